This is an optimization exercise on Yosys and OpenROAD, whose aim is small area, a short achievable clock period and few clock cycles, not a production implementation. Only simulation tests tie the RTL to the original design; equivalence was not proved. The runs stand in the order in which they began. Some may have run side by side, so a run need not build on the results above it, and the first need not be the original design. The series may have gaps, and a smaller design here may also do less where the tests do not look.

`flow/design.v`:
```
module PolyFinder (
      input  [16:0] io_startState,
      input  [16:0] io_targetState,
      input  [9:0] io_maxTick,
      input   io_start_valid,
      output  io_start_ready,
      output  io_found,
      output [4:0] io_polyFound,
      output  io_done_valid,
      input   io_done_ready,
      input   reset,
      input   Slow_clk);
  wire  _zz_96_;
  wire  _zz_97_;
  wire  _zz_98_;
  wire  _zz_99_;
  wire  _zz_100_;
  wire  _zz_101_;
  wire  _zz_102_;
  wire  _zz_103_;
  wire  _zz_104_;
  wire  _zz_105_;
  wire  _zz_106_;
  wire  _zz_107_;
  wire  _zz_108_;
  wire  _zz_109_;
  wire  _zz_110_;
  wire  _zz_111_;
  wire  _zz_112_;
  wire  _zz_113_;
  wire  _zz_114_;
  wire  _zz_115_;
  wire  _zz_116_;
  wire  _zz_117_;
  wire  _zz_118_;
  wire  _zz_119_;
  wire  _zz_120_;
  wire  _zz_121_;
  wire  _zz_122_;
  wire  _zz_123_;
  wire  _zz_124_;
  wire  _zz_125_;
  wire  _zz_126_;
  wire  _zz_127_;
  wire  _zz_128_;
  wire  _zz_129_;
  wire  _zz_130_;
  wire  _zz_131_;
  wire  _zz_132_;
  wire  _zz_133_;
  wire  _zz_134_;
  wire  _zz_135_;
  wire  _zz_136_;
  wire  _zz_137_;
  wire  _zz_138_;
  wire  _zz_139_;
  wire  _zz_140_;
  wire  _zz_141_;
  wire  _zz_142_;
  wire  _zz_143_;
  wire  _zz_144_;
  wire  _zz_145_;
  wire  _zz_146_;
  wire  _zz_147_;
  wire  _zz_148_;
  wire  _zz_149_;
  wire  _zz_150_;
  wire  _zz_151_;
  wire  _zz_152_;
  wire  _zz_153_;
  wire  _zz_154_;
  wire  _zz_155_;
  wire  _zz_156_;
  wire  _zz_157_;
  wire  _zz_158_;
  wire  _zz_159_;
  reg  searching;
  reg [31:0] found;
  wire  _zz_1_;
  wire  _zz_2_;
  wire  _zz_3_;
  wire  _zz_4_;
  wire  _zz_5_;
  wire  _zz_6_;
  wire  _zz_7_;
  wire  _zz_8_;
  wire  _zz_9_;
  wire  _zz_10_;
  wire  _zz_11_;
  wire  _zz_12_;
  wire  _zz_13_;
  wire  _zz_14_;
  wire  _zz_15_;
  wire  _zz_16_;
  wire  _zz_17_;
  wire  _zz_18_;
  wire  _zz_19_;
  wire  _zz_20_;
  wire  _zz_21_;
  wire  _zz_22_;
  wire  _zz_23_;
  wire  _zz_24_;
  wire  _zz_25_;
  wire  _zz_26_;
  wire  _zz_27_;
  wire  _zz_28_;
  wire  _zz_29_;
  wire  _zz_30_;
  wire  _zz_31_;
  reg  searching_regNext;
  reg [9:0] counter;
  wire [16:0] states_0;
  wire [16:0] states_1;
  wire [16:0] states_2;
  wire [16:0] states_3;
  wire [16:0] states_4;
  wire [16:0] states_5;
  wire [16:0] states_6;
  wire [16:0] states_7;
  wire [16:0] states_8;
  wire [16:0] states_9;
  wire [16:0] states_10;
  wire [16:0] states_11;
  wire [16:0] states_12;
  wire [16:0] states_13;
  wire [16:0] states_14;
  wire [16:0] states_15;
  wire [16:0] states_16;
  wire [16:0] states_17;
  wire [16:0] states_18;
  wire [16:0] states_19;
  wire [16:0] states_20;
  wire [16:0] states_21;
  wire [16:0] states_22;
  wire [16:0] states_23;
  wire [16:0] states_24;
  wire [16:0] states_25;
  wire [16:0] states_26;
  wire [16:0] states_27;
  wire [16:0] states_28;
  wire [16:0] states_29;
  wire [16:0] states_30;
  wire [16:0] states_31;
  reg [16:0] _zz_32_;
  wire [16:0] _zz_33_;
  reg [16:0] _zz_34_;
  wire [16:0] _zz_35_;
  reg [16:0] _zz_36_;
  wire [16:0] _zz_37_;
  reg [16:0] _zz_38_;
  wire [16:0] _zz_39_;
  reg [16:0] _zz_40_;
  wire [16:0] _zz_41_;
  reg [16:0] _zz_42_;
  wire [16:0] _zz_43_;
  reg [16:0] _zz_44_;
  wire [16:0] _zz_45_;
  reg [16:0] _zz_46_;
  wire [16:0] _zz_47_;
  reg [16:0] _zz_48_;
  wire [16:0] _zz_49_;
  reg [16:0] _zz_50_;
  wire [16:0] _zz_51_;
  reg [16:0] _zz_52_;
  wire [16:0] _zz_53_;
  reg [16:0] _zz_54_;
  wire [16:0] _zz_55_;
  reg [16:0] _zz_56_;
  wire [16:0] _zz_57_;
  reg [16:0] _zz_58_;
  wire [16:0] _zz_59_;
  reg [16:0] _zz_60_;
  wire [16:0] _zz_61_;
  reg [16:0] _zz_62_;
  wire [16:0] _zz_63_;
  reg [16:0] _zz_64_;
  wire [16:0] _zz_65_;
  reg [16:0] _zz_66_;
  wire [16:0] _zz_67_;
  reg [16:0] _zz_68_;
  wire [16:0] _zz_69_;
  reg [16:0] _zz_70_;
  wire [16:0] _zz_71_;
  reg [16:0] _zz_72_;
  wire [16:0] _zz_73_;
  reg [16:0] _zz_74_;
  wire [16:0] _zz_75_;
  reg [16:0] _zz_76_;
  wire [16:0] _zz_77_;
  reg [16:0] _zz_78_;
  wire [16:0] _zz_79_;
  reg [16:0] _zz_80_;
  wire [16:0] _zz_81_;
  reg [16:0] _zz_82_;
  wire [16:0] _zz_83_;
  reg [16:0] _zz_84_;
  wire [16:0] _zz_85_;
  reg [16:0] _zz_86_;
  wire [16:0] _zz_87_;
  reg [16:0] _zz_88_;
  wire [16:0] _zz_89_;
  reg [16:0] _zz_90_;
  wire [16:0] _zz_91_;
  reg [16:0] _zz_92_;
  wire [16:0] _zz_93_;
  reg [16:0] _zz_94_;
  wire [16:0] _zz_95_;
  assign _zz_96_ = ((_zz_33_[0] ^ _zz_33_[1]) ^ _zz_33_[2]);
  assign _zz_97_ = _zz_33_[3];
  assign _zz_98_ = ((_zz_35_[0] ^ _zz_35_[1]) ^ _zz_35_[2]);
  assign _zz_99_ = _zz_35_[3];
  assign _zz_100_ = ((_zz_37_[0] ^ _zz_37_[1]) ^ _zz_37_[2]);
  assign _zz_101_ = _zz_37_[3];
  assign _zz_102_ = ((_zz_39_[0] ^ _zz_39_[1]) ^ _zz_39_[2]);
  assign _zz_103_ = _zz_39_[3];
  assign _zz_104_ = ((_zz_41_[0] ^ _zz_41_[1]) ^ _zz_41_[2]);
  assign _zz_105_ = _zz_41_[3];
  assign _zz_106_ = ((_zz_43_[0] ^ _zz_43_[1]) ^ _zz_43_[2]);
  assign _zz_107_ = _zz_43_[3];
  assign _zz_108_ = ((_zz_45_[0] ^ _zz_45_[1]) ^ _zz_45_[2]);
  assign _zz_109_ = _zz_45_[3];
  assign _zz_110_ = ((_zz_47_[0] ^ _zz_47_[1]) ^ _zz_47_[2]);
  assign _zz_111_ = _zz_47_[3];
  assign _zz_112_ = ((_zz_49_[0] ^ _zz_49_[1]) ^ _zz_49_[2]);
  assign _zz_113_ = _zz_49_[3];
  assign _zz_114_ = ((_zz_51_[0] ^ _zz_51_[1]) ^ _zz_51_[2]);
  assign _zz_115_ = _zz_51_[3];
  assign _zz_116_ = ((_zz_53_[0] ^ _zz_53_[1]) ^ _zz_53_[2]);
  assign _zz_117_ = _zz_53_[3];
  assign _zz_118_ = ((_zz_55_[0] ^ _zz_55_[1]) ^ _zz_55_[2]);
  assign _zz_119_ = _zz_55_[3];
  assign _zz_120_ = ((_zz_57_[0] ^ _zz_57_[1]) ^ _zz_57_[2]);
  assign _zz_121_ = _zz_57_[3];
  assign _zz_122_ = ((_zz_59_[0] ^ _zz_59_[1]) ^ _zz_59_[2]);
  assign _zz_123_ = _zz_59_[3];
  assign _zz_124_ = ((_zz_61_[0] ^ _zz_61_[1]) ^ _zz_61_[2]);
  assign _zz_125_ = _zz_61_[3];
  assign _zz_126_ = ((_zz_63_[0] ^ _zz_63_[1]) ^ _zz_63_[2]);
  assign _zz_127_ = _zz_63_[3];
  assign _zz_128_ = ((_zz_65_[0] ^ _zz_65_[1]) ^ _zz_65_[2]);
  assign _zz_129_ = _zz_65_[3];
  assign _zz_130_ = ((_zz_67_[0] ^ _zz_67_[1]) ^ _zz_67_[2]);
  assign _zz_131_ = _zz_67_[3];
  assign _zz_132_ = ((_zz_69_[0] ^ _zz_69_[1]) ^ _zz_69_[2]);
  assign _zz_133_ = _zz_69_[3];
  assign _zz_134_ = ((_zz_71_[0] ^ _zz_71_[1]) ^ _zz_71_[2]);
  assign _zz_135_ = _zz_71_[3];
  assign _zz_136_ = ((_zz_73_[0] ^ _zz_73_[1]) ^ _zz_73_[2]);
  assign _zz_137_ = _zz_73_[3];
  assign _zz_138_ = ((_zz_75_[0] ^ _zz_75_[1]) ^ _zz_75_[2]);
  assign _zz_139_ = _zz_75_[3];
  assign _zz_140_ = ((_zz_77_[0] ^ _zz_77_[1]) ^ _zz_77_[2]);
  assign _zz_141_ = _zz_77_[3];
  assign _zz_142_ = ((_zz_79_[0] ^ _zz_79_[1]) ^ _zz_79_[2]);
  assign _zz_143_ = _zz_79_[3];
  assign _zz_144_ = ((_zz_81_[0] ^ _zz_81_[1]) ^ _zz_81_[2]);
  assign _zz_145_ = _zz_81_[3];
  assign _zz_146_ = ((_zz_83_[0] ^ _zz_83_[1]) ^ _zz_83_[2]);
  assign _zz_147_ = _zz_83_[3];
  assign _zz_148_ = ((_zz_85_[0] ^ _zz_85_[1]) ^ _zz_85_[2]);
  assign _zz_149_ = _zz_85_[3];
  assign _zz_150_ = ((_zz_87_[0] ^ _zz_87_[1]) ^ _zz_87_[2]);
  assign _zz_151_ = _zz_87_[3];
  assign _zz_152_ = ((_zz_89_[0] ^ _zz_89_[1]) ^ _zz_89_[2]);
  assign _zz_153_ = _zz_89_[3];
  assign _zz_154_ = ((_zz_91_[0] ^ _zz_91_[1]) ^ _zz_91_[2]);
  assign _zz_155_ = _zz_91_[3];
  assign _zz_156_ = ((_zz_93_[0] ^ _zz_93_[1]) ^ _zz_93_[2]);
  assign _zz_157_ = _zz_93_[3];
  assign _zz_158_ = ((_zz_95_[0] ^ _zz_95_[1]) ^ _zz_95_[2]);
  assign _zz_159_ = _zz_95_[3];
  assign _zz_1_ = found[3];
  assign _zz_2_ = found[5];
  assign _zz_3_ = found[6];
  assign _zz_4_ = found[7];
  assign _zz_5_ = found[9];
  assign _zz_6_ = found[10];
  assign _zz_7_ = found[11];
  assign _zz_8_ = found[12];
  assign _zz_9_ = found[13];
  assign _zz_10_ = found[14];
  assign _zz_11_ = found[15];
  assign _zz_12_ = found[17];
  assign _zz_13_ = found[18];
  assign _zz_14_ = found[19];
  assign _zz_15_ = found[20];
  assign _zz_16_ = found[21];
  assign _zz_17_ = found[22];
  assign _zz_18_ = found[23];
  assign _zz_19_ = found[24];
  assign _zz_20_ = found[25];
  assign _zz_21_ = found[26];
  assign _zz_22_ = found[27];
  assign _zz_23_ = found[28];
  assign _zz_24_ = found[29];
  assign _zz_25_ = found[30];
  assign _zz_26_ = found[31];
  assign _zz_27_ = (((((((((((((((found[1] || _zz_1_) || _zz_2_) || _zz_4_) || _zz_5_) || _zz_7_) || _zz_9_) || _zz_11_) || _zz_12_) || _zz_14_) || _zz_16_) || _zz_18_) || _zz_20_) || _zz_22_) || _zz_24_) || _zz_26_);
  assign _zz_28_ = (((((((((((((((found[2] || _zz_1_) || _zz_3_) || _zz_4_) || _zz_6_) || _zz_7_) || _zz_10_) || _zz_11_) || _zz_13_) || _zz_14_) || _zz_17_) || _zz_18_) || _zz_21_) || _zz_22_) || _zz_25_) || _zz_26_);
  assign _zz_29_ = (((((((((((((((found[4] || _zz_2_) || _zz_3_) || _zz_4_) || _zz_8_) || _zz_9_) || _zz_10_) || _zz_11_) || _zz_15_) || _zz_16_) || _zz_17_) || _zz_18_) || _zz_23_) || _zz_24_) || _zz_25_) || _zz_26_);
  assign _zz_30_ = (((((((((((((((found[8] || _zz_5_) || _zz_6_) || _zz_7_) || _zz_8_) || _zz_9_) || _zz_10_) || _zz_11_) || _zz_19_) || _zz_20_) || _zz_21_) || _zz_22_) || _zz_23_) || _zz_24_) || _zz_25_) || _zz_26_);
  assign _zz_31_ = (((((((((((((((found[16] || _zz_12_) || _zz_13_) || _zz_14_) || _zz_15_) || _zz_16_) || _zz_17_) || _zz_18_) || _zz_19_) || _zz_20_) || _zz_21_) || _zz_22_) || _zz_23_) || _zz_24_) || _zz_25_) || _zz_26_);
  assign io_polyFound = {_zz_31_,{_zz_30_,{_zz_29_,{_zz_28_,_zz_27_}}}};
  assign io_done_valid = ((! searching) && searching_regNext);
  assign io_found = (found != (32'b00000000000000000000000000000000));
  assign io_start_ready = 1'b1;
  assign states_0 = _zz_32_;
  assign _zz_33_ = (_zz_32_ & (17'b11101001001011000));
  assign states_1 = _zz_34_;
  assign _zz_35_ = (_zz_34_ & (17'b10111111000000100));
  assign states_2 = _zz_36_;
  assign _zz_37_ = (_zz_36_ & (17'b11111111101101011));
  assign states_3 = _zz_38_;
  assign _zz_39_ = (_zz_38_ & (17'b10011111101100111));
  assign states_4 = _zz_40_;
  assign _zz_41_ = (_zz_40_ & (17'b11011100111101110));
  assign states_5 = _zz_42_;
  assign _zz_43_ = (_zz_42_ & (17'b11001100011010001));
  assign states_6 = _zz_44_;
  assign _zz_45_ = (_zz_44_ & (17'b10111100011000111));
  assign states_7 = _zz_46_;
  assign _zz_47_ = (_zz_46_ & (17'b11000101001010101));
  assign states_8 = _zz_48_;
  assign _zz_49_ = (_zz_48_ & (17'b10101011101110111));
  assign states_9 = _zz_50_;
  assign _zz_51_ = (_zz_50_ & (17'b11101100100010001));
  assign states_10 = _zz_52_;
  assign _zz_53_ = (_zz_52_ & (17'b10101011101101001));
  assign states_11 = _zz_54_;
  assign _zz_55_ = (_zz_54_ & (17'b11001100100011111));
  assign states_12 = _zz_56_;
  assign _zz_57_ = (_zz_56_ & (17'b10010101111010000));
  assign states_13 = _zz_58_;
  assign _zz_59_ = (_zz_58_ & (17'b11100111101110011));
  assign states_14 = _zz_60_;
  assign _zz_61_ = (_zz_60_ & (17'b10011011001011101));
  assign states_15 = _zz_62_;
  assign _zz_63_ = (_zz_62_ & (17'b11001011111110101));
  assign states_16 = _zz_64_;
  assign _zz_65_ = (_zz_64_ & (17'b11001010010100000));
  assign states_17 = _zz_66_;
  assign _zz_67_ = (_zz_66_ & (17'b11011001001111001));
  assign states_18 = _zz_68_;
  assign _zz_69_ = (_zz_68_ & (17'b10011101000110100));
  assign states_19 = _zz_70_;
  assign _zz_71_ = (_zz_70_ & (17'b11010111001000001));
  assign states_20 = _zz_72_;
  assign _zz_73_ = (_zz_72_ & (17'b11000000011010100));
  assign states_21 = _zz_74_;
  assign _zz_75_ = (_zz_74_ & (17'b10111100010010001));
  assign states_22 = _zz_76_;
  assign _zz_77_ = (_zz_76_ & (17'b10010111001100100));
  assign states_23 = _zz_78_;
  assign _zz_79_ = (_zz_78_ & (17'b10111110001110010));
  assign states_24 = _zz_80_;
  assign _zz_81_ = (_zz_80_ & (17'b11001110001101101));
  assign states_25 = _zz_82_;
  assign _zz_83_ = (_zz_82_ & (17'b10011111100110010));
  assign states_26 = _zz_84_;
  assign _zz_85_ = (_zz_84_ & (17'b11010111000010100));
  assign states_27 = _zz_86_;
  assign _zz_87_ = (_zz_86_ & (17'b10100111001110110));
  assign states_28 = _zz_88_;
  assign _zz_89_ = (_zz_88_ & (17'b10011110010010111));
  assign states_29 = _zz_90_;
  assign _zz_91_ = (_zz_90_ & (17'b10011000011001011));
  assign states_30 = _zz_92_;
  assign _zz_93_ = (_zz_92_ & (17'b10011011101010000));
  assign states_31 = _zz_94_;
  assign _zz_95_ = (_zz_94_ & (17'b11100101110001101));
  always @ (posedge Slow_clk) begin
    if(searching)begin
      counter <= (counter - (10'b0000000001));
      if((counter == (10'b0000000000)))begin
        searching <= 1'b0;
        found <= (32'b00000000000000000000000000000000);
      end
    end else begin
      counter <= io_maxTick;
    end
    if((io_start_valid && io_start_ready))begin
      searching <= 1'b1;
      found <= (32'b00000000000000000000000000000000);
    end
    if((io_start_valid && io_start_ready))begin
      _zz_32_ <= io_startState;
    end
    if(searching)begin
      _zz_32_ <= {_zz_32_[15 : 0],((((((((((((((_zz_96_ ^ _zz_97_) ^ _zz_33_[4]) ^ _zz_33_[5]) ^ _zz_33_[6]) ^ _zz_33_[7]) ^ _zz_33_[8]) ^ _zz_33_[9]) ^ _zz_33_[10]) ^ _zz_33_[11]) ^ _zz_33_[12]) ^ _zz_33_[13]) ^ _zz_33_[14]) ^ _zz_33_[15]) ^ _zz_33_[16])};
      if(((counter[9 : 2] == (8'b00000000)) && (_zz_32_ == io_targetState)))begin
        found[0] <= 1'b1;
        searching <= 1'b0;
      end
    end
    if((io_start_valid && io_start_ready))begin
      _zz_34_ <= io_startState;
    end
    if(searching)begin
      _zz_34_ <= {_zz_34_[15 : 0],((((((((((((((_zz_98_ ^ _zz_99_) ^ _zz_35_[4]) ^ _zz_35_[5]) ^ _zz_35_[6]) ^ _zz_35_[7]) ^ _zz_35_[8]) ^ _zz_35_[9]) ^ _zz_35_[10]) ^ _zz_35_[11]) ^ _zz_35_[12]) ^ _zz_35_[13]) ^ _zz_35_[14]) ^ _zz_35_[15]) ^ _zz_35_[16])};
      if(((counter[9 : 2] == (8'b00000000)) && (_zz_34_ == io_targetState)))begin
        found[1] <= 1'b1;
        searching <= 1'b0;
      end
    end
    if((io_start_valid && io_start_ready))begin
      _zz_36_ <= io_startState;
    end
    if(searching)begin
      _zz_36_ <= {_zz_36_[15 : 0],((((((((((((((_zz_100_ ^ _zz_101_) ^ _zz_37_[4]) ^ _zz_37_[5]) ^ _zz_37_[6]) ^ _zz_37_[7]) ^ _zz_37_[8]) ^ _zz_37_[9]) ^ _zz_37_[10]) ^ _zz_37_[11]) ^ _zz_37_[12]) ^ _zz_37_[13]) ^ _zz_37_[14]) ^ _zz_37_[15]) ^ _zz_37_[16])};
      if(((counter[9 : 2] == (8'b00000000)) && (_zz_36_ == io_targetState)))begin
        found[2] <= 1'b1;
        searching <= 1'b0;
      end
    end
    if((io_start_valid && io_start_ready))begin
      _zz_38_ <= io_startState;
    end
    if(searching)begin
      _zz_38_ <= {_zz_38_[15 : 0],((((((((((((((_zz_102_ ^ _zz_103_) ^ _zz_39_[4]) ^ _zz_39_[5]) ^ _zz_39_[6]) ^ _zz_39_[7]) ^ _zz_39_[8]) ^ _zz_39_[9]) ^ _zz_39_[10]) ^ _zz_39_[11]) ^ _zz_39_[12]) ^ _zz_39_[13]) ^ _zz_39_[14]) ^ _zz_39_[15]) ^ _zz_39_[16])};
      if(((counter[9 : 2] == (8'b00000000)) && (_zz_38_ == io_targetState)))begin
        found[3] <= 1'b1;
        searching <= 1'b0;
      end
    end
    if((io_start_valid && io_start_ready))begin
      _zz_40_ <= io_startState;
    end
    if(searching)begin
      _zz_40_ <= {_zz_40_[15 : 0],((((((((((((((_zz_104_ ^ _zz_105_) ^ _zz_41_[4]) ^ _zz_41_[5]) ^ _zz_41_[6]) ^ _zz_41_[7]) ^ _zz_41_[8]) ^ _zz_41_[9]) ^ _zz_41_[10]) ^ _zz_41_[11]) ^ _zz_41_[12]) ^ _zz_41_[13]) ^ _zz_41_[14]) ^ _zz_41_[15]) ^ _zz_41_[16])};
      if(((counter[9 : 2] == (8'b00000000)) && (_zz_40_ == io_targetState)))begin
        found[4] <= 1'b1;
        searching <= 1'b0;
      end
    end
    if((io_start_valid && io_start_ready))begin
      _zz_42_ <= io_startState;
    end
    if(searching)begin
      _zz_42_ <= {_zz_42_[15 : 0],((((((((((((((_zz_106_ ^ _zz_107_) ^ _zz_43_[4]) ^ _zz_43_[5]) ^ _zz_43_[6]) ^ _zz_43_[7]) ^ _zz_43_[8]) ^ _zz_43_[9]) ^ _zz_43_[10]) ^ _zz_43_[11]) ^ _zz_43_[12]) ^ _zz_43_[13]) ^ _zz_43_[14]) ^ _zz_43_[15]) ^ _zz_43_[16])};
      if(((counter[9 : 2] == (8'b00000000)) && (_zz_42_ == io_targetState)))begin
        found[5] <= 1'b1;
        searching <= 1'b0;
      end
    end
    if((io_start_valid && io_start_ready))begin
      _zz_44_ <= io_startState;
    end
    if(searching)begin
      _zz_44_ <= {_zz_44_[15 : 0],((((((((((((((_zz_108_ ^ _zz_109_) ^ _zz_45_[4]) ^ _zz_45_[5]) ^ _zz_45_[6]) ^ _zz_45_[7]) ^ _zz_45_[8]) ^ _zz_45_[9]) ^ _zz_45_[10]) ^ _zz_45_[11]) ^ _zz_45_[12]) ^ _zz_45_[13]) ^ _zz_45_[14]) ^ _zz_45_[15]) ^ _zz_45_[16])};
      if(((counter[9 : 2] == (8'b00000000)) && (_zz_44_ == io_targetState)))begin
        found[6] <= 1'b1;
        searching <= 1'b0;
      end
    end
    if((io_start_valid && io_start_ready))begin
      _zz_46_ <= io_startState;
    end
    if(searching)begin
      _zz_46_ <= {_zz_46_[15 : 0],((((((((((((((_zz_110_ ^ _zz_111_) ^ _zz_47_[4]) ^ _zz_47_[5]) ^ _zz_47_[6]) ^ _zz_47_[7]) ^ _zz_47_[8]) ^ _zz_47_[9]) ^ _zz_47_[10]) ^ _zz_47_[11]) ^ _zz_47_[12]) ^ _zz_47_[13]) ^ _zz_47_[14]) ^ _zz_47_[15]) ^ _zz_47_[16])};
      if(((counter[9 : 2] == (8'b00000000)) && (_zz_46_ == io_targetState)))begin
        found[7] <= 1'b1;
        searching <= 1'b0;
      end
    end
    if((io_start_valid && io_start_ready))begin
      _zz_48_ <= io_startState;
    end
    if(searching)begin
      _zz_48_ <= {_zz_48_[15 : 0],((((((((((((((_zz_112_ ^ _zz_113_) ^ _zz_49_[4]) ^ _zz_49_[5]) ^ _zz_49_[6]) ^ _zz_49_[7]) ^ _zz_49_[8]) ^ _zz_49_[9]) ^ _zz_49_[10]) ^ _zz_49_[11]) ^ _zz_49_[12]) ^ _zz_49_[13]) ^ _zz_49_[14]) ^ _zz_49_[15]) ^ _zz_49_[16])};
      if(((counter[9 : 2] == (8'b00000000)) && (_zz_48_ == io_targetState)))begin
        found[8] <= 1'b1;
        searching <= 1'b0;
      end
    end
    if((io_start_valid && io_start_ready))begin
      _zz_50_ <= io_startState;
    end
    if(searching)begin
      _zz_50_ <= {_zz_50_[15 : 0],((((((((((((((_zz_114_ ^ _zz_115_) ^ _zz_51_[4]) ^ _zz_51_[5]) ^ _zz_51_[6]) ^ _zz_51_[7]) ^ _zz_51_[8]) ^ _zz_51_[9]) ^ _zz_51_[10]) ^ _zz_51_[11]) ^ _zz_51_[12]) ^ _zz_51_[13]) ^ _zz_51_[14]) ^ _zz_51_[15]) ^ _zz_51_[16])};
      if(((counter[9 : 2] == (8'b00000000)) && (_zz_50_ == io_targetState)))begin
        found[9] <= 1'b1;
        searching <= 1'b0;
      end
    end
    if((io_start_valid && io_start_ready))begin
      _zz_52_ <= io_startState;
    end
    if(searching)begin
      _zz_52_ <= {_zz_52_[15 : 0],((((((((((((((_zz_116_ ^ _zz_117_) ^ _zz_53_[4]) ^ _zz_53_[5]) ^ _zz_53_[6]) ^ _zz_53_[7]) ^ _zz_53_[8]) ^ _zz_53_[9]) ^ _zz_53_[10]) ^ _zz_53_[11]) ^ _zz_53_[12]) ^ _zz_53_[13]) ^ _zz_53_[14]) ^ _zz_53_[15]) ^ _zz_53_[16])};
      if(((counter[9 : 2] == (8'b00000000)) && (_zz_52_ == io_targetState)))begin
        found[10] <= 1'b1;
        searching <= 1'b0;
      end
    end
    if((io_start_valid && io_start_ready))begin
      _zz_54_ <= io_startState;
    end
    if(searching)begin
      _zz_54_ <= {_zz_54_[15 : 0],((((((((((((((_zz_118_ ^ _zz_119_) ^ _zz_55_[4]) ^ _zz_55_[5]) ^ _zz_55_[6]) ^ _zz_55_[7]) ^ _zz_55_[8]) ^ _zz_55_[9]) ^ _zz_55_[10]) ^ _zz_55_[11]) ^ _zz_55_[12]) ^ _zz_55_[13]) ^ _zz_55_[14]) ^ _zz_55_[15]) ^ _zz_55_[16])};
      if(((counter[9 : 2] == (8'b00000000)) && (_zz_54_ == io_targetState)))begin
        found[11] <= 1'b1;
        searching <= 1'b0;
      end
    end
    if((io_start_valid && io_start_ready))begin
      _zz_56_ <= io_startState;
    end
    if(searching)begin
      _zz_56_ <= {_zz_56_[15 : 0],((((((((((((((_zz_120_ ^ _zz_121_) ^ _zz_57_[4]) ^ _zz_57_[5]) ^ _zz_57_[6]) ^ _zz_57_[7]) ^ _zz_57_[8]) ^ _zz_57_[9]) ^ _zz_57_[10]) ^ _zz_57_[11]) ^ _zz_57_[12]) ^ _zz_57_[13]) ^ _zz_57_[14]) ^ _zz_57_[15]) ^ _zz_57_[16])};
      if(((counter[9 : 2] == (8'b00000000)) && (_zz_56_ == io_targetState)))begin
        found[12] <= 1'b1;
        searching <= 1'b0;
      end
    end
    if((io_start_valid && io_start_ready))begin
      _zz_58_ <= io_startState;
    end
    if(searching)begin
      _zz_58_ <= {_zz_58_[15 : 0],((((((((((((((_zz_122_ ^ _zz_123_) ^ _zz_59_[4]) ^ _zz_59_[5]) ^ _zz_59_[6]) ^ _zz_59_[7]) ^ _zz_59_[8]) ^ _zz_59_[9]) ^ _zz_59_[10]) ^ _zz_59_[11]) ^ _zz_59_[12]) ^ _zz_59_[13]) ^ _zz_59_[14]) ^ _zz_59_[15]) ^ _zz_59_[16])};
      if(((counter[9 : 2] == (8'b00000000)) && (_zz_58_ == io_targetState)))begin
        found[13] <= 1'b1;
        searching <= 1'b0;
      end
    end
    if((io_start_valid && io_start_ready))begin
      _zz_60_ <= io_startState;
    end
    if(searching)begin
      _zz_60_ <= {_zz_60_[15 : 0],((((((((((((((_zz_124_ ^ _zz_125_) ^ _zz_61_[4]) ^ _zz_61_[5]) ^ _zz_61_[6]) ^ _zz_61_[7]) ^ _zz_61_[8]) ^ _zz_61_[9]) ^ _zz_61_[10]) ^ _zz_61_[11]) ^ _zz_61_[12]) ^ _zz_61_[13]) ^ _zz_61_[14]) ^ _zz_61_[15]) ^ _zz_61_[16])};
      if(((counter[9 : 2] == (8'b00000000)) && (_zz_60_ == io_targetState)))begin
        found[14] <= 1'b1;
        searching <= 1'b0;
      end
    end
    if((io_start_valid && io_start_ready))begin
      _zz_62_ <= io_startState;
    end
    if(searching)begin
      _zz_62_ <= {_zz_62_[15 : 0],((((((((((((((_zz_126_ ^ _zz_127_) ^ _zz_63_[4]) ^ _zz_63_[5]) ^ _zz_63_[6]) ^ _zz_63_[7]) ^ _zz_63_[8]) ^ _zz_63_[9]) ^ _zz_63_[10]) ^ _zz_63_[11]) ^ _zz_63_[12]) ^ _zz_63_[13]) ^ _zz_63_[14]) ^ _zz_63_[15]) ^ _zz_63_[16])};
      if(((counter[9 : 2] == (8'b00000000)) && (_zz_62_ == io_targetState)))begin
        found[15] <= 1'b1;
        searching <= 1'b0;
      end
    end
    if((io_start_valid && io_start_ready))begin
      _zz_64_ <= io_startState;
    end
    if(searching)begin
      _zz_64_ <= {_zz_64_[15 : 0],((((((((((((((_zz_128_ ^ _zz_129_) ^ _zz_65_[4]) ^ _zz_65_[5]) ^ _zz_65_[6]) ^ _zz_65_[7]) ^ _zz_65_[8]) ^ _zz_65_[9]) ^ _zz_65_[10]) ^ _zz_65_[11]) ^ _zz_65_[12]) ^ _zz_65_[13]) ^ _zz_65_[14]) ^ _zz_65_[15]) ^ _zz_65_[16])};
      if(((counter[9 : 2] == (8'b00000000)) && (_zz_64_ == io_targetState)))begin
        found[16] <= 1'b1;
        searching <= 1'b0;
      end
    end
    if((io_start_valid && io_start_ready))begin
      _zz_66_ <= io_startState;
    end
    if(searching)begin
      _zz_66_ <= {_zz_66_[15 : 0],((((((((((((((_zz_130_ ^ _zz_131_) ^ _zz_67_[4]) ^ _zz_67_[5]) ^ _zz_67_[6]) ^ _zz_67_[7]) ^ _zz_67_[8]) ^ _zz_67_[9]) ^ _zz_67_[10]) ^ _zz_67_[11]) ^ _zz_67_[12]) ^ _zz_67_[13]) ^ _zz_67_[14]) ^ _zz_67_[15]) ^ _zz_67_[16])};
      if(((counter[9 : 2] == (8'b00000000)) && (_zz_66_ == io_targetState)))begin
        found[17] <= 1'b1;
        searching <= 1'b0;
      end
    end
    if((io_start_valid && io_start_ready))begin
      _zz_68_ <= io_startState;
    end
    if(searching)begin
      _zz_68_ <= {_zz_68_[15 : 0],((((((((((((((_zz_132_ ^ _zz_133_) ^ _zz_69_[4]) ^ _zz_69_[5]) ^ _zz_69_[6]) ^ _zz_69_[7]) ^ _zz_69_[8]) ^ _zz_69_[9]) ^ _zz_69_[10]) ^ _zz_69_[11]) ^ _zz_69_[12]) ^ _zz_69_[13]) ^ _zz_69_[14]) ^ _zz_69_[15]) ^ _zz_69_[16])};
      if(((counter[9 : 2] == (8'b00000000)) && (_zz_68_ == io_targetState)))begin
        found[18] <= 1'b1;
        searching <= 1'b0;
      end
    end
    if((io_start_valid && io_start_ready))begin
      _zz_70_ <= io_startState;
    end
    if(searching)begin
      _zz_70_ <= {_zz_70_[15 : 0],((((((((((((((_zz_134_ ^ _zz_135_) ^ _zz_71_[4]) ^ _zz_71_[5]) ^ _zz_71_[6]) ^ _zz_71_[7]) ^ _zz_71_[8]) ^ _zz_71_[9]) ^ _zz_71_[10]) ^ _zz_71_[11]) ^ _zz_71_[12]) ^ _zz_71_[13]) ^ _zz_71_[14]) ^ _zz_71_[15]) ^ _zz_71_[16])};
      if(((counter[9 : 2] == (8'b00000000)) && (_zz_70_ == io_targetState)))begin
        found[19] <= 1'b1;
        searching <= 1'b0;
      end
    end
    if((io_start_valid && io_start_ready))begin
      _zz_72_ <= io_startState;
    end
    if(searching)begin
      _zz_72_ <= {_zz_72_[15 : 0],((((((((((((((_zz_136_ ^ _zz_137_) ^ _zz_73_[4]) ^ _zz_73_[5]) ^ _zz_73_[6]) ^ _zz_73_[7]) ^ _zz_73_[8]) ^ _zz_73_[9]) ^ _zz_73_[10]) ^ _zz_73_[11]) ^ _zz_73_[12]) ^ _zz_73_[13]) ^ _zz_73_[14]) ^ _zz_73_[15]) ^ _zz_73_[16])};
      if(((counter[9 : 2] == (8'b00000000)) && (_zz_72_ == io_targetState)))begin
        found[20] <= 1'b1;
        searching <= 1'b0;
      end
    end
    if((io_start_valid && io_start_ready))begin
      _zz_74_ <= io_startState;
    end
    if(searching)begin
      _zz_74_ <= {_zz_74_[15 : 0],((((((((((((((_zz_138_ ^ _zz_139_) ^ _zz_75_[4]) ^ _zz_75_[5]) ^ _zz_75_[6]) ^ _zz_75_[7]) ^ _zz_75_[8]) ^ _zz_75_[9]) ^ _zz_75_[10]) ^ _zz_75_[11]) ^ _zz_75_[12]) ^ _zz_75_[13]) ^ _zz_75_[14]) ^ _zz_75_[15]) ^ _zz_75_[16])};
      if(((counter[9 : 2] == (8'b00000000)) && (_zz_74_ == io_targetState)))begin
        found[21] <= 1'b1;
        searching <= 1'b0;
      end
    end
    if((io_start_valid && io_start_ready))begin
      _zz_76_ <= io_startState;
    end
    if(searching)begin
      _zz_76_ <= {_zz_76_[15 : 0],((((((((((((((_zz_140_ ^ _zz_141_) ^ _zz_77_[4]) ^ _zz_77_[5]) ^ _zz_77_[6]) ^ _zz_77_[7]) ^ _zz_77_[8]) ^ _zz_77_[9]) ^ _zz_77_[10]) ^ _zz_77_[11]) ^ _zz_77_[12]) ^ _zz_77_[13]) ^ _zz_77_[14]) ^ _zz_77_[15]) ^ _zz_77_[16])};
      if(((counter[9 : 2] == (8'b00000000)) && (_zz_76_ == io_targetState)))begin
        found[22] <= 1'b1;
        searching <= 1'b0;
      end
    end
    if((io_start_valid && io_start_ready))begin
      _zz_78_ <= io_startState;
    end
    if(searching)begin
      _zz_78_ <= {_zz_78_[15 : 0],((((((((((((((_zz_142_ ^ _zz_143_) ^ _zz_79_[4]) ^ _zz_79_[5]) ^ _zz_79_[6]) ^ _zz_79_[7]) ^ _zz_79_[8]) ^ _zz_79_[9]) ^ _zz_79_[10]) ^ _zz_79_[11]) ^ _zz_79_[12]) ^ _zz_79_[13]) ^ _zz_79_[14]) ^ _zz_79_[15]) ^ _zz_79_[16])};
      if(((counter[9 : 2] == (8'b00000000)) && (_zz_78_ == io_targetState)))begin
        found[23] <= 1'b1;
        searching <= 1'b0;
      end
    end
    if((io_start_valid && io_start_ready))begin
      _zz_80_ <= io_startState;
    end
    if(searching)begin
      _zz_80_ <= {_zz_80_[15 : 0],((((((((((((((_zz_144_ ^ _zz_145_) ^ _zz_81_[4]) ^ _zz_81_[5]) ^ _zz_81_[6]) ^ _zz_81_[7]) ^ _zz_81_[8]) ^ _zz_81_[9]) ^ _zz_81_[10]) ^ _zz_81_[11]) ^ _zz_81_[12]) ^ _zz_81_[13]) ^ _zz_81_[14]) ^ _zz_81_[15]) ^ _zz_81_[16])};
      if(((counter[9 : 2] == (8'b00000000)) && (_zz_80_ == io_targetState)))begin
        found[24] <= 1'b1;
        searching <= 1'b0;
      end
    end
    if((io_start_valid && io_start_ready))begin
      _zz_82_ <= io_startState;
    end
    if(searching)begin
      _zz_82_ <= {_zz_82_[15 : 0],((((((((((((((_zz_146_ ^ _zz_147_) ^ _zz_83_[4]) ^ _zz_83_[5]) ^ _zz_83_[6]) ^ _zz_83_[7]) ^ _zz_83_[8]) ^ _zz_83_[9]) ^ _zz_83_[10]) ^ _zz_83_[11]) ^ _zz_83_[12]) ^ _zz_83_[13]) ^ _zz_83_[14]) ^ _zz_83_[15]) ^ _zz_83_[16])};
      if(((counter[9 : 2] == (8'b00000000)) && (_zz_82_ == io_targetState)))begin
        found[25] <= 1'b1;
        searching <= 1'b0;
      end
    end
    if((io_start_valid && io_start_ready))begin
      _zz_84_ <= io_startState;
    end
    if(searching)begin
      _zz_84_ <= {_zz_84_[15 : 0],((((((((((((((_zz_148_ ^ _zz_149_) ^ _zz_85_[4]) ^ _zz_85_[5]) ^ _zz_85_[6]) ^ _zz_85_[7]) ^ _zz_85_[8]) ^ _zz_85_[9]) ^ _zz_85_[10]) ^ _zz_85_[11]) ^ _zz_85_[12]) ^ _zz_85_[13]) ^ _zz_85_[14]) ^ _zz_85_[15]) ^ _zz_85_[16])};
      if(((counter[9 : 2] == (8'b00000000)) && (_zz_84_ == io_targetState)))begin
        found[26] <= 1'b1;
        searching <= 1'b0;
      end
    end
    if((io_start_valid && io_start_ready))begin
      _zz_86_ <= io_startState;
    end
    if(searching)begin
      _zz_86_ <= {_zz_86_[15 : 0],((((((((((((((_zz_150_ ^ _zz_151_) ^ _zz_87_[4]) ^ _zz_87_[5]) ^ _zz_87_[6]) ^ _zz_87_[7]) ^ _zz_87_[8]) ^ _zz_87_[9]) ^ _zz_87_[10]) ^ _zz_87_[11]) ^ _zz_87_[12]) ^ _zz_87_[13]) ^ _zz_87_[14]) ^ _zz_87_[15]) ^ _zz_87_[16])};
      if(((counter[9 : 2] == (8'b00000000)) && (_zz_86_ == io_targetState)))begin
        found[27] <= 1'b1;
        searching <= 1'b0;
      end
    end
    if((io_start_valid && io_start_ready))begin
      _zz_88_ <= io_startState;
    end
    if(searching)begin
      _zz_88_ <= {_zz_88_[15 : 0],((((((((((((((_zz_152_ ^ _zz_153_) ^ _zz_89_[4]) ^ _zz_89_[5]) ^ _zz_89_[6]) ^ _zz_89_[7]) ^ _zz_89_[8]) ^ _zz_89_[9]) ^ _zz_89_[10]) ^ _zz_89_[11]) ^ _zz_89_[12]) ^ _zz_89_[13]) ^ _zz_89_[14]) ^ _zz_89_[15]) ^ _zz_89_[16])};
      if(((counter[9 : 2] == (8'b00000000)) && (_zz_88_ == io_targetState)))begin
        found[28] <= 1'b1;
        searching <= 1'b0;
      end
    end
    if((io_start_valid && io_start_ready))begin
      _zz_90_ <= io_startState;
    end
    if(searching)begin
      _zz_90_ <= {_zz_90_[15 : 0],((((((((((((((_zz_154_ ^ _zz_155_) ^ _zz_91_[4]) ^ _zz_91_[5]) ^ _zz_91_[6]) ^ _zz_91_[7]) ^ _zz_91_[8]) ^ _zz_91_[9]) ^ _zz_91_[10]) ^ _zz_91_[11]) ^ _zz_91_[12]) ^ _zz_91_[13]) ^ _zz_91_[14]) ^ _zz_91_[15]) ^ _zz_91_[16])};
      if(((counter[9 : 2] == (8'b00000000)) && (_zz_90_ == io_targetState)))begin
        found[29] <= 1'b1;
        searching <= 1'b0;
      end
    end
    if((io_start_valid && io_start_ready))begin
      _zz_92_ <= io_startState;
    end
    if(searching)begin
      _zz_92_ <= {_zz_92_[15 : 0],((((((((((((((_zz_156_ ^ _zz_157_) ^ _zz_93_[4]) ^ _zz_93_[5]) ^ _zz_93_[6]) ^ _zz_93_[7]) ^ _zz_93_[8]) ^ _zz_93_[9]) ^ _zz_93_[10]) ^ _zz_93_[11]) ^ _zz_93_[12]) ^ _zz_93_[13]) ^ _zz_93_[14]) ^ _zz_93_[15]) ^ _zz_93_[16])};
      if(((counter[9 : 2] == (8'b00000000)) && (_zz_92_ == io_targetState)))begin
        found[30] <= 1'b1;
        searching <= 1'b0;
      end
    end
    if((io_start_valid && io_start_ready))begin
      _zz_94_ <= io_startState;
    end
    if(searching)begin
      _zz_94_ <= {_zz_94_[15 : 0],((((((((((((((_zz_158_ ^ _zz_159_) ^ _zz_95_[4]) ^ _zz_95_[5]) ^ _zz_95_[6]) ^ _zz_95_[7]) ^ _zz_95_[8]) ^ _zz_95_[9]) ^ _zz_95_[10]) ^ _zz_95_[11]) ^ _zz_95_[12]) ^ _zz_95_[13]) ^ _zz_95_[14]) ^ _zz_95_[15]) ^ _zz_95_[16])};
      if(((counter[9 : 2] == (8'b00000000)) && (_zz_94_ == io_targetState)))begin
        found[31] <= 1'b1;
        searching <= 1'b0;
      end
    end
    if(reset)begin
      searching <= 1'b0;
      found <= (32'b00000000000000000000000000000000);
    end
  end
  always @ (posedge Slow_clk) begin
    searching_regNext <= searching;
    if(reset)begin
      searching_regNext <= 1'b0;
    end
  end
endmodule
module OffsetFinder (
      input   io_start,
      output  io_done,
      input   io_reset,
      input  [4:0] io_nPoly,
      input  [16:0] io_targetState,
      output  io_found,
      output [16:0] io_offset,
      input   reset,
      input   Slow_clk);
  reg [16:0] _zz_37_;
  reg [16:0] _zz_38_;
  reg [16:0] _zz_39_;
  reg [16:0] _zz_40_;
  wire  _zz_41_;
  wire  _zz_42_;
  wire  _zz_43_;
  wire  _zz_44_;
  wire  _zz_45_;
  wire  _zz_46_;
  wire  _zz_47_;
  wire  _zz_48_;
  wire [6:0] _zz_49_;
  wire [6:0] _zz_50_;
  wire [6:0] _zz_51_;
  wire  _zz_52_;
  wire  _zz_53_;
  wire  _zz_54_;
  wire  _zz_55_;
  wire  _zz_56_;
  wire  _zz_57_;
  wire  _zz_58_;
  wire  _zz_59_;
  wire  _zz_60_;
  wire  _zz_61_;
  wire  _zz_62_;
  wire  _zz_63_;
  wire [16:0] lfsrLut_0;
  wire [16:0] lfsrLut_1;
  wire [16:0] lfsrLut_2;
  wire [16:0] lfsrLut_3;
  wire [16:0] lfsrLut_4;
  wire [16:0] lfsrLut_5;
  wire [16:0] lfsrLut_6;
  wire [16:0] lfsrLut_7;
  wire [16:0] lfsrLut_8;
  wire [16:0] lfsrLut_9;
  wire [16:0] lfsrLut_10;
  wire [16:0] lfsrLut_11;
  wire [16:0] lfsrLut_12;
  wire [16:0] lfsrLut_13;
  wire [16:0] lfsrLut_14;
  wire [16:0] lfsrLut_15;
  wire [16:0] lfsrLut_16;
  wire [16:0] lfsrLut_17;
  wire [16:0] lfsrLut_18;
  wire [16:0] lfsrLut_19;
  wire [16:0] lfsrLut_20;
  wire [16:0] lfsrLut_21;
  wire [16:0] lfsrLut_22;
  wire [16:0] lfsrLut_23;
  wire [16:0] lfsrLut_24;
  wire [16:0] lfsrLut_25;
  wire [16:0] lfsrLut_26;
  wire [16:0] lfsrLut_27;
  wire [16:0] lfsrLut_28;
  wire [16:0] lfsrLut_29;
  wire [16:0] lfsrLut_30;
  wire [16:0] lfsrLut_31;
  wire [16:0] lfsrLut_32;
  wire [16:0] lfsrLut_33;
  wire [16:0] lfsrLut_34;
  wire [16:0] lfsrLut_35;
  wire [16:0] lfsrLut_36;
  wire [16:0] lfsrLut_37;
  wire [16:0] lfsrLut_38;
  wire [16:0] lfsrLut_39;
  wire [16:0] lfsrLut_40;
  wire [16:0] lfsrLut_41;
  wire [16:0] lfsrLut_42;
  wire [16:0] lfsrLut_43;
  wire [16:0] lfsrLut_44;
  wire [16:0] lfsrLut_45;
  wire [16:0] lfsrLut_46;
  wire [16:0] lfsrLut_47;
  wire [16:0] lfsrLut_48;
  wire [16:0] lfsrLut_49;
  wire [16:0] lfsrLut_50;
  wire [16:0] lfsrLut_51;
  wire [16:0] lfsrLut_52;
  wire [16:0] lfsrLut_53;
  wire [16:0] lfsrLut_54;
  wire [16:0] lfsrLut_55;
  wire [16:0] lfsrLut_56;
  wire [16:0] lfsrLut_57;
  wire [16:0] lfsrLut_58;
  wire [16:0] lfsrLut_59;
  wire [16:0] lfsrLut_60;
  wire [16:0] lfsrLut_61;
  wire [16:0] lfsrLut_62;
  wire [16:0] lfsrLut_63;
  wire [16:0] lfsrLut_64;
  wire [16:0] lfsrLut_65;
  wire [16:0] lfsrLut_66;
  wire [16:0] lfsrLut_67;
  wire [16:0] lfsrLut_68;
  wire [16:0] lfsrLut_69;
  wire [16:0] lfsrLut_70;
  wire [16:0] lfsrLut_71;
  wire [16:0] lfsrLut_72;
  wire [16:0] lfsrLut_73;
  wire [16:0] lfsrLut_74;
  wire [16:0] lfsrLut_75;
  wire [16:0] lfsrLut_76;
  wire [16:0] lfsrLut_77;
  wire [16:0] lfsrLut_78;
  wire [16:0] lfsrLut_79;
  wire [16:0] lfsrLut_80;
  wire [16:0] lfsrLut_81;
  wire [16:0] lfsrLut_82;
  wire [16:0] lfsrLut_83;
  wire [16:0] lfsrLut_84;
  wire [16:0] lfsrLut_85;
  wire [16:0] lfsrLut_86;
  wire [16:0] lfsrLut_87;
  wire [16:0] lfsrLut_88;
  wire [16:0] lfsrLut_89;
  wire [16:0] lfsrLut_90;
  wire [16:0] lfsrLut_91;
  wire [16:0] lfsrLut_92;
  wire [16:0] lfsrLut_93;
  wire [16:0] lfsrLut_94;
  wire [16:0] lfsrLut_95;
  wire [16:0] lfsrLut_96;
  wire [16:0] lfsrLut_97;
  wire [16:0] lfsrLut_98;
  wire [16:0] lfsrLut_99;
  wire [16:0] lfsrLut_100;
  wire [16:0] lfsrLut_101;
  wire [16:0] lfsrLut_102;
  wire [16:0] lfsrLut_103;
  wire [16:0] lfsrLut_104;
  wire [16:0] lfsrLut_105;
  wire [16:0] lfsrLut_106;
  wire [16:0] lfsrLut_107;
  wire [16:0] lfsrLut_108;
  wire [16:0] lfsrLut_109;
  wire [16:0] lfsrLut_110;
  wire [16:0] lfsrLut_111;
  wire [16:0] lfsrLut_112;
  wire [16:0] lfsrLut_113;
  wire [16:0] lfsrLut_114;
  wire [16:0] lfsrLut_115;
  wire [16:0] lfsrLut_116;
  wire [16:0] lfsrLut_117;
  wire [16:0] lfsrLut_118;
  wire [16:0] lfsrLut_119;
  wire [16:0] lfsrLut_120;
  wire [16:0] lfsrLut_121;
  wire [16:0] lfsrLut_122;
  wire [16:0] lfsrLut_123;
  wire [16:0] lfsrLut_124;
  wire [16:0] lfsrLut_125;
  wire [16:0] lfsrLut_126;
  wire [16:0] lfsrLut_127;
  reg [3:0] done;
  reg  found;
  reg [16:0] offset;
  reg [6:0] _zz_2_;
  wire [16:0] _zz_3_;
  reg [16:0] _zz_4_;
  reg [16:0] _zz_5_;
  reg [14:0] _zz_6_;
  reg [6:0] _zz_8_;
  wire [16:0] _zz_9_;
  reg [16:0] _zz_10_;
  reg [16:0] _zz_11_;
  reg [14:0] _zz_12_;
  reg [6:0] _zz_14_;
  wire [16:0] _zz_15_;
  reg [16:0] _zz_16_;
  reg [16:0] _zz_17_;
  reg [14:0] _zz_18_;
  reg [6:0] _zz_20_;
  wire [16:0] _zz_21_;
  reg [16:0] _zz_22_;
  reg [16:0] _zz_23_;
  reg [14:0] _zz_24_;
  reg [2:0] _zz_25_;
  reg [2:0] _zz_26_;
  wire [16:0] _zz_27_;
  reg [2:0] _zz_28_;
  reg [2:0] _zz_29_;
  wire [16:0] _zz_30_;
  reg [2:0] _zz_31_;
  reg [2:0] _zz_32_;
  wire [16:0] _zz_33_;
  reg [2:0] _zz_34_;
  reg [2:0] _zz_35_;
  wire [16:0] _zz_36_;
  reg [16:0] _zz_1_ [0:127];
  reg [16:0] _zz_7_ [0:127];
  reg [16:0] _zz_13_ [0:127];
  reg [16:0] _zz_19_ [0:127];
  assign _zz_41_ = (_zz_5_ == io_targetState);
  assign _zz_42_ = ((_zz_6_ == (15'b111111111111111)) || found);
  assign _zz_43_ = (_zz_11_ == io_targetState);
  assign _zz_44_ = ((_zz_12_ == (15'b111111111111111)) || found);
  assign _zz_45_ = (_zz_17_ == io_targetState);
  assign _zz_46_ = ((_zz_18_ == (15'b111111111111111)) || found);
  assign _zz_47_ = (_zz_23_ == io_targetState);
  assign _zz_48_ = ((_zz_24_ == (15'b111111111111111)) || found);
  assign _zz_49_ = ({2'd0,io_nPoly} <<< 2);
  assign _zz_50_ = ({2'd0,io_nPoly} <<< 2);
  assign _zz_51_ = ({2'd0,io_nPoly} <<< 2);
  assign _zz_52_ = 1'b1;
  assign _zz_53_ = 1'b1;
  assign _zz_54_ = 1'b1;
  assign _zz_55_ = 1'b1;
  assign _zz_56_ = ((_zz_27_[0] ^ _zz_27_[1]) ^ _zz_27_[2]);
  assign _zz_57_ = _zz_27_[3];
  assign _zz_58_ = ((_zz_30_[0] ^ _zz_30_[1]) ^ _zz_30_[2]);
  assign _zz_59_ = _zz_30_[3];
  assign _zz_60_ = ((_zz_33_[0] ^ _zz_33_[1]) ^ _zz_33_[2]);
  assign _zz_61_ = _zz_33_[3];
  assign _zz_62_ = ((_zz_36_[0] ^ _zz_36_[1]) ^ _zz_36_[2]);
  assign _zz_63_ = _zz_36_[3];
  initial begin
    $readmemb("offset_rom.mem",_zz_1_);
  end
  always @ (posedge Slow_clk) begin
    if(_zz_52_) begin
      _zz_37_ <= _zz_1_[_zz_2_];
    end
  end
  initial begin
    $readmemb("offset_rom.mem",_zz_7_);
  end
  always @ (posedge Slow_clk) begin
    if(_zz_53_) begin
      _zz_38_ <= _zz_7_[_zz_8_];
    end
  end
  initial begin
    $readmemb("offset_rom.mem",_zz_13_);
  end
  always @ (posedge Slow_clk) begin
    if(_zz_54_) begin
      _zz_39_ <= _zz_13_[_zz_14_];
    end
  end
  initial begin
    $readmemb("offset_rom.mem",_zz_19_);
  end
  always @ (posedge Slow_clk) begin
    if(_zz_55_) begin
      _zz_40_ <= _zz_19_[_zz_20_];
    end
  end
  assign lfsrLut_0 = (17'b11101001001011000);
  assign lfsrLut_1 = (17'b11001011000111111);
  assign lfsrLut_2 = (17'b01110001100110111);
  assign lfsrLut_3 = (17'b11001010111101010);
  assign lfsrLut_4 = (17'b10111111000000100);
  assign lfsrLut_5 = (17'b01011100011011101);
  assign lfsrLut_6 = (17'b00110000001000011);
  assign lfsrLut_7 = (17'b01100101001101100);
  assign lfsrLut_8 = (17'b11111111101101011);
  assign lfsrLut_9 = (17'b11100011110110100);
  assign lfsrLut_10 = (17'b00000100111010110);
  assign lfsrLut_11 = (17'b11111101011111110);
  assign lfsrLut_12 = (17'b10011111101100111);
  assign lfsrLut_13 = (17'b00111110100011000);
  assign lfsrLut_14 = (17'b01111000100001011);
  assign lfsrLut_15 = (17'b01101010110111111);
  assign lfsrLut_16 = (17'b11011100111101110);
  assign lfsrLut_17 = (17'b10010001111000001);
  assign lfsrLut_18 = (17'b10001010101110100);
  assign lfsrLut_19 = (17'b10100101011010100);
  assign lfsrLut_20 = (17'b11001100011010001);
  assign lfsrLut_21 = (17'b10110111001101000);
  assign lfsrLut_22 = (17'b00011101101100001);
  assign lfsrLut_23 = (17'b10100110001010000);
  assign lfsrLut_24 = (17'b10111100011000111);
  assign lfsrLut_25 = (17'b11100010011100000);
  assign lfsrLut_26 = (17'b01001100010010010);
  assign lfsrLut_27 = (17'b01000110011011001);
  assign lfsrLut_28 = (17'b11000101001010101);
  assign lfsrLut_29 = (17'b00011100110001100);
  assign lfsrLut_30 = (17'b00100001101010101);
  assign lfsrLut_31 = (17'b00110001011011110);
  assign lfsrLut_32 = (17'b10101011101110111);
  assign lfsrLut_33 = (17'b11101111011000001);
  assign lfsrLut_34 = (17'b01110100001110111);
  assign lfsrLut_35 = (17'b01011001111001000);
  assign lfsrLut_36 = (17'b11101100100010001);
  assign lfsrLut_37 = (17'b11000111100101000);
  assign lfsrLut_38 = (17'b00110001111101101);
  assign lfsrLut_39 = (17'b01011110011110010);
  assign lfsrLut_40 = (17'b10101011101101001);
  assign lfsrLut_41 = (17'b10110110111101111);
  assign lfsrLut_42 = (17'b01011101000010110);
  assign lfsrLut_43 = (17'b00011100101010111);
  assign lfsrLut_44 = (17'b11001100100011111);
  assign lfsrLut_45 = (17'b10111100011001011);
  assign lfsrLut_46 = (17'b01010000000110111);
  assign lfsrLut_47 = (17'b11001100001000011);
  assign lfsrLut_48 = (17'b10010101111010000);
  assign lfsrLut_49 = (17'b00010000110000101);
  assign lfsrLut_50 = (17'b00001101100110000);
  assign lfsrLut_51 = (17'b11001000010000111);
  assign lfsrLut_52 = (17'b11100111101110011);
  assign lfsrLut_53 = (17'b00001001100010010);
  assign lfsrLut_54 = (17'b00000011101110100);
  assign lfsrLut_55 = (17'b01000001101100001);
  assign lfsrLut_56 = (17'b10011011001011101);
  assign lfsrLut_57 = (17'b10100101100010101);
  assign lfsrLut_58 = (17'b11000000101011110);
  assign lfsrLut_59 = (17'b10101110001001110);
  assign lfsrLut_60 = (17'b11001011111110101);
  assign lfsrLut_61 = (17'b10011111110011000);
  assign lfsrLut_62 = (17'b11011000100001001);
  assign lfsrLut_63 = (17'b11111100100000100);
  assign lfsrLut_64 = (17'b11001010010100000);
  assign lfsrLut_65 = (17'b01100100001110101);
  assign lfsrLut_66 = (17'b11010011100110010);
  assign lfsrLut_67 = (17'b00000100000100100);
  assign lfsrLut_68 = (17'b11011001001111001);
  assign lfsrLut_69 = (17'b10001111001011001);
  assign lfsrLut_70 = (17'b11101101100010010);
  assign lfsrLut_71 = (17'b01010000111000110);
  assign lfsrLut_72 = (17'b10011101000110100);
  assign lfsrLut_73 = (17'b01101011111010110);
  assign lfsrLut_74 = (17'b11011010010001110);
  assign lfsrLut_75 = (17'b00111110011100111);
  assign lfsrLut_76 = (17'b11010111001000001);
  assign lfsrLut_77 = (17'b00010000000010101);
  assign lfsrLut_78 = (17'b11101011110011011);
  assign lfsrLut_79 = (17'b11000111111100111);
  assign lfsrLut_80 = (17'b11000000011010100);
  assign lfsrLut_81 = (17'b10100000001111011);
  assign lfsrLut_82 = (17'b11000111101111000);
  assign lfsrLut_83 = (17'b11111111101100101);
  assign lfsrLut_84 = (17'b10111100010010001);
  assign lfsrLut_85 = (17'b10100010000001010);
  assign lfsrLut_86 = (17'b11111100110001100);
  assign lfsrLut_87 = (17'b00010000100000010);
  assign lfsrLut_88 = (17'b10010111001100100);
  assign lfsrLut_89 = (17'b10110111100010010);
  assign lfsrLut_90 = (17'b00101111011101100);
  assign lfsrLut_91 = (17'b10000010011011011);
  assign lfsrLut_92 = (17'b10111110001110010);
  assign lfsrLut_93 = (17'b01101010011011100);
  assign lfsrLut_94 = (17'b01101001100001101);
  assign lfsrLut_95 = (17'b11100001010101011);
  assign lfsrLut_96 = (17'b11001110001101101);
  assign lfsrLut_97 = (17'b11110110010110001);
  assign lfsrLut_98 = (17'b00001100100011001);
  assign lfsrLut_99 = (17'b00100000101110010);
  assign lfsrLut_100 = (17'b10011111100110010);
  assign lfsrLut_101 = (17'b11101010001001111);
  assign lfsrLut_102 = (17'b00100111111000100);
  assign lfsrLut_103 = (17'b11111011000100001);
  assign lfsrLut_104 = (17'b11010111000010100);
  assign lfsrLut_105 = (17'b11000000111100001);
  assign lfsrLut_106 = (17'b11001010001001111);
  assign lfsrLut_107 = (17'b01111001001001011);
  assign lfsrLut_108 = (17'b10100111001110110);
  assign lfsrLut_109 = (17'b00011101100111110);
  assign lfsrLut_110 = (17'b01111011100000111);
  assign lfsrLut_111 = (17'b11100010000011111);
  assign lfsrLut_112 = (17'b10011110010010111);
  assign lfsrLut_113 = (17'b00000010101111101);
  assign lfsrLut_114 = (17'b10110001001001111);
  assign lfsrLut_115 = (17'b00111110001001100);
  assign lfsrLut_116 = (17'b10011000011001011);
  assign lfsrLut_117 = (17'b10110000101101110);
  assign lfsrLut_118 = (17'b11011001100011110);
  assign lfsrLut_119 = (17'b11111010000001001);
  assign lfsrLut_120 = (17'b10011011101010000);
  assign lfsrLut_121 = (17'b10011000111111010);
  assign lfsrLut_122 = (17'b01000001100011110);
  assign lfsrLut_123 = (17'b11111001101011011);
  assign lfsrLut_124 = (17'b11100101110001101);
  assign lfsrLut_125 = (17'b00011100110110010);
  assign lfsrLut_126 = (17'b10011001110110111);
  assign lfsrLut_127 = (17'b10010101001011000);
  always @ (*) begin
    done = (4'b0000);
    case(_zz_25_)
      3'b001 : begin
      end
      3'b010 : begin
      end
      3'b011 : begin
      end
      3'b100 : begin
      end
      3'b101 : begin
        done[0] = 1'b1;
      end
      default : begin
      end
    endcase
    case(_zz_28_)
      3'b001 : begin
      end
      3'b010 : begin
      end
      3'b011 : begin
      end
      3'b100 : begin
      end
      3'b101 : begin
        done[1] = 1'b1;
      end
      default : begin
      end
    endcase
    case(_zz_31_)
      3'b001 : begin
      end
      3'b010 : begin
      end
      3'b011 : begin
      end
      3'b100 : begin
      end
      3'b101 : begin
        done[2] = 1'b1;
      end
      default : begin
      end
    endcase
    case(_zz_34_)
      3'b001 : begin
      end
      3'b010 : begin
      end
      3'b011 : begin
      end
      3'b100 : begin
      end
      3'b101 : begin
        done[3] = 1'b1;
      end
      default : begin
      end
    endcase
  end
  assign io_done = (done != (4'b0000));
  assign io_found = found;
  assign io_offset = offset;
  assign _zz_3_ = _zz_37_;
  always @ (*) begin
    _zz_2_ = (7'b0000000);
    case(_zz_25_)
      3'b001 : begin
        _zz_2_ = ({2'd0,io_nPoly} <<< 2);
      end
      3'b010 : begin
      end
      3'b011 : begin
      end
      3'b100 : begin
      end
      3'b101 : begin
        _zz_2_ = ({2'd0,io_nPoly} <<< 2);
      end
      default : begin
      end
    endcase
  end
  assign _zz_9_ = _zz_38_;
  always @ (*) begin
    _zz_8_ = (7'b0000000);
    case(_zz_28_)
      3'b001 : begin
        _zz_8_ = ({2'd0,io_nPoly} <<< 2);
      end
      3'b010 : begin
        _zz_8_ = (_zz_49_ | (7'b0000001));
      end
      3'b011 : begin
      end
      3'b100 : begin
      end
      3'b101 : begin
        _zz_8_ = ({2'd0,io_nPoly} <<< 2);
      end
      default : begin
      end
    endcase
  end
  assign _zz_15_ = _zz_39_;
  always @ (*) begin
    _zz_14_ = (7'b0000000);
    case(_zz_31_)
      3'b001 : begin
        _zz_14_ = ({2'd0,io_nPoly} <<< 2);
      end
      3'b010 : begin
        _zz_14_ = (_zz_50_ | (7'b0000010));
      end
      3'b011 : begin
      end
      3'b100 : begin
      end
      3'b101 : begin
        _zz_14_ = ({2'd0,io_nPoly} <<< 2);
      end
      default : begin
      end
    endcase
  end
  assign _zz_21_ = _zz_40_;
  always @ (*) begin
    _zz_20_ = (7'b0000000);
    case(_zz_34_)
      3'b001 : begin
        _zz_20_ = ({2'd0,io_nPoly} <<< 2);
      end
      3'b010 : begin
        _zz_20_ = (_zz_51_ | (7'b0000011));
      end
      3'b011 : begin
      end
      3'b100 : begin
      end
      3'b101 : begin
        _zz_20_ = ({2'd0,io_nPoly} <<< 2);
      end
      default : begin
      end
    endcase
  end
  always @ (*) begin
    _zz_26_ = _zz_25_;
    case(_zz_25_)
      3'b001 : begin
        if(io_start)begin
          _zz_26_ = 3'b010;
        end
      end
      3'b010 : begin
        _zz_26_ = 3'b100;
      end
      3'b011 : begin
        _zz_26_ = 3'b100;
      end
      3'b100 : begin
        if(_zz_41_)begin
          _zz_26_ = 3'b101;
        end else begin
          if(_zz_42_)begin
            _zz_26_ = 3'b101;
          end
        end
      end
      3'b101 : begin
        if(io_start)begin
          _zz_26_ = 3'b010;
        end
        if(io_reset)begin
          _zz_26_ = 3'b001;
        end
      end
      default : begin
        _zz_26_ = 3'b001;
      end
    endcase
  end
  assign _zz_27_ = (_zz_5_ & _zz_4_);
  always @ (*) begin
    _zz_29_ = _zz_28_;
    case(_zz_28_)
      3'b001 : begin
        if(io_start)begin
          _zz_29_ = 3'b010;
        end
      end
      3'b010 : begin
        _zz_29_ = 3'b011;
      end
      3'b011 : begin
        _zz_29_ = 3'b100;
      end
      3'b100 : begin
        if(_zz_43_)begin
          _zz_29_ = 3'b101;
        end else begin
          if(_zz_44_)begin
            _zz_29_ = 3'b101;
          end
        end
      end
      3'b101 : begin
        if(io_start)begin
          _zz_29_ = 3'b010;
        end
        if(io_reset)begin
          _zz_29_ = 3'b001;
        end
      end
      default : begin
        _zz_29_ = 3'b001;
      end
    endcase
  end
  assign _zz_30_ = (_zz_11_ & _zz_10_);
  always @ (*) begin
    _zz_32_ = _zz_31_;
    case(_zz_31_)
      3'b001 : begin
        if(io_start)begin
          _zz_32_ = 3'b010;
        end
      end
      3'b010 : begin
        _zz_32_ = 3'b011;
      end
      3'b011 : begin
        _zz_32_ = 3'b100;
      end
      3'b100 : begin
        if(_zz_45_)begin
          _zz_32_ = 3'b101;
        end else begin
          if(_zz_46_)begin
            _zz_32_ = 3'b101;
          end
        end
      end
      3'b101 : begin
        if(io_start)begin
          _zz_32_ = 3'b010;
        end
        if(io_reset)begin
          _zz_32_ = 3'b001;
        end
      end
      default : begin
        _zz_32_ = 3'b001;
      end
    endcase
  end
  assign _zz_33_ = (_zz_17_ & _zz_16_);
  always @ (*) begin
    _zz_35_ = _zz_34_;
    case(_zz_34_)
      3'b001 : begin
        if(io_start)begin
          _zz_35_ = 3'b010;
        end
      end
      3'b010 : begin
        _zz_35_ = 3'b011;
      end
      3'b011 : begin
        _zz_35_ = 3'b100;
      end
      3'b100 : begin
        if(_zz_47_)begin
          _zz_35_ = 3'b101;
        end else begin
          if(_zz_48_)begin
            _zz_35_ = 3'b101;
          end
        end
      end
      3'b101 : begin
        if(io_start)begin
          _zz_35_ = 3'b010;
        end
        if(io_reset)begin
          _zz_35_ = 3'b001;
        end
      end
      default : begin
        _zz_35_ = 3'b001;
      end
    endcase
  end
  assign _zz_36_ = (_zz_23_ & _zz_22_);
  always @ (posedge Slow_clk) begin
    _zz_25_ <= _zz_26_;
    if(reset)begin
      _zz_25_ <= 3'b000;
    end
    case(_zz_25_)
      3'b001 : begin
        found <= 1'b0;
      end
      3'b010 : begin
      end
      3'b011 : begin
      end
      3'b100 : begin
        if(_zz_41_)begin
          found <= 1'b1;
          offset <= {(2'b00),_zz_6_};
        end
      end
      3'b101 : begin
        if(io_start)begin
          found <= 1'b0;
        end
      end
      default : begin
      end
    endcase
    _zz_28_ <= _zz_29_;
    if(reset)begin
      _zz_28_ <= 3'b000;
    end
    case(_zz_28_)
      3'b001 : begin
        found <= 1'b0;
      end
      3'b010 : begin
      end
      3'b011 : begin
      end
      3'b100 : begin
        if(_zz_43_)begin
          found <= 1'b1;
          offset <= {(2'b01),_zz_12_};
        end
      end
      3'b101 : begin
        if(io_start)begin
          found <= 1'b0;
        end
      end
      default : begin
      end
    endcase
    _zz_31_ <= _zz_32_;
    if(reset)begin
      _zz_31_ <= 3'b000;
    end
    case(_zz_31_)
      3'b001 : begin
        found <= 1'b0;
      end
      3'b010 : begin
      end
      3'b011 : begin
      end
      3'b100 : begin
        if(_zz_45_)begin
          found <= 1'b1;
          offset <= {(2'b10),_zz_18_};
        end
      end
      3'b101 : begin
        if(io_start)begin
          found <= 1'b0;
        end
      end
      default : begin
      end
    endcase
    _zz_34_ <= _zz_35_;
    if(reset)begin
      _zz_34_ <= 3'b000;
    end
    case(_zz_34_)
      3'b001 : begin
        found <= 1'b0;
      end
      3'b010 : begin
      end
      3'b011 : begin
      end
      3'b100 : begin
        if(_zz_47_)begin
          found <= 1'b1;
          offset <= {(2'b11),_zz_24_};
        end
      end
      3'b101 : begin
        if(io_start)begin
          found <= 1'b0;
        end
      end
      default : begin
      end
    endcase
    if(reset)begin
      found <= 1'b0;
    end
  end
  always @ (posedge Slow_clk) begin
    case(_zz_25_)
      3'b001 : begin
        _zz_6_ <= (15'b000000000000000);
      end
      3'b010 : begin
        _zz_4_ <= _zz_3_;
        _zz_5_ <= (17'b00000000000000001);
      end
      3'b011 : begin
        _zz_5_ <= _zz_3_;
      end
      3'b100 : begin
        if(! _zz_41_) begin
          if(! _zz_42_) begin
            _zz_6_ <= (_zz_6_ + (15'b000000000000001));
            _zz_5_ <= {_zz_5_[15 : 0],((((((((((((((_zz_56_ ^ _zz_57_) ^ _zz_27_[4]) ^ _zz_27_[5]) ^ _zz_27_[6]) ^ _zz_27_[7]) ^ _zz_27_[8]) ^ _zz_27_[9]) ^ _zz_27_[10]) ^ _zz_27_[11]) ^ _zz_27_[12]) ^ _zz_27_[13]) ^ _zz_27_[14]) ^ _zz_27_[15]) ^ _zz_27_[16])};
          end
        end
      end
      3'b101 : begin
      end
      default : begin
      end
    endcase
    case(_zz_28_)
      3'b001 : begin
        _zz_12_ <= (15'b000000000000000);
      end
      3'b010 : begin
        _zz_10_ <= _zz_9_;
      end
      3'b011 : begin
        _zz_11_ <= _zz_9_;
      end
      3'b100 : begin
        if(! _zz_43_) begin
          if(! _zz_44_) begin
            _zz_12_ <= (_zz_12_ + (15'b000000000000001));
            _zz_11_ <= {_zz_11_[15 : 0],((((((((((((((_zz_58_ ^ _zz_59_) ^ _zz_30_[4]) ^ _zz_30_[5]) ^ _zz_30_[6]) ^ _zz_30_[7]) ^ _zz_30_[8]) ^ _zz_30_[9]) ^ _zz_30_[10]) ^ _zz_30_[11]) ^ _zz_30_[12]) ^ _zz_30_[13]) ^ _zz_30_[14]) ^ _zz_30_[15]) ^ _zz_30_[16])};
          end
        end
      end
      3'b101 : begin
      end
      default : begin
      end
    endcase
    case(_zz_31_)
      3'b001 : begin
        _zz_18_ <= (15'b000000000000000);
      end
      3'b010 : begin
        _zz_16_ <= _zz_15_;
      end
      3'b011 : begin
        _zz_17_ <= _zz_15_;
      end
      3'b100 : begin
        if(! _zz_45_) begin
          if(! _zz_46_) begin
            _zz_18_ <= (_zz_18_ + (15'b000000000000001));
            _zz_17_ <= {_zz_17_[15 : 0],((((((((((((((_zz_60_ ^ _zz_61_) ^ _zz_33_[4]) ^ _zz_33_[5]) ^ _zz_33_[6]) ^ _zz_33_[7]) ^ _zz_33_[8]) ^ _zz_33_[9]) ^ _zz_33_[10]) ^ _zz_33_[11]) ^ _zz_33_[12]) ^ _zz_33_[13]) ^ _zz_33_[14]) ^ _zz_33_[15]) ^ _zz_33_[16])};
          end
        end
      end
      3'b101 : begin
      end
      default : begin
      end
    endcase
    case(_zz_34_)
      3'b001 : begin
        _zz_24_ <= (15'b000000000000000);
      end
      3'b010 : begin
        _zz_22_ <= _zz_21_;
      end
      3'b011 : begin
        _zz_23_ <= _zz_21_;
      end
      3'b100 : begin
        if(! _zz_47_) begin
          if(! _zz_48_) begin
            _zz_24_ <= (_zz_24_ + (15'b000000000000001));
            _zz_23_ <= {_zz_23_[15 : 0],((((((((((((((_zz_62_ ^ _zz_63_) ^ _zz_36_[4]) ^ _zz_36_[5]) ^ _zz_36_[6]) ^ _zz_36_[7]) ^ _zz_36_[8]) ^ _zz_36_[9]) ^ _zz_36_[10]) ^ _zz_36_[11]) ^ _zz_36_[12]) ^ _zz_36_[13]) ^ _zz_36_[14]) ^ _zz_36_[15]) ^ _zz_36_[16])};
          end
        end
      end
      3'b101 : begin
      end
      default : begin
      end
    endcase
  end
endmodule
module PulseIdentifier (
      input   io_pulseIn_valid,
      output reg  io_pulseIn_ready,
      input  [1:0] io_pulseIn_payload_id,
      input  [15:0] io_pulseIn_payload_pulse_width,
      input  [23:0] io_pulseIn_payload_pulse_timestamp,
      input  [16:0] io_pulseIn_payload_beamWord,
      output reg  io_pulseOut_valid,
      input   io_pulseOut_ready,
      output [5:0] io_pulseOut_payload_npoly,
      output [15:0] io_pulseOut_payload_pulse_width,
      output [23:0] io_pulseOut_payload_pulse_timestamp,
      output [16:0] io_pulseOut_payload_beamWord,
      output [1:0] io_pulseOut_payload_id,
      input   reset,
      input   Slow_clk);
  wire [9:0] _zz_1_;
  reg  _zz_2_;
  wire  _zz_3_;
  wire  polyFinder_1__io_start_ready;
  wire  polyFinder_1__io_found;
  wire [4:0] polyFinder_1__io_polyFound;
  wire  polyFinder_1__io_done_valid;
  wire  _zz_4_;
  wire  _zz_5_;
  wire  _zz_6_;
  wire [21:0] _zz_7_;
  wire [21:0] _zz_8_;
  wire [21:0] _zz_9_;
  reg [16:0] lastState;
  reg [23:0] lastTimestamp;
  wire [23:0] pulseDelta;
  reg [5:0] nPoly;
  wire  fsm_wantExit;
  reg [2:0] fsm_stateReg;
  reg [2:0] fsm_stateNext;
  assign _zz_4_ = (io_pulseOut_valid && io_pulseOut_ready);
  assign _zz_5_ = (_zz_9_ < (22'b0000000000010000000000));
  assign _zz_6_ = (polyFinder_1__io_done_valid && _zz_3_);
  assign _zz_7_ = (_zz_8_ + (22'b0000000000000000000010));
  assign _zz_8_ = (pulseDelta >>> 2);
  assign _zz_9_ = (pulseDelta >>> 2);
  PolyFinder polyFinder_1_ (
    .io_startState(lastState),
    .io_targetState(io_pulseIn_payload_beamWord),
    .io_maxTick(_zz_1_),
    .io_start_valid(_zz_2_),
    .io_start_ready(polyFinder_1__io_start_ready),
    .io_found(polyFinder_1__io_found),
    .io_polyFound(polyFinder_1__io_polyFound),
    .io_done_valid(polyFinder_1__io_done_valid),
    .io_done_ready(_zz_3_),
    .reset(reset),
    .Slow_clk(Slow_clk)
  );
  assign _zz_3_ = 1'b1;
  assign pulseDelta = (io_pulseIn_payload_pulse_timestamp - lastTimestamp);
  assign _zz_1_ = _zz_7_[9:0];
  assign io_pulseOut_payload_npoly = nPoly;
  assign io_pulseOut_payload_pulse_width = io_pulseIn_payload_pulse_width;
  assign io_pulseOut_payload_pulse_timestamp = io_pulseIn_payload_pulse_timestamp;
  assign io_pulseOut_payload_beamWord = io_pulseIn_payload_beamWord;
  assign io_pulseOut_payload_id = io_pulseIn_payload_id;
  assign fsm_wantExit = 1'b0;
  always @ (*) begin
    io_pulseOut_valid = 1'b0;
    case(fsm_stateReg)
      3'b001 : begin
      end
      3'b010 : begin
      end
      3'b011 : begin
      end
      3'b100 : begin
        io_pulseOut_valid = 1'b1;
      end
      default : begin
      end
    endcase
  end
  always @ (*) begin
    io_pulseIn_ready = 1'b0;
    case(fsm_stateReg)
      3'b001 : begin
      end
      3'b010 : begin
      end
      3'b011 : begin
      end
      3'b100 : begin
        if(_zz_4_)begin
          io_pulseIn_ready = 1'b1;
        end
      end
      default : begin
      end
    endcase
  end
  always @ (*) begin
    _zz_2_ = 1'b0;
    case(fsm_stateReg)
      3'b001 : begin
      end
      3'b010 : begin
        if(_zz_5_)begin
          _zz_2_ = 1'b1;
        end
      end
      3'b011 : begin
      end
      3'b100 : begin
      end
      default : begin
      end
    endcase
    if(((! (fsm_stateReg == 3'b011)) && (fsm_stateNext == 3'b011)))begin
      _zz_2_ = 1'b1;
    end
  end
  always @ (*) begin
    fsm_stateNext = fsm_stateReg;
    case(fsm_stateReg)
      3'b001 : begin
        if(io_pulseIn_valid)begin
          fsm_stateNext = 3'b010;
        end
      end
      3'b010 : begin
        if(_zz_5_)begin
          fsm_stateNext = 3'b011;
        end else begin
          fsm_stateNext = 3'b100;
        end
      end
      3'b011 : begin
        if(_zz_6_)begin
          fsm_stateNext = 3'b100;
        end
      end
      3'b100 : begin
        if(_zz_4_)begin
          fsm_stateNext = 3'b001;
        end
      end
      default : begin
        fsm_stateNext = 3'b001;
      end
    endcase
  end
  always @ (posedge Slow_clk) begin
    fsm_stateReg <= fsm_stateNext;
    if(reset)begin
      fsm_stateReg <= 3'b000;
    end
  end
  always @ (posedge Slow_clk) begin
    case(fsm_stateReg)
      3'b001 : begin
      end
      3'b010 : begin
        if(! _zz_5_) begin
          nPoly <= (6'b111111);
        end
      end
      3'b011 : begin
        if(_zz_6_)begin
          if(polyFinder_1__io_found)begin
            nPoly <= {1'd0, polyFinder_1__io_polyFound};
          end else begin
            nPoly <= (6'b111111);
          end
        end
      end
      3'b100 : begin
        lastTimestamp <= io_pulseIn_payload_pulse_timestamp;
        lastState <= io_pulseIn_payload_beamWord;
      end
      default : begin
      end
    endcase
    if(reset)begin
      lastTimestamp <= 24'h000000;
      lastState <= 17'h00000;
    end
  end
endmodule
module PulseOffsetFinder (
      input   io_pulseIn_valid,
      output reg  io_pulseIn_ready,
      input  [5:0] io_pulseIn_payload_npoly,
      input  [15:0] io_pulseIn_payload_pulse_width,
      input  [23:0] io_pulseIn_payload_pulse_timestamp,
      input  [16:0] io_pulseIn_payload_beamWord,
      input  [1:0] io_pulseIn_payload_id,
      output reg  io_pulseOut_valid,
      input   io_pulseOut_ready,
      output reg [16:0] io_pulseOut_payload_offset,
      output [5:0] io_pulseOut_payload_npoly,
      output [15:0] io_pulseOut_payload_pulse_width,
      output [23:0] io_pulseOut_payload_pulse_timestamp,
      output [16:0] io_pulseOut_payload_beamWord,
      output [1:0] io_pulseOut_payload_id,
      input   reset,
      input   Slow_clk);
  reg  _zz_1_;
  reg  _zz_2_;
  wire [4:0] _zz_3_;
  wire  offsetFinder_1__io_done;
  wire  offsetFinder_1__io_found;
  wire [16:0] offsetFinder_1__io_offset;
  wire  _zz_4_;
  wire  _zz_5_;
  wire [21:0] _zz_6_;
  reg [23:0] lastTimestamp;
  wire [23:0] pulseDelta;
  reg [5:0] lastNPoly;
  wire  fsm_wantExit;
  reg [2:0] fsm_stateReg;
  reg [2:0] fsm_stateNext;
  assign _zz_4_ = (io_pulseOut_valid && io_pulseOut_ready);
  assign _zz_5_ = ((io_pulseIn_payload_npoly != (6'b111111)) && (((22'b0000000000100000000000) < _zz_6_) || (io_pulseIn_payload_npoly != lastNPoly)));
  assign _zz_6_ = (pulseDelta >>> 2);
  OffsetFinder offsetFinder_1_ (
    .io_start(_zz_1_),
    .io_done(offsetFinder_1__io_done),
    .io_reset(_zz_2_),
    .io_nPoly(_zz_3_),
    .io_targetState(io_pulseIn_payload_beamWord),
    .io_found(offsetFinder_1__io_found),
    .io_offset(offsetFinder_1__io_offset),
    .reset(reset),
    .Slow_clk(Slow_clk)
  );
  assign _zz_3_ = io_pulseIn_payload_npoly[4:0];
  assign pulseDelta = (io_pulseIn_payload_pulse_timestamp - lastTimestamp);
  assign io_pulseOut_payload_pulse_width = io_pulseIn_payload_pulse_width;
  assign io_pulseOut_payload_pulse_timestamp = io_pulseIn_payload_pulse_timestamp;
  assign io_pulseOut_payload_beamWord = io_pulseIn_payload_beamWord;
  assign io_pulseOut_payload_id = io_pulseIn_payload_id;
  assign io_pulseOut_payload_npoly = io_pulseIn_payload_npoly;
  always @ (*) begin
    io_pulseOut_payload_offset = (17'b00000000000000000);
    if(offsetFinder_1__io_found)begin
      io_pulseOut_payload_offset = offsetFinder_1__io_offset;
    end
  end
  always @ (*) begin
    io_pulseOut_valid = 1'b0;
    case(fsm_stateReg)
      3'b001 : begin
      end
      3'b010 : begin
      end
      3'b011 : begin
      end
      3'b100 : begin
        io_pulseOut_valid = 1'b1;
      end
      default : begin
      end
    endcase
  end
  always @ (*) begin
    io_pulseIn_ready = 1'b0;
    case(fsm_stateReg)
      3'b001 : begin
      end
      3'b010 : begin
      end
      3'b011 : begin
      end
      3'b100 : begin
        if(_zz_4_)begin
          io_pulseIn_ready = 1'b1;
        end
      end
      default : begin
      end
    endcase
  end
  always @ (*) begin
    _zz_1_ = 1'b0;
    case(fsm_stateReg)
      3'b001 : begin
      end
      3'b010 : begin
        if(_zz_5_)begin
          _zz_1_ = 1'b1;
        end
      end
      3'b011 : begin
      end
      3'b100 : begin
      end
      default : begin
      end
    endcase
    if(((! (fsm_stateReg == 3'b011)) && (fsm_stateNext == 3'b011)))begin
      _zz_1_ = 1'b1;
    end
  end
  always @ (*) begin
    _zz_2_ = 1'b0;
    case(fsm_stateReg)
      3'b001 : begin
      end
      3'b010 : begin
        if(! _zz_5_) begin
          _zz_2_ = 1'b1;
        end
      end
      3'b011 : begin
      end
      3'b100 : begin
        if(_zz_4_)begin
          _zz_2_ = 1'b1;
        end
      end
      default : begin
      end
    endcase
  end
  assign fsm_wantExit = 1'b0;
  always @ (*) begin
    fsm_stateNext = fsm_stateReg;
    case(fsm_stateReg)
      3'b001 : begin
        if(io_pulseIn_valid)begin
          fsm_stateNext = 3'b010;
        end
      end
      3'b010 : begin
        if(_zz_5_)begin
          fsm_stateNext = 3'b011;
        end else begin
          fsm_stateNext = 3'b100;
        end
      end
      3'b011 : begin
        if(offsetFinder_1__io_done)begin
          fsm_stateNext = 3'b100;
        end
      end
      3'b100 : begin
        if(_zz_4_)begin
          fsm_stateNext = 3'b001;
        end
      end
      default : begin
        fsm_stateNext = 3'b001;
      end
    endcase
  end
  always @ (posedge Slow_clk) begin
    fsm_stateReg <= fsm_stateNext;
    if(reset)begin
      fsm_stateReg <= 3'b000;
    end
  end
  always @ (posedge Slow_clk) begin
    case(fsm_stateReg)
      3'b001 : begin
      end
      3'b010 : begin
      end
      3'b011 : begin
      end
      3'b100 : begin
        if(offsetFinder_1__io_found)begin
          lastTimestamp <= io_pulseIn_payload_pulse_timestamp;
        end
        lastNPoly <= io_pulseIn_payload_npoly;
      end
      default : begin
      end
    endcase
    if(reset)begin
      lastTimestamp <= 24'h000000;
      lastNPoly <= 6'h00;
    end
  end
endmodule
module LighthousePulseDecoder (
      input          clk,
      input          reset,
      input          in_valid,
      output         in_ready,
      input  [1:0]   in_id,
      input  [15:0]  in_width,
      input  [23:0]  in_timestamp,
      input  [16:0]  in_beamWord,
      output         out_valid,
      input          out_ready,
      output [16:0]  out_offset,
      output [5:0]   out_npoly,
      output [15:0]  out_width,
      output [23:0]  out_timestamp,
      output [16:0]  out_beamWord,
      output [1:0]   out_id);
  wire         ident_valid;
  wire         ident_ready;
  wire [5:0]   ident_npoly;
  wire [15:0]  ident_width;
  wire [23:0]  ident_timestamp;
  wire [16:0]  ident_beamWord;
  wire [1:0]   ident_id;
  PulseIdentifier pulseIdentifier (
    .io_pulseIn_valid(in_valid),
    .io_pulseIn_ready(in_ready),
    .io_pulseIn_payload_id(in_id),
    .io_pulseIn_payload_pulse_width(in_width),
    .io_pulseIn_payload_pulse_timestamp(in_timestamp),
    .io_pulseIn_payload_beamWord(in_beamWord),
    .io_pulseOut_valid(ident_valid),
    .io_pulseOut_ready(ident_ready),
    .io_pulseOut_payload_npoly(ident_npoly),
    .io_pulseOut_payload_pulse_width(ident_width),
    .io_pulseOut_payload_pulse_timestamp(ident_timestamp),
    .io_pulseOut_payload_beamWord(ident_beamWord),
    .io_pulseOut_payload_id(ident_id),
    .reset(reset),
    .Slow_clk(clk)
  );
  PulseOffsetFinder pulseOffsetFinder (
    .io_pulseIn_valid(ident_valid),
    .io_pulseIn_ready(ident_ready),
    .io_pulseIn_payload_npoly(ident_npoly),
    .io_pulseIn_payload_pulse_width(ident_width),
    .io_pulseIn_payload_pulse_timestamp(ident_timestamp),
    .io_pulseIn_payload_beamWord(ident_beamWord),
    .io_pulseIn_payload_id(ident_id),
    .io_pulseOut_valid(out_valid),
    .io_pulseOut_ready(out_ready),
    .io_pulseOut_payload_offset(out_offset),
    .io_pulseOut_payload_npoly(out_npoly),
    .io_pulseOut_payload_pulse_width(out_width),
    .io_pulseOut_payload_pulse_timestamp(out_timestamp),
    .io_pulseOut_payload_beamWord(out_beamWord),
    .io_pulseOut_payload_id(out_id),
    .reset(reset),
    .Slow_clk(clk)
  );
endmodule
```
`flow/config.mk`:
```
export PLATFORM = sky130hd
export DESIGN_NAME = LighthousePulseDecoder
export DESIGN_NICKNAME = LighthousePulseDecoder
export VERILOG_FILES = /design/flow/design.v
export SDC_FILE = /design/flow/constraint.sdc
export NUM_CORES = 4
export LEC_CHECK = 0
export CAP_MARGIN = 20
export CORE_MARGIN = 2
export CORE_UTILIZATION = 30
export GPL_ROUTABILITY_DRIVEN = 1
export PLACE_DENSITY = 0.45
export SLEW_MARGIN = 20
```
`flow/run.sh`:
```
#!/bin/bash
# synth_recipe.tcl (not shown) runs the flow's synth.tcl, then flattens the netlist and writes it again
# the make line also repeats each setting of config.mk as NAME=value (left out here)
make -C /OpenROAD-flow-scripts/flow DESIGN_CONFIG=/design/flow/config.mk WORK_HOME=/design/flow/orfs CLKGATE_MAP_FILE= SYNTH_SCRIPT=/design/flow/synth_recipe.tcl finish
```
`flow/constraint.sdc`:
```
create_clock -name core_clock -period 8.0 [get_ports {clk}]
set_input_delay 1.6000 -clock core_clock [delete_from_list [all_inputs] [get_ports {clk}]]
set_output_delay 1.6000 -clock core_clock [all_outputs]
set_load 0.01 [all_outputs]
```
`flow/offset_rom.mem`:
```
11101001001011000
11001011000111111
01110001100110111
11001010111101010
10111111000000100
01011100011011101
00110000001000011
01100101001101100
11111111101101011
11100011110110100
00000100111010110
11111101011111110
10011111101100111
00111110100011000
01111000100001011
01101010110111111
11011100111101110
10010001111000001
10001010101110100
10100101011010100
11001100011010001
10110111001101000
00011101101100001
10100110001010000
10111100011000111
11100010011100000
01001100010010010
01000110011011001
11000101001010101
00011100110001100
00100001101010101
00110001011011110
10101011101110111
11101111011000001
01110100001110111
01011001111001000
11101100100010001
11000111100101000
00110001111101101
01011110011110010
10101011101101001
10110110111101111
01011101000010110
00011100101010111
11001100100011111
10111100011001011
01010000000110111
11001100001000011
10010101111010000
00010000110000101
00001101100110000
11001000010000111
11100111101110011
00001001100010010
00000011101110100
01000001101100001
10011011001011101
10100101100010101
11000000101011110
10101110001001110
11001011111110101
10011111110011000
11011000100001001
11111100100000100
11001010010100000
01100100001110101
11010011100110010
00000100000100100
11011001001111001
10001111001011001
11101101100010010
01010000111000110
10011101000110100
01101011111010110
11011010010001110
00111110011100111
11010111001000001
00010000000010101
11101011110011011
11000111111100111
11000000011010100
10100000001111011
11000111101111000
11111111101100101
10111100010010001
10100010000001010
11111100110001100
00010000100000010
10010111001100100
10110111100010010
00101111011101100
10000010011011011
10111110001110010
01101010011011100
01101001100001101
11100001010101011
11001110001101101
11110110010110001
00001100100011001
00100000101110010
10011111100110010
11101010001001111
00100111111000100
11111011000100001
11010111000010100
11000000111100001
11001010001001111
01111001001001011
10100111001110110
00011101100111110
01111011100000111
11100010000011111
10011110010010111
00000010101111101
10110001001001111
00111110001001100
10011000011001011
10110000101101110
11011001100011110
11111010000001001
10011011101010000
10011000111111010
01000001100011110
11111001101011011
11100101110001101
00011100110110010
10011001110110111
10010101001011000
```
==> impl_metrics.yaml, run 1 <==
run_status:
  outcome: "finished clean"
clock_network:
  clkSinkCount: 963
  cts_resized: 0
  cts_htree_levels: 3
  cts_buffer_depth: 3
  clk-insertion-delay-late_ns: 0.74
  cts_setup_buffers: 0
  clk_pin_slew_worst_paths_ns: 0.06
  hold_buffers: 0
  cts_tree: "built"
  cts_root_buffer: "clkbuf_16"
  cts_made_buffers: 112
cells_and_area:
  layout_common_cells: "nand2_1, edfxtp_1, xor2_1"
  final_common_cell: "nand2_1"
  largest_reg_flops: 32
  final_nets: 6099
  fillers: 19346
  utilization_pct: 33.95
  seq_area_um2: 26740
  area_delta_synth_final_pct: 12.41
  layout-drive-gt1-share_pct: 5.916
  reg_top3: "pulseIdentifier.polyFinder_1_.found: 32 flops, pulseIdentifier.lastTimestamp: 24 flops, pulseOffsetFinder.lastTimestamp: 24 flops"
  top_register: "pulseIdentifier.polyFinder_1_.found"
  multi_input_area_um2: 26940
place:
  dp_hpwl_um: 120600
  gp_congestion: 0.8781
  portBuffers: 110
  pre_cts_slack_ns: 1.512
critical_path:
  path_cells: "clkdlybuf4s50_1, ha_1, a21o_1, a21oi_1, o211ai_1, a311oi_2, o41ai_4, a221oi_2, xnor2_2, or4_4, o21ai_4, buf_12, buf_4"
  r2r-end: "pulseIdentifier.polyFinder_1_._zz_48_[0]"
  path_class: "primary input to register"
  r2r_slack_ns: 3.39
  critPathSlowestCell: "buf_4"
  cp_data_required_time_ns: 8.36
  crit_path_max_incr_delay_ns: 0.60
  r2r-start: "pulseIdentifier.lastTimestamp[12]"
  arrival_ns: 6.10
  r2r_cells: 13
  end_kind: "register"
  critical_path_buf_inv_count: 3
  cp_top_family: "compound AO/OA/AOI/OAI gates"
  critPathMaxFanout: 61
  critPathLaunchType: "primary input"
hold_path:
  hold_end: "pulseOffsetFinder.offsetFinder_1_._zz_4_[12]"
  hold_class: "register to register"
  whs_path_depth: 0
  hp-start: "pulseOffsetFinder.offsetFinder_1_._zz_37_[12]"
timing:
  rsz0062_at_grt: "false"
  maxSlewViolCount: 0
  max-slew-margin-rel_pct: 16.07
  fmax_mhz: 174.0
  whs_ns: 0.4129
  finalHoldViolCount: 0
  setup_tns_ns: 0
  finalWorstSetupSlack_ns: 2.254
  post-route-period-util_pct: 71.83
  fin_crit_ns: 5.746
  fin_skew_ns: 0.03182
  final-setup-viol-count: 0
  tightest_slew_ns: 1.254
drt:
  drtIter0Drc: 4499
  routed-wl-met3_um: 10330
  post-route-drc-count: 0
  vias: 44622
  topRoutingLayerUsed: "met5"
  wirelength_met1_um: 90490
  wl_met2_um: 92380
  wl_per_cell_um: 23.29
  antenna_left: 0
  vias_per_cell: 5.218
  dr.pass1.iters: 6
  routed_wl_um: 199200
floorplanning:
  die_h_um: 436.1
  die_w_um: 436.1
  die_area_um2: 190200
  pin_count: 147
  num_rows: 158
  start_util_pct: 30.20
  core-area_um2: 185400
logic_synthesis:
  ys_seq_elements: 963
  synth_edf_count: 745
  syn_area_per_cell_um2: 9.153
  synth_nets: 6246
  synthCells: 6119
  ys_seq_area_share_pct: 47.73
  synthFlopType: "edfxtp_1"
  async_reset_ff_share_pct: 0
  synth.distinct_cells: 84
  synth_area_um2: 56010
  yosys_warnings: 4
global_route:
  grt_pass1_wl_um: 294500
  overflow: 0
  grt_usage_pct: 20.32
  grt_pass1_vias: 43153
  antenna_found_initial: 5
  grt_max_degree: 195
flow_run:
  cap_violations: 0
==> worst max-delay path by stage <==
stage,cells after the start,slack (ns),to,from
finish,13,2.25,pulseIdentifier.polyFinder_1_._zz_48_[0],in_timestamp[12]
global route,13,2.07,pulseIdentifier.polyFinder_1_._zz_48_[0],in_timestamp[12]
CTS,13,2.29,pulseIdentifier.polyFinder_1_._zz_60_[4],in_timestamp[12]
floorplan,11,-5.19,pulseIdentifier.polyFinder_1_._zz_32_[0],in_timestamp[6]
detailed placement,13,1.51,pulseIdentifier.polyFinder_1_._zz_48_[0],in_timestamp[12]
global placement,13,1.52,pulseIdentifier.polyFinder_1_._zz_48_[0],in_timestamp[12]
==> kinds of logic after synthesis <==
family | Yosys count | synth area share (%)
buffers and inverters | 599 | 4.423
adder cells (fa/ha/maj) | 64 | 1.430
multiplexers | 45 | 0.8131
AO/OA/AOI/OAI | 982 | 10.91
flip-flops | 963 | 47.73
AND/OR/NAND/NOR | 2428 | 18.46
XOR/XNOR | 1038 | 16.23
==> Yosys cell counts, types with 41 or more instances <==
cell	number	area, um2
nand2_1	1605	6025
edfxtp_1	745	22370
xor2_1	527	4616
xnor2_1	511	4476
a21oi_1	362	1812
clkbuf_1	329	1235
nor2_1	302	1134
o21ai_0	226	1131
dfxtp_1	218	4364
nor4_1	129	807.0
inv_1	117	439.2
nand4_1	96	600.6
buf_1	89	334.1
nor3_1	72	360.4
ha_1	64	800.8
nand3_1	63	315.3
buf_4	60	450.4
a31oi_1	41	256.5
mux2i_1	41	410.4
==> metal layers <==
metal | global-route usage (%) | up-vias
met1 | 28.48 | 22174
met5 | 0 | -
met4 | 5.882 | 4
met2 | 32.82 | 1396
met3 | 2.379 | 305
li1 | - | 20743
==> worst register-to-register path, cell delays in order, from the launching register on <==
cell and delay, ns:
dfxtp_1 0.33, inv_1 0.06, ha_1 0.41, a21o_1 0.25, a21oi_1 0.15, o211ai_1 0.14
a311oi_2 0.50, o41ai_4 0.15, a221oi_2 0.36, xnor2_2 0.15, or4_4 0.48, o21ai_4 0.19
buf_12 0.33, buf_4 0.69
==> layout make-up <==
type / instances / area share, %
antenna: 4 / 0.01590
clock buffer: 160 / 5.143
clock inverter: 50 / 0.7313
inverter: 118 / 0.7035
multi-input combinational: 4557 / 42.79
sequential: 963 / 42.47
tap: 2480 / 4.929
timing repair buffer: 220 / 3.220
==> through the flow <==
stage,std cells,area (um2)
final,8552,62960
after CTS,8548,62950
after global placement,8337,59230
after floorplan,6119,56090
after global routing,8548,62950
after detailed placement,8338,59250
Testbench counts, summed over its fixed seeds: cycles 1,747,643.
Power of run 1 is not shown: the default activity estimate is doubtful for this run.
--- run 2: outline of the changes from run 1 ---
flow/design.v: 2048 -> 1877 lines; modules unchanged: 0
  LhLanes: new, 1619 lines, shown in part
  LhMask: new, 38 lines
  LighthousePulseDecoder: edited, 61 -> 220 lines
  removed: PolyFinder, OffsetFinder, PulseIdentifier, PulseOffsetFinder
==> module LhLanes as of run 2, first 41 of 1619 lines <==
module LhLanes (
  input             clk,
  input             op_lp,      
  input             op_lr,      
  input             op_j,       
  input             srch,
  input      [4:0]  nsel,
  input      [16:0] pbeam,
  input      [19:0] x,
  output reg [31:0] match,
  output reg [3:0]  mwin);
  wire [3:0] mw [0:31];
  reg  [16:0] ln0;
  reg  [16:0] cp0;
  wire [16:0] s1_0 = {ln0[15:0], ^(ln0 & 17'h1d258)};
  wire [16:0] sj_0 = {ln0[8], ln0[7], ln0[6], ln0[5], ln0[4], ln0[3], ln0[2], ln0[1], ln0[0], (^(ln0 & 17'h1d258)), (^(ln0 & 17'h0e92c)), (^(ln0 & 17'h07496)), (^(ln0 & 17'h03a4b)), (^(ln0 & 17'h1cf7d)), (^(ln0 & 17'h135e6)), (^(ln0 & 17'h09af3)), (^(ln0 & 17'h19f21))};
  always @(*) begin
    cp0 = 17'h0;
    if (nsel == 5'd0) cp0 = cp0 | 17'h00001;
    if (nsel == 5'd1) cp0 = cp0 | 17'h00001;
    if (nsel == 5'd2) cp0 = cp0 | 17'h00001;
    if (nsel == 5'd3) cp0 = cp0 | 17'h00001;
    if (nsel == 5'd4) cp0 = cp0 | 17'h00001;
    if (nsel == 5'd5) cp0 = cp0 | 17'h00001;
    if (nsel == 5'd6) cp0 = cp0 | 17'h00001;
    if (nsel == 5'd7) cp0 = cp0 | 17'h00001;
    if (nsel == 5'd8) cp0 = cp0 | 17'h00001;
    if (nsel == 5'd9) cp0 = cp0 | 17'h00001;
    if (nsel == 5'd10) cp0 = cp0 | 17'h00001;
    if (nsel == 5'd11) cp0 = cp0 | 17'h00001;
    if (nsel == 5'd12) cp0 = cp0 | 17'h00001;
    if (nsel == 5'd13) cp0 = cp0 | 17'h00001;
    if (nsel == 5'd14) cp0 = cp0 | 17'h00001;
    if (nsel == 5'd15) cp0 = cp0 | 17'h00001;
    if (nsel == 5'd16) cp0 = cp0 | 17'h00001;
    if (nsel == 5'd17) cp0 = cp0 | 17'h00001;
    if (nsel == 5'd18) cp0 = cp0 | 17'h00001;
    if (nsel == 5'd19) cp0 = cp0 | 17'h00001;
    if (nsel == 5'd20) cp0 = cp0 | 17'h00001;
    if (nsel == 5'd21) cp0 = cp0 | 17'h00001;
    if (nsel == 5'd22) cp0 = cp0 | 17'h00001;
==> module LhMask as of run 2 <==
module LhMask (input [4:0] n, output reg [16:0] t);
  always @(*) begin
    case (n)
      5'd0: t = 17'h1d258;
      5'd1: t = 17'h17e04;
      5'd2: t = 17'h1ff6b;
      5'd3: t = 17'h13f67;
      5'd4: t = 17'h1b9ee;
      5'd5: t = 17'h198d1;
      5'd6: t = 17'h178c7;
      5'd7: t = 17'h18a55;
      5'd8: t = 17'h15777;
      5'd9: t = 17'h1d911;
      5'd10: t = 17'h15769;
      5'd11: t = 17'h1991f;
      5'd12: t = 17'h12bd0;
      5'd13: t = 17'h1cf73;
      5'd14: t = 17'h1365d;
      5'd15: t = 17'h197f5;
      5'd16: t = 17'h194a0;
      5'd17: t = 17'h1b279;
      5'd18: t = 17'h13a34;
      5'd19: t = 17'h1ae41;
      5'd20: t = 17'h180d4;
      5'd21: t = 17'h17891;
      5'd22: t = 17'h12e64;
      5'd23: t = 17'h17c72;
      5'd24: t = 17'h19c6d;
      5'd25: t = 17'h13f32;
      5'd26: t = 17'h1ae14;
      5'd27: t = 17'h14e76;
      5'd28: t = 17'h13c97;
      5'd29: t = 17'h130cb;
      5'd30: t = 17'h13750;
      5'd31: t = 17'h1cb8d;
    endcase
  end
endmodule
==> module LighthousePulseDecoder as of run 2 <==
module LighthousePulseDecoder (
      input          clk,
      input          reset,
      input          in_valid,
      output         in_ready,
      input  [1:0]   in_id,
      input  [15:0]  in_width,
      input  [23:0]  in_timestamp,
      input  [16:0]  in_beamWord,
      output         out_valid,
      input          out_ready,
      output [16:0]  out_offset,
      output [5:0]   out_npoly,
      output [15:0]  out_width,
      output [23:0]  out_timestamp,
      output [16:0]  out_beamWord,
      output [1:0]   out_id);
  localparam [2:0] S_IDLE = 3'd0, S_D1 = 3'd1, S_D2 = 3'd2, S_IR = 3'd3,
                   S_IC = 3'd4, S_IF = 3'd5, S_S0 = 3'd6, S_SL = 3'd7;
  localparam [16:0] NSTATES = 17'd131071;
  reg  [2:0]  st;
  reg         rdy_r, val_r;
  reg  [1:0]  it_id;
  reg  [15:0] it_w;
  reg  [23:0] it_ts;
  reg  [16:0] it_beam;
  reg  [23:0] p_ts;
  reg  [16:0] p_beam;
  reg  [23:0] o_ts;
  reg  [5:0]  o_np;
  reg  [16:0] q_off;      
  reg  [4:0]  q_np;
  reg         q_v;
  reg  [23:0] diff, diff2;
  reg         d2gt;
  reg  [1:0]  nw;         
  reg  [10:0] kk;         
  reg  [10:0] rem;        
  reg  [1:0]  cw;
  reg         op_lp, op_lr, op_j, srch;
  reg  [16:0] tsel;
  reg  [19:0] x;          
  reg         mt_v, mt_last;
  reg  [10:0] mt_k;
  reg  [9:0]  cnt, mt_c;
  reg  [5:0]  npoly;
  reg  [10:0] kf;
  reg         derm, der;
  reg  [17:0] ks;
  reg  [16:0] o_off;
  reg  [5:0]  o_npr;
  wire [31:0] mt;
  wire [3:0]  mwin;
  wire [16:0] tmask;
  wire        mt_any = |mt;
  wire [4:0]  mt_enc;
  genvar g, h;
  generate
    for (g = 0; g < 5; g = g + 1) begin : enc
      wire [31:0] sel;
      for (h = 0; h < 32; h = h + 1) begin : b
        assign sel[h] = ((h >> g) & 1) ? mt[h] : 1'b0;
      end
      assign mt_enc[g] = |sel;
    end
  endgenerate
  wire [1:0] win_enc = {mwin[2] | mwin[3], mwin[1] | mwin[3]};
  wire [23:0] xn;         
  wire [19:0] xi;         
  assign xn[19:0] = x;
  assign xi[16:0] = it_beam;
  generate
    for (g = 0; g < 4; g = g + 1) begin : px
      assign xn[20 + g] = xn[3 + g] ^ (^(xn[19 + g:4 + g] & tsel[15:0]));
    end
    for (g = 0; g < 3; g = g + 1) begin : pi
      assign xi[17 + g] = xi[g] ^ (^(xi[16 + g:1 + g] & tsel[15:0]));
    end
  endgenerate
  LhLanes lanes (
    .clk(clk), .op_lp(op_lp), .op_lr(op_lr), .op_j(op_j), .srch(srch),
    .nsel(npoly[4:0]), .pbeam(p_beam), .x(x), .match(mt), .mwin(mwin));
  LhMask maskrom (.n(npoly[4:0]), .t(tmask));
  wire need = (npoly != 6'd63) && (d2gt || (npoly != o_np));
  wire [17:0] ks_red = ks - {1'b0, NSTATES};
  wire [16:0] kn = ks_red[17] ? ks[16:0] : ks_red[16:0];
  wire [9:0]  dd = diff[11:2];
  assign in_ready      = rdy_r;
  assign out_valid     = val_r;
  assign out_offset    = o_off;
  assign out_npoly     = o_npr;
  assign out_width     = it_w;
  assign out_timestamp = it_ts;
  assign out_beamWord  = it_beam;
  assign out_id        = it_id;
  task finish(input [16:0] off, input found);
    begin
      o_off <= off;
      o_npr <= npoly;
      val_r <= 1'b1;
      p_ts <= it_ts;
      p_beam <= it_beam;
      o_np <= npoly;
      if (found) o_ts <= it_ts;
      if (found) begin
        q_v <= 1'b1; q_np <= npoly[4:0]; q_off <= off;
      end else if (der && it_beam != 17'd0) begin
        q_v <= 1'b1; q_np <= npoly[4:0]; q_off <= kn;
      end else
        q_v <= 1'b0;
      srch <= 1'b0;
      op_lr <= 1'b0;
      mt_v <= 1'b0;
      st <= S_IDLE;
    end
  endtask
  always @(posedge clk) begin
    op_lp <= 1'b0;
    case (st)
      S_IDLE: begin
        if (val_r) begin
          if (out_ready) begin val_r <= 1'b0; rdy_r <= 1'b1; end
        end else if (in_valid) begin
          it_id <= in_id; it_w <= in_width; it_ts <= in_timestamp;
          it_beam <= in_beamWord;
          rdy_r <= 1'b0;
          st <= S_D1;
        end
      end
      S_D1: begin
        diff  <= it_ts - p_ts;
        diff2 <= it_ts - o_ts;
        x[16:0] <= it_beam;
        op_lp <= 1'b1;
        st <= S_D2;
      end
      S_D2: begin
        d2gt <= (diff2[23:2] > 22'd2048);
        kk <= 11'd0;
        if (dd == 10'd0 || dd == 10'd1022 || dd == 10'd1023) begin
          rem <= 11'd0; op_j <= 1'b0;
          nw <= (dd == 10'd0) ? 2'd2 : (dd == 10'd1022) ? 2'd0 : 2'd1;
        end else begin
          rem <= {1'b0, dd} - 11'd1; op_j <= (dd >= 10'd9);
          nw <= 2'd3;
        end
        der <= 1'b0;
        mt_v <= 1'b0;
        if (diff[23:12] == 12'd0) st <= S_IR;
        else begin npoly <= 6'd63; st <= S_S0; end
      end
      S_IR: begin
        if (rem == 11'd0) begin
          mt_v <= 1'b1; mt_k <= kk; mt_last <= (nw == 2'd0);
          kk <= kk + 11'd1; cw <= nw;
          st <= S_IC;
        end else begin
          kk  <= kk  + (op_j ? 11'd8 : 11'd1);
          rem <= rem - (op_j ? 11'd8 : 11'd1);
          op_j <= op_j ? (rem >= 11'd16) : (rem >= 11'd9);
        end
      end
      S_IC: begin
        if (mt_v && mt_any) begin
          npoly <= {1'b0, mt_enc};
          kf <= mt_k;
          derm <= mt[q_np];
          mt_v <= 1'b0;
          op_lr <= 1'b1;
          st <= S_IF;
        end else if (mt_v && mt_last) begin
          npoly <= 6'd63;
          mt_v <= 1'b0;
          st <= S_S0;
        end else begin
          mt_v <= (cw != 2'd0);
          mt_last <= (cw == 2'd1);
          mt_k <= kk;
          kk <= kk + 11'd1;
          cw <= cw - 2'd1;
        end
      end
      S_IF: begin
        der <= q_v && derm && (q_np == npoly[4:0]);
        ks <= {1'b0, q_off} + {7'd0, kf};
        tsel <= tmask;
        st <= S_S0;
      end
      S_S0: begin
        if (!need || it_beam == 17'd0) finish(17'd0, 1'b0);
        else if (der) finish(kn, 1'b1);
        else begin
          x[19:17] <= xi[19:17];
          srch <= 1'b1;
          cnt <= 10'd0;
          mt_v <= 1'b0;
          st <= S_SL;
        end
      end
      S_SL: begin
        x <= xn[23:4];
        mt_v <= 1'b1;
        mt_c <= cnt;
        cnt <= cnt + 10'd1;
        if (mt_v && mt_any) finish({mt_enc, mt_c, win_enc}, 1'b1);
        else if (mt_v && mt_c == 10'd1023) finish(17'd0, 1'b0);
      end
      default: st <= S_IDLE;
    endcase
    if (reset) begin
      st <= S_IDLE;
      rdy_r <= 1'b1;
      val_r <= 1'b0;
      p_ts <= 24'd0; p_beam <= 17'd0; o_ts <= 24'd0; o_np <= 6'd0;
      q_v <= 1'b0;
      op_lp <= 1'b0; op_lr <= 1'b0; op_j <= 1'b0; srch <= 1'b0;
      mt_v <= 1'b0;
    end
  end
endmodule
removed: flow/offset_rom.mem
--- a/flow/config.mk
+++ b/flow/config.mk
@@ -6,8 +6,11 @@
 export NUM_CORES = 4
 export LEC_CHECK = 0
+export ABC_CLOCK_PERIOD_IN_PS = 3000
 export CAP_MARGIN = 20
 export CORE_MARGIN = 2
-export CORE_UTILIZATION = 30
+export CORE_UTILIZATION = 40
 export GPL_ROUTABILITY_DRIVEN = 1
-export PLACE_DENSITY = 0.45
+export GPL_TIMING_DRIVEN = 1
+export PLACE_DENSITY = 0.55
+export SETUP_SLACK_MARGIN = 4.5
 export SLEW_MARGIN = 20
==> run 2 against run 1 <==
Effect of this change:
- the flow now stops in global routing
- area after synthesis increased by 63%
- synthesized cell count increased by 91%
==> impl_metrics.yaml, run 2 <==
logic_synthesis:
  syn_area_per_cell_um2: 7.811
  synthFlopType: "dfxtp_1"
  ys_seq_area_share_pct: 23.65
  synth.area.top_cells: "xnor2_1, dfxtp_1, xor2_1, edfxtp_1, nand2_1"
  synth_nets: 11857
  synthCells: 11715
  ys_seq_elements: 941
  yosysTopAreaCell: "xnor2_1"
  async_reset_ff_share_pct: 0
  synth_edf_count: 280
  yosys.cell_count.top_type: "xnor2_1"
  synth_area_um2: 91500
  yosys_warnings: 3
  synthTopCellsByCount: "xnor2_1, xor2_1, nand2_1"
  synth.distinct_cells: 78
  synth_top_area_share_pct: 23.16
global_route:
  grt_usage_pct: 73.44
  overflow: 4
  grt_max_degree: 146
floorplanning:
  die_w_um: 482.3
  die_h_um: 482.3
  num_rows: 175
  pin_count: 147
  start_util_pct: 40.22
clock_network:
  cts_made_buffers: 113
  cts_root_buffer: "clkbuf_16"
  cts_htree_levels: 3
  cts_buffer_depth: 3
  clkSinkCount: 941
place:
  dp_hpwl_um: 585600
  portBuffers: 146
  gp_congestion: 1.367
run_status:
  outcome: "did not finish"
  stop_stage: "global routing"
  error: "[ERROR GRT-0232] Routing congestion too high. Check the congestion heatmap in the GUI."
[run 2: what timing repair did]
item	in CTS
hold buffers	0
resized for setup	983
hold endpoints to repair	0
pin swaps	141
endpoints found under the setup margin	750
buffers inserted	272
cloned	23
[run 2: worst max path at each step]
stage	startpoint	endpoint	slack, ns	cells after the start
2_1_floorplan	npoly[0]	lanes.ln24[15]	4.74	13
3_3_place_gp	npoly[3]	lanes.ln13[10]	0.63	7
3_5_place_dp	npoly[1]	lanes.ln31[2]	2.08	14
4_1_cts	npoly[2]	lanes.ln21[1]	4.37	11
[run 2: through the flow]
step / instances / setup slack, ns / hold WS, ns / area (um2) / utilization (%)
after floorplan: 11715 / 4.738 / 0.4003 / 91510 / -
after global placement: 14091 / 0.6291 / 0.4031 / 98090 / 43.12
after detailed placement: 14123 / 2.079 / 0.4045 / 98740 / 43.40
after CTS: 14632 / 4.367 / 0.4199 / 110700 / 48.65
[run 2: logic make-up after synthesis]
logic type               after synthesis  share of synthesized area (%)
AND/OR/NAND/NOR                     3583                          18.88
XOR/XNOR                            3556                          34.15
AO/OA/AOI/OAI                       1771                          12.40
buffers and inverters               1453                          5.985
flip-flops                           941                          23.65
multiplexers                         332                          3.851
adder cells (fa/ha/maj)               79                          1.088
[run 2: routing by layer]
layer | track usage, % | GRT overflow
met1 | 76.34 | 3
met2 | 86.85 | 1
met4 | 66.10 | 0
met3 | 59.93 | 0
met5 | 41.09 | 0
Testbench counts for the RTL of run 2, summed over its fixed seeds: cycles 63,986.
## Run 3: large edit since run 2, in outline
flow/design.v: 1877 -> 1564 lines; modules unchanged: 1
  LhLanes: edited, 1619 -> 1236 lines, shown in part
  LighthousePulseDecoder: edited, 220 -> 290 lines
==> module LhLanes, changes in run 3, first 44 of 2555 lines <==
@@ -2,1618 +2,1235 @@
   input             clk,
   input             op_lp,      
-  input             op_lr,      
   input             op_j,       
+  input             op_q,       
+  input             op_s,       
   input             srch,
-  input      [4:0]  nsel,
+  input      [31:0] dec,        
   input      [16:0] pbeam,
   input      [19:0] x,
   output reg [31:0] match,
-  output reg [3:0]  mwin);
+  input      [19:0] z,
+  output reg [31:0] mwg,
+  output reg [31:0] matchf,
+  output reg [31:0] mwgf);
   wire [3:0] mw [0:31];
+  wire [3:0] mf [0:31];
   reg  [16:0] ln0;
-  reg  [16:0] cp0;
+  wire [16:0] cp0;
   wire [16:0] s1_0 = {ln0[15:0], ^(ln0 & 17'h1d258)};
-  wire [16:0] sj_0 = {ln0[8], ln0[7], ln0[6], ln0[5], ln0[4], ln0[3], ln0[2], ln0[1], ln0[0], (^(ln0 & 17'h1d258)), (^(ln0 & 17'h0e92c)), (^(ln0 & 17'h07496)), (^(ln0 & 17'h03a4b)), (^(ln0 & 17'h1cf7d)), (^(ln0 & 17'h135e6)), (^(ln0 & 17'h09af3)), (^(ln0 & 17'h19f21))};
-  always @(*) begin
-    cp0 = 17'h0;
-    if (nsel == 5'd0) cp0 = cp0 | 17'h00001;
-    if (nsel == 5'd1) cp0 = cp0 | 17'h00001;
-    if (nsel == 5'd2) cp0 = cp0 | 17'h00001;
-    if (nsel == 5'd3) cp0 = cp0 | 17'h00001;
-    if (nsel == 5'd4) cp0 = cp0 | 17'h00001;
-    if (nsel == 5'd5) cp0 = cp0 | 17'h00001;
-    if (nsel == 5'd6) cp0 = cp0 | 17'h00001;
-    if (nsel == 5'd7) cp0 = cp0 | 17'h00001;
-    if (nsel == 5'd8) cp0 = cp0 | 17'h00001;
-    if (nsel == 5'd9) cp0 = cp0 | 17'h00001;
-    if (nsel == 5'd10) cp0 = cp0 | 17'h00001;
-    if (nsel == 5'd11) cp0 = cp0 | 17'h00001;
-    if (nsel == 5'd12) cp0 = cp0 | 17'h00001;
-    if (nsel == 5'd13) cp0 = cp0 | 17'h00001;
-    if (nsel == 5'd14) cp0 = cp0 | 17'h00001;
-    if (nsel == 5'd15) cp0 = cp0 | 17'h00001;
-    if (nsel == 5'd16) cp0 = cp0 | 17'h00001;
==> module LighthousePulseDecoder as of run 3 <==
module LighthousePulseDecoder (
      input          clk,
      input          reset,
      input          in_valid,
      output         in_ready,
      input  [1:0]   in_id,
      input  [15:0]  in_width,
      input  [23:0]  in_timestamp,
      input  [16:0]  in_beamWord,
      output         out_valid,
      input          out_ready,
      output [16:0]  out_offset,
      output [5:0]   out_npoly,
      output [15:0]  out_width,
      output [23:0]  out_timestamp,
      output [16:0]  out_beamWord,
      output [1:0]   out_id);
  localparam [2:0] S_IDLE = 3'd0, S_D1 = 3'd1, S_D2 = 3'd2, S_IR = 3'd3,
                   S_IC = 3'd4, S_S0 = 3'd6, S_SL = 3'd7;
  localparam [16:0] NSTATES = 17'd131071;
  reg  [2:0]  st;
  reg         rdy_r, val_r;
  reg  [1:0]  it_id;
  reg  [15:0] it_w;
  reg  [23:0] it_ts;
  reg  [16:0] it_beam;
  reg         bz;         
  reg  [23:0] p_ts;
  reg  [16:0] p_beam;
  reg  [23:0] o_ts;
  reg  [5:0]  o_np;
  reg  [16:0] q_off;      
  reg  [4:0]  q_np;
  reg         q_v;
  reg  [23:0] diff, diff2;
  reg         d2gt, need;
  reg  [1:0]  nw;         
  reg  [10:0] kk;         
  reg  [10:0] rem;        
  reg  [1:0]  cw;
  reg         op_lp, op_j, op_q, op_s, srch;
  reg  [31:0] dec;        
  reg  [16:0] tsel;
  reg  [19:0] x;          
  reg  [19:0] z;          
  reg  [9:0]  cnt;
  reg  [5:0]  npoly;
  reg         der;
  reg  [17:0] ks;
  reg  [16:0] o_off;
  reg  [5:0]  o_npr;
  reg  [1:0]  o_id;
  reg  [15:0] o_w;
  reg  [23:0] o_tsr;
  reg  [16:0] o_beam;
  reg         a_v, a_last, b_v, b_last;
  reg  [10:0] a_k, b_k;
  reg  [9:0]  a_c, b_c;
  reg         any_r, derm_r;
  reg  [4:0]  enc_r;
  reg  [3:0]  win_r;
  reg         anyf_r;
  reg  [4:0]  encf_r;
  reg  [3:0]  winf_r;
  wire [31:0] mt;
  wire [31:0] mwg;
  wire [31:0] mtf, mwgf;
  wire [4:0]  mtf_enc;
  wire [3:0]  mwinf;
  wire [16:0] tmask;
  wire [4:0]  mt_enc;
  wire [3:0]  mwin;
  genvar g, h;
  integer i;
  generate
    for (g = 0; g < 5; g = g + 1) begin : enc
      wire [31:0] sel;
      for (h = 0; h < 32; h = h + 1) begin : b
        assign sel[h] = ((h >> g) & 1) ? mt[h] : 1'b0;
      end
      assign mt_enc[g] = |sel;
    end
    for (g = 0; g < 5; g = g + 1) begin : encf
      wire [31:0] sel;
      for (h = 0; h < 32; h = h + 1) begin : b
        assign sel[h] = ((h >> g) & 1) ? mtf[h] : 1'b0;
      end
      assign mtf_enc[g] = |sel;
    end
    for (g = 0; g < 4; g = g + 1) begin : win
      assign mwin[g] = mwg[g] | mwg[4 + g] | mwg[8 + g] | mwg[12 + g] |
                       mwg[16 + g] | mwg[20 + g] | mwg[24 + g] | mwg[28 + g];
      assign mwinf[g] = mwgf[g] | mwgf[4 + g] | mwgf[8 + g] | mwgf[12 + g] |
                        mwgf[16 + g] | mwgf[20 + g] | mwgf[24 + g] | mwgf[28 + g];
    end
  endgenerate
  wire [1:0] win_enc = {win_r[2] | win_r[3], win_r[1] | win_r[3]};
  wire [1:0] winf_enc = {winf_r[2] | winf_r[3], winf_r[1] | winf_r[3]};
  wire [11:0] fv = {b_c, winf_enc};
  wire [16:0] f_off = (encf_r == 5'd0) ? (NSTATES - {5'd0, fv})
                                       : ({encf_r, 12'd0} - {5'd0, fv});
  wire [23:0] xn;         
  wire [19:0] xi;         
  assign xn[19:0] = x;
  assign xi[16:0] = it_beam;
  generate
    for (g = 0; g < 4; g = g + 1) begin : px
      assign xn[20 + g] = xn[3 + g] ^ (^(xn[19 + g:4 + g] & tsel[15:0]));
    end
    for (g = 0; g < 3; g = g + 1) begin : pi
      assign xi[17 + g] = xi[g] ^ (^(xi[16 + g:1 + g] & tsel[15:0]));
    end
  endgenerate
  wire [23:0] zn;         
  wire [19:0] zi;         
  assign zn[23:4] = z;
  assign zi[19:3] = it_beam;
  generate
    for (g = 0; g < 4; g = g + 1) begin : sx
      assign zn[3 - g] = ^(zn[20 - g:4 - g] & tsel);
    end
    for (g = 0; g < 3; g = g + 1) begin : si
      assign zi[2 - g] = ^(zi[19 - g:3 - g] & tsel);
    end
  endgenerate
  LhLanes lanes (
    .clk(clk), .op_lp(op_lp), .op_j(op_j), .op_q(op_q), .op_s(op_s), .srch(srch),
    .dec(dec), .pbeam(p_beam), .x(x), .match(mt), .mwg(mwg),
    .z(z), .matchf(mtf), .mwgf(mwgf));
  LhMask maskrom (.n(enc_r), .t(tmask));
  wire [17:0] ks_red = ks - {1'b0, NSTATES};
  wire [16:0] kn = ks_red[17] ? ks[16:0] : ks_red[16:0];
  wire [9:0]  dd = diff[11:2];
  wire [10:0] stp = op_j ? 11'd64 : op_q ? 11'd4 : 11'd1;
  wire [10:0] rn = rem - stp;
  assign in_ready      = rdy_r;
  assign out_valid     = val_r;
  assign out_offset    = o_off;
  assign out_npoly     = o_npr;
  assign out_width     = o_w;
  assign out_timestamp = o_tsr;
  assign out_beamWord  = o_beam;
  assign out_id        = o_id;
  task finish(input [16:0] off, input found);
    begin
      o_off <= off;
      o_npr <= npoly;
      o_id <= it_id; o_w <= it_w; o_tsr <= it_ts; o_beam <= it_beam;
      val_r <= 1'b1;
      rdy_r <= 1'b1;
      p_ts <= it_ts;
      p_beam <= it_beam;
      o_np <= npoly;
      if (found) o_ts <= it_ts;
      if (found) begin
        q_v <= 1'b1; q_np <= npoly[4:0]; q_off <= off;
      end else if (der && !bz) begin
        q_v <= 1'b1; q_np <= npoly[4:0]; q_off <= kn;
      end else
        q_v <= 1'b0;
      srch <= 1'b0;
      dec <= 32'd0;
      a_v <= 1'b0;
      b_v <= 1'b0;
      st <= S_IDLE;
    end
  endtask
  always @(posedge clk) begin
    op_lp <= 1'b0;
    if (out_ready) val_r <= 1'b0;
    a_v <= 1'b0;
    b_v <= a_v; b_last <= a_last; b_k <= a_k; b_c <= a_c;
    any_r <= |mt;
    enc_r <= mt_enc;
    derm_r <= mt[q_np];
    win_r <= mwin;
    anyf_r <= |mtf;
    encf_r <= mtf_enc;
    winf_r <= mwinf;
    case (st)
      S_IDLE: begin
        if (in_valid) begin
          it_id <= in_id; it_w <= in_width; it_ts <= in_timestamp;
          it_beam <= in_beamWord;
          rdy_r <= 1'b0;
          st <= S_D1;
        end
      end
      S_D1: if (!val_r || out_ready) begin
        diff  <= it_ts - p_ts;
        diff2 <= it_ts - o_ts;
        bz <= (it_beam == 17'd0);
        x[16:0] <= it_beam;
        op_lp <= 1'b1;
        op_j <= 1'b0;
        op_q <= 1'b0;
        op_s <= 1'b0;
        st <= S_D2;
      end
      S_D2: begin
        d2gt <= (diff2[23:2] > 22'd2048);
        kk <= 11'd0;
        if (dd == 10'd0 || dd == 10'd1022 || dd == 10'd1023) begin
          rem <= 11'd0; op_j <= 1'b0; op_q <= 1'b0; op_s <= 1'b1;
          nw <= (dd == 10'd0) ? 2'd2 : (dd == 10'd1022) ? 2'd0 : 2'd1;
        end else begin
          rem <= {1'b0, dd} - 11'd1;
          op_j <= (dd >= 10'd65);
          op_q <= (dd < 10'd65) && (dd >= 10'd5);
          op_s <= (dd < 10'd5);
          nw <= 2'd3;
        end
        der <= 1'b0;
        need <= 1'b0;
        if (diff[23:12] == 12'd0) st <= S_IR;
        else begin npoly <= 6'd63; st <= S_S0; end
      end
      S_IR: begin
        if (rem == 11'd0) begin
          a_v <= 1'b1; a_k <= kk; a_last <= (nw == 2'd0);
          kk <= kk + 11'd1; cw <= nw;
          st <= S_IC;
        end else begin
          kk  <= kk  + stp;
          rem <= rn;
          op_j <= (rn >= 11'd64);
          op_q <= (rn < 11'd64) && (rn >= 11'd4);
          op_s <= (rn < 11'd4);
        end
      end
      S_IC: begin
        if (b_v && any_r) begin
          npoly <= {1'b0, enc_r};
          der <= q_v && derm_r && (q_np == enc_r);
          need <= d2gt || ({1'b0, enc_r} != o_np);
          ks <= {1'b0, q_off} + {7'd0, b_k};
          tsel <= tmask;
          op_s <= 1'b0;
          op_j <= 1'b0;
          op_q <= 1'b0;
          for (i = 0; i < 32; i = i + 1) dec[i] <= (enc_r == i);
          a_v <= 1'b0; b_v <= 1'b0;
          st <= S_S0;
        end else if (b_v && b_last) begin
          npoly <= 6'd63;
          a_v <= 1'b0; b_v <= 1'b0;
          st <= S_S0;
        end else begin
          a_v <= (cw != 2'd0);
          a_last <= (cw == 2'd1);
          a_k <= kk;
          kk <= kk + 11'd1;
          if (cw != 2'd0) cw <= cw - 2'd1;
        end
      end
      S_S0: begin
        if (!need || bz) finish(17'd0, 1'b0);
        else if (der) finish(kn, 1'b1);
        else begin
          x[19:17] <= xi[19:17];
          z <= zi;
          srch <= 1'b1;
          cnt <= 10'd0;
          st <= S_SL;
        end
      end
      S_SL: begin
        x <= xn[23:4];
        z <= zn[19:0];
        a_v <= 1'b1;
        a_c <= cnt;
        cnt <= cnt + 10'd1;
        if (b_v && any_r) finish({enc_r, b_c, win_enc}, 1'b1);
        else if (b_v && anyf_r) finish(f_off, 1'b1);
        else if (b_v && b_c == 10'd1023) finish(17'd0, 1'b0);
      end
      default: st <= S_IDLE;
    endcase
    if (reset) begin
      st <= S_IDLE;
      rdy_r <= 1'b1;
      val_r <= 1'b0;
      p_ts <= 24'd0; p_beam <= 17'd0; o_ts <= 24'd0; o_np <= 6'd0;
      q_v <= 1'b0;
      op_lp <= 1'b0; op_j <= 1'b0; op_q <= 1'b0; op_s <= 1'b0; srch <= 1'b0;
      dec <= 32'd0;
      a_v <= 1'b0; b_v <= 1'b0;
    end
  end
endmodule
--- a/flow/config.mk
+++ b/flow/config.mk
@@ -7,10 +7,10 @@
 export LEC_CHECK = 0
 export ABC_CLOCK_PERIOD_IN_PS = 3000
-export CAP_MARGIN = 20
+export CAP_MARGIN = 40
 export CORE_MARGIN = 2
-export CORE_UTILIZATION = 40
+export CORE_UTILIZATION = 30
 export GPL_ROUTABILITY_DRIVEN = 1
 export GPL_TIMING_DRIVEN = 1
-export PLACE_DENSITY = 0.55
+export PLACE_DENSITY = 0.42
 export SETUP_SLACK_MARGIN = 4.5
-export SLEW_MARGIN = 20
+export SLEW_MARGIN = 40
==> run 3 against run 2 <==
Effect of this change:
- now fails the layout checks on antenna violations
- area after synthesis increased by 48%
- synthesized cell count increased by 44%
==> impl_metrics.yaml, run 3 <==
run_status:
  outcome: "complete, but fails checks"
  violations: "antenna violations"
clock_network:
  cts_root_buffer: "clkbuf_16"
  cts_buffer_depth: 4
  hold_buffers: 0
  cts_tree: "built"
  clk_pin_slew_worst_paths_ns: 0.06
  clkSinkCount: 1162
  cts_htree_levels: 4
  cts_made_buffers: 175
  clk-insertion-delay-late_ns: 1.02
drt:
  dr.pass1.iters: 10
  antenna_left: 2
  routed_wl_um: 1242000
  drtIter0Drc: 25993
  wl_per_cell_um: 54.40
  post-route-drc-count: 0
  vias: 153235
  vias_per_cell: 6.713
logic_synthesis:
  synthTopCellsByCount: "xnor2_1, xor2_1, clkbuf_1"
  synth_area_um2: 135100
  yosys.cell_count.top_type: "xnor2_1"
  synth.distinct_cells: 73
  async_reset_ff_share_pct: 0
  synthFlopType: "dfxtp_1"
  ys_seq_area_share_pct: 19.80
  syn_area_per_cell_um2: 8.004
  synth_nets: 17028
  synth_top_area_share_pct: 25.72
  synth.area.top_cells: "xnor2_1, xor2_1, dfxtp_1, edfxtp_1, nor4_1"
  yosys_warnings: 3
  ys_seq_elements: 1162
  yosysTopAreaCell: "xnor2_1"
  synth_edf_count: 349
  synthCells: 16883
critical_path:
  path_cells: "buf_12, or2_2, nor2_1, nand3_1, nor4_2, o21ai_0"
  cp_top_family: "simple AND/OR/NAND/NOR gates"
  end_kind: "register"
  critPathLaunchType: "register"
  crit_path_max_incr_delay_ns: 1.13
  cp_data_required_time_ns: 8.78
  path_class: "register to register"
  critPathSlowestCell: "nor4_2"
  critPathMaxFanout: 40
  critical_path_buf_inv_count: 1
  arrival_ns: 4.77
timing:
  post-route-period-util_pct: 49.86
  fmax_mhz: 250.7
  maxSlewViolCount: 0
  finalHoldViolCount: 0
  max-slew-margin-rel_pct: 21.33
  fin_crit_ns: 3.989
  final-setup-viol-count: 0
  setup_tns_ns: 0
  fin_skew_ns: 0.08561
  tightest_slew_ns: 1.180
  rsz0062_at_grt: "true"
global_route:
  grt_max_degree: 114
  grt_pass1_wl_um: 1560000
  antenna_found_initial: 356
  grt_pass1_vias: 132703
  grt_usage_pct: 52.37
  overflow: 0
cells_and_area:
  fillers: 47042
  layout_common_cells: "xnor2_1, xor2_1, buf_4"
  area_delta_synth_final_pct: 16.69
  final_common_cell: "xnor2_1"
  reg_top3: "dec: 32 flops, lanes.match: 32 flops, lanes.matchf: 32 flops"
  layout-drive-gt1-share_pct: 14.74
  final_nets: 16522
place:
  dp_hpwl_um: 925500
  gp_congestion: 1.229
  portBuffers: 146
flow_run:
  cap_violations: 0
floorplanning:
  die_h_um: 675.2
  core-area_um2: 448800
  pin_count: 147
  die_area_um2: 455800
  num_rows: 246
  start_util_pct: 30.11
  die_w_um: 675.2
hold_path:
  hold_class: "register to register"
[run 3: kinds of logic after synthesis]
group | share of synthesized area [%]
AOI/OAI and AO/OA | 8.300
xor gates and xnor gates | 47.13
adders and majority gates | 0.7648
buffers and inverters | 5.939
DFF | 19.80
muxes | 0.4963
and+or+nand+nor | 17.57
[run 3: area by class of cell]
| cell class | instances | area, um2 | area share (%) |
|---|---|---|---|
| inverters | 93 | 370.4 | 0.2349 |
| multi-input cells | 13588 | 103700 | 65.74 |
| diodes | 354 | 885.9 | 0.5618 |
| well taps | 5952 | 7447 | 4.723 |
| clock buffers | 225 | 4872 | 3.090 |
| clock inverters | 96 | 1226 | 0.7776 |
| flip-flops and latches | 1162 | 27070 | 17.17 |
| repair buffers | 1357 | 12160 | 7.711 |
[run 3: per-layer routing]
| metal | GRT usage (%) | routed length (um) |
|---|---|---|
| met4 | 37.52 | 111500 |
| met5 | 10.97 | 5949 |
| met3 | 30.04 | 176300 |
| met2 | 67.06 | 458000 |
| met1 | 63.10 | 490100 |
[run 3: final timing paths]
| check | startpoint | endpoint | slack [ns] | cells past startpoint |
|---|---|---|---|---|
| setup / recovery | dec[29] | lanes.ln9[7] | 4.01 | 6 |
| hold reg to reg | a_k[1] | b_k[1] | 0.33 | 0 |
| hold / removal | a_k[1] | b_k[1] | 0.33 | 0 |
| setup reg to reg | dec[29] | lanes.ln9[7] | 4.01 | 6 |
[run 3: through the flow]
stage | area [um2] | worst slack, ns | std cells | hold slack, ns | util [%]
final | 157700 | 4.011 | 22827 | 0.3342 | 35.14
after global routing | 157100 | 4.467 | 22598 | 0.3355 | 35.01
after CTS | 155500 | 4.320 | 22419 | 0.3367 | 34.65
after detailed placement | 149000 | 3.990 | 22078 | 0.3269 | 33.20
after global placement | 147100 | 3.300 | 22041 | 0.3232 | 32.77
after floorplan | 135100 | 4.775 | 16883 | 0.3233 | -
[run 3: timing repair]
item | in CTS | in global routing
cloned | 0 | 2
resized for setup | 79 | 73
setup buffers | 20 | 35
endpoints found under the setup margin | 207 | 180
pin swaps | 8 | 18
hold endpoints to repair | 0 | 0
[run 3: worst register-to-register path, stage by stage, from the launching register on]
cell and delay, ns:
dfxtp_2 0.33, buf_12 0.18, or2_2 0.80, nor2_1 0.32, nand3_1 0.84, nor4_2 1.14, o21ai_0 0.19
Testbench counts for the RTL of run 3, summed over its fixed seeds: cycles 26,522.
Power of run 3 is not shown: the default activity estimate is doubtful for this run.
==> run 4, diff against run 3 <==
==> flow/flow/run.sh (new file) <==
#!/bin/bash
{
  echo ""
  echo "export MAX_REPAIR_ANTENNAS_ITER_GRT = 20"
  echo "export MAX_REPAIR_ANTENNAS_ITER_DRT = 20"
} >> config.mk 2> run_config.log
export MAX_REPAIR_ANTENNAS_ITER_GRT=20
export MAX_REPAIR_ANTENNAS_ITER_DRT=20
bash standard.sh > standard.log 2>&1
==> flow/standard.sh (new file) <==
#!/bin/bash
# synth_recipe.tcl (not shown) runs the flow's synth.tcl, then flattens the netlist and writes it again
# the make line also repeats each setting of config.mk as NAME=value (left out here)
make -C /OpenROAD-flow-scripts/flow DESIGN_CONFIG=/design/flow/config.mk WORK_HOME=/design/flow/orfs CLKGATE_MAP_FILE= SYNTH_SCRIPT=/design/flow/synth_recipe.tcl "${@:-finish}"
--- a/flow/config.mk
+++ b/flow/config.mk
@@ -15,2 +15,5 @@
 export SETUP_SLACK_MARGIN = 4.5
 export SLEW_MARGIN = 40
+
+export MAX_REPAIR_ANTENNAS_ITER_GRT = 20
+export MAX_REPAIR_ANTENNAS_ITER_DRT = 20
removed: flow/run.sh
==> run 4 against run 3 <==
Effect of this change:
- now clean on timing, DRC and antenna
- critical path depth stayed put
- setup slack worse by 0.029 ns
- clock skew hardly changed
- core utilization hardly changed
- wire length hardly changed
- final area hardly changed
- die area stayed put
- fmax is 0.73% lower
- area after synthesis stayed put
- critical endpoint unchanged
- largest cell class unchanged
==> impl_metrics.yaml, run 4 <==
global_route:
  antenna_found_initial: 356
  grt_pass1_wl_um: 1560000
  grt_usage_pct: 52.37
  overflow: 0
  grt_max_degree: 114
  grt_pass1_vias: 132703
cells_and_area:
  layout_common_cells: "xnor2_1, xor2_1, buf_4"
  final_common_cell: "xnor2_1"
  layout-drive-gt1-share_pct: 14.74
  area_delta_synth_final_pct: 16.71
  final_nets: 16522
  fin_area_um2: 157700
  fillers: 47040
  reg_top3: "dec: 32 flops, lanes.match: 32 flops, lanes.matchf: 32 flops"
timing:
  max-slew-margin-rel_pct: 21.55
  final-setup-viol-count: 0
  maxSlewViolCount: 0
  fin_crit_ns: 4.019
  rsz0062_at_grt: "true"
  fmax_mhz: 248.8
  setup_tns_ns: 0
  tightest_slew_ns: 1.177
  fin_skew_ns: 0.08546
  finalHoldViolCount: 0
  post-route-period-util_pct: 50.23
drt:
  post-route-drc-count: 0
  antenna_left: 0
  routed_wl_um: 1242000
  dr.pass1.iters: 10
  vias_per_cell: 6.720
  wl_per_cell_um: 54.38
  vias: 153476
  drtIter0Drc: 25993
place:
  gp_congestion: 1.229
  portBuffers: 146
  dpl_cell_area_um2: 149000
  dp_hpwl_um: 925500
critical_path:
  critPathMaxFanout: 40
  crit_start: "dec[29]"
  arrival_ns: 4.80
  cp_data_required_time_ns: 8.78
  r2r-start: "dec[29]"
  path_class: "register to register"
  critPathLaunchType: "register"
  end_kind: "register"
logic_synthesis:
  synthCells: 16883
  synth.area.mux_share_pct: 0.4963
  yosys_warnings: 3
  synth_compound_area_share_pct: 8.300
  synthFlopType: "dfxtp_1"
  synth.distinct_cells: 73
  synthTopCellsByCount: "xnor2_1, xor2_1, clkbuf_1"
  yosysTopAreaCell: "xnor2_1"
  ys_seq_area_share_pct: 19.80
  synth.area.top_cells: "xnor2_1, xor2_1, dfxtp_1, edfxtp_1, nor4_1"
  synth_edf_count: 349
  synth_area_um2: 135100
  synth_top_family_by_area: "XOR/XNOR gates"
  synth-xor-area-share_pct: 47.13
  syn_area_per_cell_um2: 8.004
  synth_fa_ha_area_share_pct: 0.7648
  synth_top_area_share_pct: 25.72
  synthSimpleGateAreaFrac_pct: 17.57
  async_reset_ff_share_pct: 0
  yosys.cell_count.top_type: "xnor2_1"
  synth_nets: 17028
  ys_seq_elements: 1162
clock_network:
  cts_tree: "built"
  clk-insertion-delay-late_ns: 1.03
  clk_pin_slew_worst_paths_ns: 0.06
  cts_root_buffer: "clkbuf_16"
  cts_buffer_depth: 4
  cts_htree_levels: 4
  clkSinkCount: 1162
  cts_made_buffers: 175
floorplanning:
  pin_count: 147
  die_w_um: 675.2
  die_h_um: 675.2
  num_rows: 246
  die_area_um2: 455800
  start_util_pct: 30.11
  core-area_um2: 448800
flow_run:
  cap_violations: 0
hold_path:
  hold_class: "register to register"
  hp-start: "a_k[1]"
run_status:
  outcome: "finished clean"
## run 4: cell families (layout without fill, tap and decap cells)
kind of cell | count (synthesis) | count (layout)
adder cells (fa/ha/maj) | 82 | 82
multiplexers | 51 | 51
flip-flops | 1162 | 1162
buffers and inverters | 2133 | 1771
AO/OA/AOI/OAI | 1583 | 1583
other | 0 | 366
XOR/XNOR | 7251 | 7251
AND/OR/NAND/NOR | 4621 | 4621
## run 4: path summary, 6_finish.rpt
kind / end / slack (ns) / depth (start not counted)
max: lanes.ln9[7] / 3.98 / 6
min: b_k[1] / 0.33 / 0
max reg2reg: lanes.ln9[7] / 3.98 / 6
min reg2reg: b_k[1] / 0.33 / 0
## run 4: what timing repair did
item,in CTS,in global routing
setup buffers,20,35
gates resized for setup,79,73
endpoints found under the setup margin,207,180
hold buffers,0,0
gates cloned,0,2
pin swaps,8,18
## run 4: worst max-delay path, stage by stage, from the launching register on
cell and delay [ns]:
dfxtp_2 0.33, buf_12 0.17, or2_2 0.67, nor2_1 0.31, nand3_1 0.84, nor4_2 1.14
o21ai_0 0.18
## run 4: layer usage
layer	vias up	global-route usage, %	routed length [um]
li1	56661	-	-
met1	77988	63.10	489200
met2	14252	67.06	457400
met3	4404	30.04	177300
met4	171	37.52	112200
met5	-	10.97	5949
## run 4: layout make-up
type                    count  area, um2  area share, %
diodes                    366      915.9         0.5807
clock inverters            96       1226         0.7775
flip-flops and latches   1162      27070          17.16
clock buffers             225       4872          3.089
multi-input cells       13588     103700          65.72
inverters                  93      370.4         0.2348
repair buffers           1357      12160          7.710
well taps                5952       7447          4.722
## run 4: through the flow
step	worst slack, ns	hold WS, ns	cells	utilization, %
after floorplan	4.775	0.3233	16883	-
after global placement	3.300	0.3232	22041	32.77
after detailed placement	3.990	0.3269	22078	33.20
after CTS	4.320	0.3367	22419	34.65
after global routing	4.467	0.3355	22598	35.01
final	3.981	0.3342	22839	35.14
Power of run 4 is not shown: the default activity estimate is doubtful for this run.

[what the ideal ports hide]
No port has a modelled driver above. Below, the same layouts with a new extraction and two added sets of constraints. Step 1, drivers: a clkbuf_16 drives clk and a buf_2 each remaining input, both assumed. Step 2 moves the port delays by t, midway between the first and last clock arrival at a register: inputs arrive t later, outputs are due t later. That takes back most of the time a late clock gives input paths. a / b / c = ideal ports / drivers / drivers and shift; a / b = the first two.
run | t, ns | setup WS [ns] | hold slack, ns | worst register clock-pin slew, ns | pins driven straight from the clock port
run 1 | 0.807 | 2.254 / 2.319 / 1.512 | 0.413 / 0.413 / 0.413 | 0.08 / 0.08 | 1
run 3 | 1.103 | 4.011 / 4.011 / 4.011 | 0.334 / 0.334 / 0.334 | 0.08 / 0.08 | 1
run 4 | 1.105 | 3.981 / 3.981 / 3.981 | 0.334 / 0.334 / 0.334 | 0.08 / 0.08 | 1
For run 1, which loses most, drivers alone change the setup slack by +0.065 ns; drivers and shift together by -0.742 ns.
